Source: an optimization exercise on an open RTL-to-GDS flow (aim: a short achievable clock period and few clock cycles). Production flows keep margins and buffers that such runs may drop. At most, simulation tests tie the RTL to the original design; equivalence was not proved. Runs are listed by start time; runs that overlapped did not see each other's results, and the first one shown may already differ from the original design. Some runs may be left out. An edit can pass the tests and still lose a function that they never use. The RTL of runs 1 to 3 was laid out without a check of its function.

## flow/run.sh

```bash
#!/bin/bash
# synth_recipe.tcl (not shown) runs the flow's synth.tcl, then flattens the netlist and writes it again
# the make line also repeats each setting of config.mk as NAME=value (left out here)
make -C /OpenROAD-flow-scripts/flow DESIGN_CONFIG=/design/flow/config.mk WORK_HOME=/design/flow/orfs CLKGATE_MAP_FILE= SYNTH_SCRIPT=/design/flow/synth_recipe.tcl finish
```

## flow/config.mk

```make
export PLATFORM = sky130hd
export DESIGN_NAME = cpu
export DESIGN_NICKNAME = cpu
export VERILOG_FILES = /design/flow/design.v
export SDC_FILE = /design/flow/constraint.sdc
export NUM_CORES = 4
export LEC_CHECK = 0
export CAP_MARGIN = 20
export CORE_MARGIN = 2
export CORE_UTILIZATION = 30
export SLEW_MARGIN = 20
```

## flow/constraint.sdc

```tcl
create_clock -name core_clock -period 10.0 [get_ports {clk}]
set_input_delay 2.0000 -clock core_clock [delete_from_list [all_inputs] [get_ports {clk}]]
set_output_delay 2.0000 -clock core_clock [all_outputs]
set_load 0.01 [all_outputs]
```

## flow/design.v

```verilog
module cpu (
	input clk,
	input reset,
	output [15:0] o_mem_addr,
	output o_mem_rd,
	output o_mem_wr,
	input  [15:0] i_mem_rddata,
	output [15:0] o_mem_wrdata
);
	logic [15:0] addr_q, wdata_q;
	logic        rd_q, wr_q;
	assign o_mem_addr   = addr_q;
	assign o_mem_rd     = rd_q;
	assign o_mem_wr     = wr_q;
	assign o_mem_wrdata = wdata_q;
	logic [15:0] lfa_q;      
	logic        fly_q;      
	logic        arv_q;      
	logic [15:0] arpc_q;     
	logic [1:0]  cnt_q;
	logic [15:0] qw_q [3];
	logic [15:0] qpc_q [3];
	logic       ldb_q, lda_q;
	logic [2:0] ldbd_q, ldad_q;
	logic [15:0] r_q [8];
	logic        n_q, z_q;
	logic [15:0] iw, ipc;
	assign iw  = qw_q[0];
	assign ipc = qpc_q[0];
	logic [3:0] op;
	logic       ii;
	logic [2:0] x, y;
	assign op = iw[3:0];
	assign ii = iw[4];
	assign x  = iw[7:5];
	assign y  = iw[10:8];
	logic [15:0] rx, ry, imm8, imm11, opb, sum, npc, target;
	assign rx = r_q[x];
	assign ry = r_q[y];
	assign imm8  = {{8{iw[15]}}, iw[15:8]};
	assign imm11 = {{5{iw[15]}}, iw[15:5]};
	assign opb = ii ? imm8 : ry;
	assign sum = (op[1]) ? rx - opb : rx + opb;
	assign npc = ipc + 16'd2;
	logic is_mv, is_alu, is_ld, is_st, is_hi, is_br, is_call;
	assign is_mv   = (op == 4'h0);
	assign is_alu  = (op == 4'h1) | (op == 4'h2) | (op == 4'h3);
	assign is_ld   = (op == 4'h4);
	assign is_st   = (op == 4'h5);
	assign is_hi   = (op == 4'h6);
	assign is_br   = (op == 4'h8) | (op == 4'h9) | (op == 4'hA) | (op == 4'hC);
	assign is_call = (op == 4'hC);
	logic use_x, use_y, hz;
	assign use_x = ~(op[3] & ii);
	assign use_y = ~ii & ~op[3] & ~op[2] | ~ii & (op == 4'h4 | op == 4'h5);
	logic hzb, hza;
	assign hzb = (use_x & (x == ldbd_q)) | (use_y & (y == ldbd_q)) | (is_call & (ldbd_q == 3'd7));
	assign hza = (use_x & (x == ldad_q)) | (use_y & (y == ldad_q)) | (is_call & (ldad_q == 3'd7));
	assign hz = (ldb_q & hzb) | (lda_q & hza);
	logic ex;    
	assign ex = (cnt_q != 2'd0) & ~hz;
	logic taken, redirect;
	assign taken = (op == 4'h8) | (op == 4'hC) | ((op == 4'h9) & z_q) | ((op == 4'hA) & n_q);
	assign target = ii ? npc + {imm11[14:0], 1'b0} : ((is_call & (x == 3'd7)) ? npc : rx);
	assign redirect = ex & is_br & taken & ~(ii & (iw[15:5] == 11'd0));
	logic        wex;
	logic [2:0]  wxi;
	logic [15:0] wxd;
	always_comb begin
		wex = ex & (is_mv | ((op == 4'h1) | (op == 4'h2)) | is_hi | is_call);
		wxi = is_call ? 3'd7 : x;
		if (is_mv)      wxd = ii ? imm8 : ry;
		else if (is_hi) wxd = {iw[15:8], rx[7:0]};
		else if (is_call) wxd = npc;
		else            wxd = sum;
	end
	logic [1:0] cnt_rm, cnt_n;
	logic       arv_n, memop, can_fetch;
	assign cnt_rm = cnt_q - {1'b0, ex};
	assign cnt_n  = redirect ? 2'd0 : cnt_rm + {1'b0, arv_q};
	assign arv_n  = fly_q & ~redirect;
	assign memop  = ex & (is_ld | is_st);
	assign can_fetch = ({1'b0, cnt_n} + {2'b0, arv_n}) <= 3'd2;
	always_ff @(posedge clk or posedge reset) begin
		if (reset) begin
			addr_q <= 16'd0;
			wdata_q <= 16'd0;
			rd_q <= 1'b1;
			wr_q <= 1'b0;
			lfa_q <= 16'd0;
			fly_q <= 1'b1;
			arv_q <= 1'b0;
			arpc_q <= 16'd0;
			cnt_q <= 2'd0;
			for (int i = 0; i < 3; i++) begin
				qw_q[i] <= 16'd0;
				qpc_q[i] <= 16'd0;
			end
			ldb_q <= 1'b0;
			lda_q <= 1'b0;
			ldbd_q <= 3'd0;
			ldad_q <= 3'd0;
			for (int i = 0; i < 8; i++) r_q[i] <= 16'd0;
			n_q <= 1'b0;
			z_q <= 1'b0;
		end else begin
			rd_q <= 1'b0;
			wr_q <= 1'b0;
			fly_q <= 1'b0;
			if (memop) begin
				addr_q <= ry;
				rd_q <= is_ld;
				wr_q <= is_st;
				wdata_q <= rx;
			end else if (redirect) begin
				addr_q <= target;
				lfa_q <= target;
				rd_q <= 1'b1;
				fly_q <= 1'b1;
			end else if (can_fetch) begin
				addr_q <= lfa_q + 16'd2;
				lfa_q <= lfa_q + 16'd2;
				rd_q <= 1'b1;
				fly_q <= 1'b1;
			end
			arv_q <= arv_n;
			arpc_q <= addr_q;
			cnt_q <= cnt_n;
			for (int i = 0; i < 3; i++) begin
				if (ex && i < 2) begin
					qw_q[i] <= qw_q[i+1];
					qpc_q[i] <= qpc_q[i+1];
				end
				if (arv_q && cnt_rm == i[1:0]) begin
					qw_q[i] <= i_mem_rddata;
					qpc_q[i] <= arpc_q;
				end
			end
			ldb_q <= ex & is_ld;
			ldbd_q <= x;
			lda_q <= ldb_q;
			ldad_q <= ldbd_q;
			for (int i = 0; i < 8; i++) begin
				if (lda_q && ldad_q == i[2:0]) r_q[i] <= i_mem_rddata;
				else if (wex && wxi == i[2:0]) r_q[i] <= wxd;
			end
			if (ex && is_alu) begin
				n_q <= sum[15];
				z_q <= (sum == 16'd0);
			end
		end
	end
endmodule
```

==> implementation parameters, run 1 <==
Parameter                              Value

Clock tree
  Longest Clk Path Bufs ... 3
  Number of buffers inserted for hold repair after clock tree synthesis ... 0
  Later-pin clock latency in the skew report ... 570 ps
  Clock tree root driver cell ... clkbuf_16
  Total number of clock tree sinks ... 304
  # Post-CTS Setup Buffers ... 0
  Clock tree from TritonCTS ... yes
  CTS Buf Count ... 35
  Clock transition time at the flip-flop clock pins of the worst setup and hold paths ... 60 ps
  Post_cts resized ... 0
  Number of H-tree levels ... 2

Setup path
  Reg-to-Reg Start ... qw_q[0][10]
  Capturing point of the worst reg2reg path ... r_q[7][15]
  Critical path depth ... 18
  Data required time at the worst endpoint ... 10,420 ps
  Worst Path Buf+Inv ... 2
  Register-to-register setup slack ... 2980 ps
  Endpoint type of the worst setup path ... register
  Delay of the slowest cell on the worst path ... 890 ps
  Chain of cells forming the critical path ... buf_4 > inv_1 > a32o_1 > o32ai_1 > o21ai_0 > nor4_2 > and2_1 > nor2_1 > xnor2_1 > ha_1 > o21a_1 > o211ai_1 > a21oi_1 > o41ai_1 > xnor2_1 > and2_1 > a211oi_2 > o31ai_1
  Cell family contributing the most delay on the critical path ... compound AO/OA/AOI/OAI gates
  Setup crit start kind ... register
  Critical path peak fanout ... 30
  Crit-path slowest cell ... dfrtp_2
  Signal arrival time at the worst endpoint ... 7430 ps
  Cell count of the worst reg-to-reg path ... 18
  Type of the setup path with the least slack ... reg2reg

Yosys
  Number of distinct standard cells referenced by the synthesized netlist ... 74
  Share of cell area taken by muxes after synthesis ... 10.8%
  Total of flip-flops plus latches after synthesis ... 304
  Count of yosys warnings during synthesis ... 4
  Adder-cell share of the synthesized area ... 2.84%
  Xor/xnor cell area share of the yosys netlist ... 3.69%
  Synthesized area ... 18,200 um^2
  Largest family of logic cells by synthesized area ... compound AO/OA/AOI/OAI gates
  Post-synth EDFFs ... 0
  Most instantiated flip-flop cell in the synthesis netlist ... dfrtp_1
  Synth Area in Compound Gates ... 22.4%
  Fraction of the yosys area taken by sequential cells ... 41.9%
  Share of synthesized registers carrying an async set or reset ... 100%
  Avg Cell Area, Syn ... 9.31 um^2
  Simple-gate share of the synthesized area ... 14.7%
  Synthesized netlist cell count ... 1,952

Floorplan
  Cell Rows ... 90
  Width of the die ... 250 um
  Placeable core region ... 60,100 um^2
  I/O pin count ... 52
  Chip Height ... 250 um
  Initial standard-cell utilization of the core ... 30.2%
  Floorplan die area ... 62,600 um^2

GRT
  Initial antenna violation count ... 3
  Sum of overflow across all layers after global routing ... 0
  Overall Global Routing Usage ... 22.6%
  Wire length of the first global-routing pass ... 107 mm
  Pin count of the biggest net entering global routing ... 170
  Number of global-route vias before repair ... 16,067

Detailed routing
  Vias per cell ... 6.01
  Count of vias placed by the detailed router ... 16,577
  Average routed wire per standard cell ... 26.0 um
  DRC violation count after routing ... 0
  Number of nets still failing antenna checks after routing ... 0
  Starting DRT DRC Count ... 2,003
  Drt pass-1 iters ... 8
  Detailed Route WL ... 71.7 mm

STA
  Min cycle time layout ... 7020 ps
  Number of failing setup endpoints in the final timing report ... 0
  Total Neg Setup Slack ... 0 ps
  Final Hold Violating Endpoints ... 0
  Fmax achieved ... 143 MHz
  Number of max-slew violations in the final report ... 0
  Slew headroom ... 13.9%
  Period Utilization, post-route ... 70.2%
  Transition time at the pin with the least slew margin ... 1290 ps
  RSZ-0062 raised after global routing ... false
  Final Skew ... 27.5 ps

Layout
  Total Nets Final ... 2,006
  Fill count ... 6,015
  Area growth, synth to finish ... 14.0%
  Share of post-route cells with drive strength above 1 ... 11.0%

Placed design
  DP Wirelength ... 50.3 mm
  # port buffers ... 51
  Placer congestion estimate ... 0.999

Hold path
  Hold path depth ... 0
  Worst hold start ... ldb_q
  Type of the tightest min-delay check ... reg2reg
  Min-Delay Endpoint ... lda_q

Flow run
  Reported max-cap violation count ... 0

Run status
  Outcome ... no timing/DRC/antenna violations
state kept, by name (all words and copies together), names as in the netlist, 2 cells and up:
register	count
r_q	128
qpc_q	48
qw_q	48
addr_q	16
arpc_q	16
lfa_q	16
wdata_q	16
ldad_q	3
ldbd_q	3
cnt_q	2
synth_stat cells, types with 11 or more instances:
| master | n | share of area (%) |
|---|---|---|
| mux4_2 | 18 | 2.2 |
| nand2b_1 | 20 | 0.69 |
| ha_1 | 38 | 2.6 |
| o31ai_1 | 19 | 0.78 |
| o21ai_0 | 119 | 3.3 |
| mux2i_1 | 110 | 6.1 |
| nor3_1 | 25 | 0.69 |
| o22ai_1 | 36 | 1.2 |
| xnor2_1 | 29 | 1.4 |
| a21o_1 | 18 | 0.74 |
| a31oi_1 | 17 | 0.59 |
| a22oi_1 | 70 | 2.9 |
| o221a_2 | 35 | 2.2 |
| buf_1 | 17 | 0.35 |
| mux2_2 | 41 | 2.5 |
| clkbuf_1 | 90 | 1.9 |
| dfrtp_1 | 302 | 42 |
| buf_2 | 15 | 0.41 |
| nor2_1 | 211 | 4.4 |
| o211ai_1 | 18 | 0.74 |
| or3_1 | 11 | 0.38 |
| inv_1 | 41 | 0.85 |
| a221oi_1 | 18 | 0.87 |
| a211oi_1 | 22 | 0.91 |
| and3_1 | 14 | 0.48 |
| nor2b_1 | 22 | 0.76 |
| a21oi_1 | 171 | 4.7 |
| nand2_1 | 165 | 3.4 |
| xor2_1 | 45 | 2.2 |
| nand3_1 | 38 | 1.0 |
stage by stage:
stage | utilization (%) | std cells | area (um^2) | hold WS, ps | setup WS (ps)
finish | 34.5 | 2757 | 20700 | 388 | 2980
global route | 34.5 | 2755 | 20700 | 413 | 2780
CTS | 34.4 | 2752 | 20700 | 391 | 3170
detailed placement | 32.4 | 2690 | 19500 | 378 | 3160
global placement | 32.4 | 2690 | 19500 | 374 | 3440
floorplan | - | 1952 | 18200 | 354 | 3960
cells in the final DEF, fill, tap and decap left out, types with 14 or more instances in the layout:
master / count
a21oi_1: 171
clkbuf_16: 36
a211oi_1: 22
nand2_1: 165
mux2i_1: 110
ha_1: 38
nand3_1: 36
a31oi_1: 17
nor2b_1: 22
buf_4: 29
clkdlybuf4s50_1: 51
mux2_2: 41
a21o_1: 18
a221oi_1: 18
a22oi_1: 70
o21ai_0: 117
nor3_1: 22
o31ai_1: 19
dfrtp_1: 297
mux4_2: 18
inv_1: 40
and3_1: 14
o22ai_1: 36
xor2_1: 45
nand2b_1: 20
nor2_1: 208
o211ai_1: 18
xnor2_1: 29
o221a_2: 35
how the worst max path moves through the flow:
stage | start | to | slack, ps
3_3_place_gp | qw_q[0][10] | r_q[5][15] | 3440
5_1_grt | qw_q[0][10] | r_q[7][15] | 2780
2_1_floorplan | reset | addr_q[0] | 3960
3_5_place_dp | qw_q[0][10] | r_q[6][15] | 3160
4_1_cts | qw_q[0][10] | r_q[6][15] | 3170
6_report | qw_q[0][10] | r_q[7][15] | 2980
cell type report:
cell class	count	area [um^2]	area share, %
antenna	2	5.00	0.0241
timing repair buffer	83	758	3.66
clock buffer	50	1020	4.94
sequential	304	7620	36.7
tap	782	978	4.72
inverter	45	173	0.833
clock inverter	12	205	0.990
multi-input combinational	1479	9970	48.1
worst register-to-register path, cell delays in order (launching register included):
cell,delay [ps]
dfrtp_2,890
buf_4,520
inv_1,310
a32o_1,320
o32ai_1,510
o21ai_0,350
nor4_2,660
and2_1,300
nor2_1,70
xnor2_1,140
ha_1,380
o21a_1,160
o211ai_1,290
a21oi_1,80
o41ai_1,620
xnor2_1,260
and2_1,220
a211oi_2,610
o31ai_1,180
logic make-up after synthesis:
family / after synthesis
AO/OA/AOI/OAI: 619
XOR/XNOR: 75
adder cells (fa/ha/maj): 40
buffers and inverters: 169
flip-flops: 304
multiplexers: 169
AND/OR/NAND/NOR: 576
layer usage:
metal / share of wire [%] / GRT usage (%) / up-vias
li1: - / - / 7197
met1: 41 / 30.2 / 8251
met2: 44 / 34.0 / 949
met3: 10 / 5.87 / 180
met4: 4.9 / 10.6 / 0
met5: 0 / 0 / -
Power of run 1 is not shown: default switching activity piles up to over one toggle a cycle in this logic, so the estimate is an artifact.
==> run 2, diff against run 1 <==
--- a/flow/config.mk
+++ b/flow/config.mk
@@ -10,2 +10,3 @@
 export CORE_UTILIZATION = 30
+export SETUP_SLACK_MARGIN = 5
 export SLEW_MARGIN = 20
==> run 2 against run 1 <==
Compared with the run above: still clean; global-route usage is 0.45 points higher; die area unchanged; utilization rose by 1.9 points; first-iteration DRC count grew 11%; largest cell class unchanged.
==> implementation parameters, run 2 <==
Parameter                              Value

Layout
  # diodes ... 0
  Registers with the most flip-flops ... r_q (128), qpc_q (48), qw_q (48)
  Area growth, synth to finish ... 20.4%
  Area occupied by multi-input gates ... 10,600 um^2
  Leading cell type in the layout, fill and taps excluded ... dfrtp_1
  Utilization after layout ... 36.4%
  Max FFs per register ... 128
  Most frequent cells in the layout ... dfrtp_1 (293), nor2_1 (199), nand2_1 (160)
  Largest register by flop count ... r_q
  Total Nets Final ... 2,052
  Fill count ... 5,934
  Share of post-route cells with drive strength above 1 ... 17.8%
  FF+latch area ... 7640 um^2
  Final Non-Filler Cells ... 2,801

Detailed routing
  Drt pass-1 iters ... 8
  Starting DRT DRC Count ... 2,229
  Average routed wire per standard cell ... 26.5 um
  Amount of wire on met3 after detailed routing ... 8.23 mm
  Number of nets still failing antenna checks after routing ... 0
  Highest metal layer used by the detailed router ... met5
  Met2 WL post-DR ... 32.3 mm
  DRC violation count after routing ... 0
  Detailed Route WL ... 74.2 mm
  Vias per cell ... 6.07
  Routed length on met1 ... 29.9 mm
  Count of vias placed by the detailed router ... 17,002

Yosys
  Leading cell type by number of instances after synthesis ... dfrtp_1
  Xor/xnor cell area share of the yosys netlist ... 3.69%
  Total of flip-flops plus latches after synthesis ... 304
  Number of distinct standard cells referenced by the synthesized netlist ... 74
  Share of synthesized registers carrying an async set or reset ... 100%
  Adder-cell share of the synthesized area ... 2.84%
  Synth Area in Compound Gates ... 22.4%
  Count of yosys warnings during synthesis ... 4
  Simple-gate share of the synthesized area ... 14.7%
  Largest family of logic cells by synthesized area ... compound AO/OA/AOI/OAI gates
  Synthesized netlist cell count ... 1,952
  Avg Cell Area, Syn ... 9.31 um^2
  Most instantiated flip-flop cell in the synthesis netlist ... dfrtp_1
  Area share of the largest cell type after synthesis ... 41.6%
  Largest cells by area after synthesis ... dfrtp_1 (42%), mux2i_1 (6.1%), a21oi_1 (4.7%), nor2_1 (4.4%), nand2_1 (3.4%)
  Fraction of the yosys area taken by sequential cells ... 41.9%
  Post-synth EDFFs ... 0
  Synthesized area ... 18,200 um^2
  Yosys top cell by area ... dfrtp_1
  Share of cell area taken by muxes after synthesis ... 10.8%
  Most numerous cell types in the synthesized netlist ... dfrtp_1 (302), nor2_1 (211), a21oi_1 (171), nand2_1 (165), o21ai_0 (119)

GRT
  Wire length of the first global-routing pass ... 108 mm
  Pin count of the biggest net entering global routing ... 170
  Initial antenna violation count ... 6
  Sum of overflow across all layers after global routing ... 0
  Overall Global Routing Usage ... 23.0%
  Number of global-route vias before repair ... 16,236

STA
  Slew headroom ... 15.8%
  Final Skew ... 27.1 ps
  Fmax achieved ... 203 MHz
  Min cycle time layout ... 4930 ps
  Number of failing setup endpoints in the final timing report ... 0
  Final Hold Violating Endpoints ... 0
  Period Utilization, post-route ... 49.3%
  RSZ-0062 raised after global routing ... true
  Transition time at the pin with the least slew margin ... 1260 ps
  Total Neg Setup Slack ... 0 ps
  Number of max-slew violations in the final report ... 0

Clock tree
  Clock tree root driver cell ... clkbuf_16
  Total number of clock tree sinks ... 304
  Number of H-tree levels ... 2
  Clock tree from TritonCTS ... yes
  Clock transition time at the flip-flop clock pins of the worst setup and hold paths ... 60 ps
  CTS Buf Count ... 35
  Later-pin clock latency in the skew report ... 560 ps
  Longest Clk Path Bufs ... 3
  Number of buffers inserted for hold repair after clock tree synthesis ... 0

Floorplan
  Placeable core region ... 60,100 um^2
  Cell Rows ... 90
  Width of the die ... 250 um
  I/O pin count ... 52
  Floorplan die area ... 62,600 um^2
  Chip Height ... 250 um
  Initial standard-cell utilization of the core ... 30.2%

Run status
  Outcome ... no timing/DRC/antenna violations

Hold path
  Type of the tightest min-delay check ... reg2reg

Placed design
  # port buffers ... 51
  DP Wirelength ... 50.3 mm
  Placer congestion estimate ... 0.999
  Cell count after placement ... 2,690

Setup path
  Critical path peak fanout ... 47
  Type of the setup path with the least slack ... reg2reg
  Endpoint type of the worst setup path ... register
  Signal arrival time at the worst endpoint ... 5400 ps
  Setup crit start kind ... register
  Data required time at the worst endpoint ... 10,460 ps

Flow run
  Reported max-cap violation count ... 0
[run 2: logic make-up after synthesis]
kind of cell | after synthesis
buffers and inverters | 169
adder cells (fa/ha/maj) | 40
AO/OA/AOI/OAI | 619
AND/OR/NAND/NOR | 576
XOR/XNOR | 75
flip-flops | 304
multiplexers | 169
[run 2: routing by layer]
metal,GRT usage (%),vias up
li1,-,7301
met3,6.48,210
met4,10.9,8
met1,30.5,8456
met5,0,-
met2,34.7,1027
[run 2: timing repair]
action,4_1_cts,5_1_grt
buffers inserted,20,27
endpoints found under the setup margin,143,92
pin swaps,14,23
cloned,0,2
gates resized for setup,68,94
[run 2: through the flow]
step	instance area (um^2)	setup slack [ps]	hold WS [ps]
2_1_floorplan	18200	3960	354
3_3_place_gp	19500	3440	374
3_5_place_dp	19500	3160	378
4_1_cts	21200	4980	391
5_1_grt	21900	4960	413
6_report	21900	5070	396
[run 2: worst max-delay path: stages, from the launching register on]
cell and delay, ps:
dfrtp_2 410, buf_12 200, nor2b_2 250, a221oi_1 560, o22ai_4 240, o21ai_1 470
nor2_1 120, a31oi_1 220, xor2_1 190, ha_1 300, and3_4 210, o211ai_1 130
a21oi_2 70, o41ai_4 420, xnor2_2 180, nor4b_4 340, a211oi_4 70, buf_6 170
o31ai_2 240
[run 2: worst paths after layout]
kind | startpoint | to | slack, ps | cells after the start
worst min register to register | ldb_q | lda_q | 400 | 0
worst max-delay path | qw_q[0][9] | r_q[6][15] | 5070 | 18
worst min-delay path | ldb_q | lda_q | 400 | 0
min in group asynchronous | reset | qpc_q[2][4] | 1870 | 2
max in group asynchronous | reset | wdata_q[11] | 6300 | 4
worst max register to register | qw_q[0][9] | r_q[6][15] | 5070 | 18
[run 2: final cells by class]
cell class | count | area share [%]
repair buffers | 128 | 5.79
well taps | 782 | 4.47
clock inverters | 12 | 0.938
inverters | 45 | 0.852
clock buffers | 50 | 4.68
flip-flops and latches | 304 | 34.9
multi-input cells | 1480 | 48.4
Power of run 2 is left out for the same reason.
==> run 3, diff against run 2 <==
==> flow/design.v (replaced) <==
module cpu (
	input clk,
	input reset,
	output [15:0] o_mem_addr,
	output o_mem_rd,
	output o_mem_wr,
	input  [15:0] i_mem_rddata,
	output [15:0] o_mem_wrdata
);
	logic [15:0] addr_q, wdata_q;
	logic        rd_q, wr_q;
	assign o_mem_addr   = addr_q;
	assign o_mem_rd     = rd_q;
	assign o_mem_wr     = wr_q;
	assign o_mem_wrdata = wdata_q;
	logic [15:0] nfa_q;      
	logic        pend_q;
	logic        fly_q;      
	logic        arv_q;      
	logic [15:0] arpc_q;     
	localparam int NC = 14;
	localparam int C_MV = 0, C_ADD = 1, C_SUB = 2, C_CMP = 3, C_LD = 4, C_ST = 5,
	               C_HI = 6, C_BR = 7, C_JZ = 8, C_JN = 9, C_CALL = 10, C_TIMM = 11,
	               C_NXT = 12, C_WR = 13;
	logic [2:0]         v_q;
	logic [2:0][15:0]   qw_q;
	logic [2:0][15:0]   qnpc_q;
	logic [2:0][15:0]   qtg_q;
	logic [2:0][7:0]    qxo_q;
	logic [2:0][7:0]    qyo_q;
	logic [2:0][7:0]    qtm_q;
	logic [2:0][NC-1:0] qc_q;
	logic [2:0][15:0]   qa_q;    
	logic [2:0][15:0]   qb_q;    
	logic               hz_q;    
	logic       ldb_q, lda_q;
	logic [7:0] ldbo_q, ldao_q;
	logic [7:0][15:0] r_q;
	logic             n_q, z_q;
	function automatic logic [15:0] rsel(input logic [7:0][15:0] r, input logic [7:0] o);
		rsel = '0;
		for (int i = 0; i < 8; i++) rsel = rsel | (r[i] & {16{o[i]}});
	endfunction
	logic [15:0]   iw;
	logic [NC-1:0] c;
	logic [7:0]    xo, yo;
	logic          ii;
	assign iw = qw_q[0];
	assign c  = qc_q[0];
	assign xo = qxo_q[0];
	assign yo = qyo_q[0];
	assign ii = iw[4];
	logic ex, setf;
	assign ex   = v_q[0] & ~hz_q;
	assign setf = ex & (c[C_ADD] | c[C_SUB]);
	logic [15:0] rx, ry, opb, sum, xtg;
	assign rx  = qa_q[0];
	assign opb = qb_q[0];
	assign ry  = qb_q[0];
	cpu_add #(.W(16)) u_alu (.a(rx), .b(opb ^ {16{c[C_SUB]}}), .ci(c[C_SUB]), .s(sum), .co());
	logic zf;
	assign zf = c[C_SUB] ? (rx == opb) : ((rx ^ opb) == {rx[14:0] | opb[14:0], 1'b0});
	logic taken, xred;
	assign taken = ~(c[C_JZ] | c[C_JN]) | (c[C_JZ] & z_q) | (c[C_JN] & n_q);
	assign xred  = ex & c[C_BR] & taken & ~c[C_NXT];
	assign xtg   = c[C_TIMM] ? qtg_q[0] : rx;
	logic        wex;
	logic [7:0]  wxo;
	logic [15:0] wxd, wxf;
	assign wex = ex & c[C_WR];
	assign wxo = c[C_CALL] ? 8'h80 : xo;
	assign wxf = c[C_MV] ? opb : (c[C_HI] ? {iw[15:8], rx[7:0]} : qnpc_q[0]);
	assign wxd = (c[C_ADD] | c[C_SUB]) ? sum : wxf;
	logic [15:0]   aw;
	logic [3:0]    aop;
	logic          aii;
	logic [NC-1:0] ac;
	logic [7:0]    axo, ayo, atm;
	logic [15:0]   aoff, anpc, atgi, arx, atg;
	assign aw  = i_mem_rddata;
	assign aop = aw[3:0];
	assign aii = aw[4];
	always_comb begin
		for (int i = 0; i < 8; i++) begin
			axo[i] = (aw[7:5] == i[2:0]);
			ayo[i] = (aw[10:8] == i[2:0]);
		end
	end
	logic [11:0] atlo;
	logic [3:0]  ahi, ahi_p, ahi_m;
	assign anpc  = arpc_q + 16'd2;
	assign ahi   = anpc[15:12];
	assign ahi_p = anpc[15:12] + 4'd1;
	assign ahi_m = anpc[15:12] - 4'd1;
	logic acy;
	cpu_add #(.W(11)) u_atg (.a(anpc[11:1]), .b(aw[15:5]), .ci(1'b0), .s(atlo[11:1]), .co(acy));
	assign atlo[0] = anpc[0];
	assign atgi = {(acy == aw[15]) ? ahi : (acy ? ahi_p : ahi_m), atlo};
	logic a_br, a_j, a_jz, a_jn, a_call, a_nxt, a_safe, a_res, a_tk, ared;
	logic fwd, fwd_slow, a_usex, a_usey;
	assign a_j    = (aop == 4'h8);
	assign a_jz   = (aop == 4'h9);
	assign a_jn   = (aop == 4'hA);
	assign a_call = (aop == 4'hC);
	assign a_br   = a_j | a_jz | a_jn | a_call;
	assign a_nxt  = (aii & (aw[15:5] == 11'd0)) | (~aii & a_call & (aw[7:5] == 3'd7));
	assign a_usex = ~(a_br & aii);
	assign a_usey = ~aii & ~aop[3] & ~(aop[2] & aop[1]);
	assign atm    = (axo & {8{a_usex}}) | (ayo & {8{a_usey}}) | {a_call, 7'd0};
	assign fwd  = wex & |(wxo & axo);
	assign fwd_slow = fwd & (c[C_ADD] | c[C_SUB]);
	logic [15:0] rfx, rfy, aqa, aqb;
	assign rfx  = rsel(r_q, axo);
	assign rfy  = rsel(r_q, ayo);
	assign arx  = fwd ? wxf : rfx;
	assign aqa  = fwd ? wxd : rfx;
	assign aqb  = aii ? {{8{aw[15]}}, aw[15:8]} : ((wex & |(wxo & ayo)) ? wxd : rfy);
	assign atg  = aii ? atgi : arx;
	assign a_safe = ((a_j | a_call) & aii) |
	                (~v_q[1] & (~v_q[0] | ex) &
	                 ~(~aii & ((ldb_q & |(ldbo_q & axo)) | (ex & c[C_LD] & |(xo & axo)) | fwd_slow)) &
	                 ~((a_jz | a_jn) & setf));
	assign a_res  = arv_q & ~xred & a_br & a_safe;
	assign a_tk   = a_j | a_call | (a_jz & z_q) | (a_jn & n_q);
	assign ared   = a_res & a_tk & ~a_nxt;
	always_comb begin
		ac = '0;
		ac[C_MV]  = (aop == 4'h0);
		ac[C_ADD] = (aop == 4'h1);
		ac[C_SUB] = (aop == 4'h2) | (aop == 4'h3);
		ac[C_CMP] = (aop == 4'h3);
		ac[C_LD]  = (aop == 4'h4);
		ac[C_ST]  = (aop == 4'h5);
		ac[C_HI]  = (aop == 4'h6);
		ac[C_BR]  = a_br & ~a_safe;    
		ac[C_JZ]  = a_jz;
		ac[C_JN]  = a_jn;
		ac[C_CALL] = a_call;
		ac[C_TIMM] = aii | (a_call & (aw[7:5] == 3'd7));
		ac[C_NXT]  = a_nxt;
		ac[C_WR]   = (aop == 4'h0) | (aop == 4'h1) | (aop == 4'h2) | (aop == 4'h6) | a_call;
	end
	logic       enq, memop, arv_n, can_fetch, issue, redir;
	logic [2:0] v_rm, v_n, wpos;
	logic [15:0] nxt;
	assign enq    = arv_q & ~xred & ~(a_res & ~a_call);
	assign v_rm   = ex ? {1'b0, v_q[2:1]} : v_q;
	assign wpos   = {v_rm[1] & ~v_rm[2], v_rm[0] & ~v_rm[1], ~v_rm[0]};
	assign v_n    = xred ? 3'd0 : (v_rm | (wpos & {3{enq}}));
	assign arv_n  = fly_q & ~xred & ~ared;
	assign memop  = ex & (c[C_LD] | c[C_ST]);
	assign can_fetch = ({2'b0, v_rm[0]} + {2'b0, v_rm[1]} + {2'b0, v_rm[2]} +
	                    {2'b0, arv_q} + {2'b0, fly_q & ~xred}) <= 3'd2;
	assign issue  = ~memop & (can_fetch | xred);
	assign redir  = xred | ared;
	assign nxt    = pend_q ? nfa_q : nfa_q + 16'd2;
	logic [7:0] ntm;
	logic       ldb_n, hz_n;
	assign ntm   = (ex | ~v_q[0]) ? (v_q[1] & ex ? qtm_q[1] : atm) : qtm_q[0];
	assign ldb_n = ex & c[C_LD];
	assign hz_n  = (ldb_n & |(ntm & xo)) | (ldb_q & |(ntm & ldbo_q));
	logic [2:0][15:0] sna, snb;
	for (genvar i = 0; i < 3; i++) begin : g_snoop
		localparam int J = (i < 2) ? i + 1 : i;
		logic [15:0] sa, sb;
		logic [7:0]  so, sy;
		logic        sbr;
		assign sa  = ex ? qa_q[J] : qa_q[i];
		assign sb  = ex ? qb_q[J] : qb_q[i];
		assign so  = ex ? qxo_q[J] : qxo_q[i];
		assign sy  = ex ? qyo_q[J] : qyo_q[i];
		assign sbr = ex ? ~qw_q[J][4] : ~qw_q[i][4];
		assign sna[i] = (wex & |(wxo & so)) ? wxd :
		                (lda_q & |(ldao_q & so)) ? i_mem_rddata : sa;
		assign snb[i] = (sbr & wex & |(wxo & sy)) ? wxd :
		                (sbr & lda_q & |(ldao_q & sy)) ? i_mem_rddata : sb;
	end
	always_ff @(posedge clk or posedge reset) begin
		if (reset) begin
			addr_q <= 16'd0;
			wdata_q <= 16'd0;
			rd_q <= 1'b1;
			wr_q <= 1'b0;
			nfa_q <= 16'd0;
			pend_q <= 1'b0;
			fly_q <= 1'b1;
			arv_q <= 1'b0;
			arpc_q <= 16'd0;
			v_q <= 3'd0;
			qw_q <= '0;
			qnpc_q <= '0;
			qtg_q <= '0;
			qxo_q <= '0;
			qyo_q <= '0;
			qtm_q <= '0;
			qc_q <= '0;
			qa_q <= '0;
			qb_q <= '0;
			hz_q <= 1'b0;
			ldb_q <= 1'b0;
			lda_q <= 1'b0;
			ldbo_q <= 8'd0;
			ldao_q <= 8'd0;
			r_q <= '0;
			n_q <= 1'b0;
			z_q <= 1'b0;
		end else begin
			rd_q <= 1'b0;
			wr_q <= 1'b0;
			fly_q <= 1'b0;
			if (memop) begin
				rd_q <= c[C_LD];
				wr_q <= c[C_ST];
				wdata_q <= rx;
			end else if (issue) begin
				rd_q <= 1'b1;
				fly_q <= 1'b1;
			end
			if (ared & issue) addr_q <= atg;
			else if (memop)   addr_q <= ry;
			else if (xred)    addr_q <= xtg;
			else              addr_q <= nxt;
			if (ared)         nfa_q <= atg;
			else if (xred)    nfa_q <= xtg;
			else if (issue)   nfa_q <= nxt;
			if (issue)        pend_q <= 1'b0;
			else if (redir)   pend_q <= 1'b1;
			arv_q <= arv_n;
			arpc_q <= addr_q;
			v_q <= v_n;
			hz_q <= hz_n;
			for (int i = 0; i < 3; i++) begin
				if (arv_q && wpos[i]) begin
					qa_q[i] <= aqa;
					qb_q[i] <= aqb;
				end else begin
					qa_q[i] <= sna[i];
					qb_q[i] <= snb[i];
				end
			end
			if (ex) begin
				for (int i = 0; i < 2; i++) begin
					qw_q[i] <= qw_q[i+1];
					qnpc_q[i] <= qnpc_q[i+1];
					qtg_q[i] <= qtg_q[i+1];
					qxo_q[i] <= qxo_q[i+1];
					qyo_q[i] <= qyo_q[i+1];
					qtm_q[i] <= qtm_q[i+1];
					qc_q[i] <= qc_q[i+1];
				end
			end
			for (int i = 0; i < 3; i++) begin
				if (arv_q && wpos[i]) begin
					qw_q[i] <= aw;
					qnpc_q[i] <= anpc;
					qtg_q[i] <= atgi;
					qxo_q[i] <= axo;
					qyo_q[i] <= ayo;
					qtm_q[i] <= atm;
					qc_q[i] <= ac;
				end
			end
			ldb_q <= ldb_n;
			ldbo_q <= xo;
			lda_q <= ldb_q;
			ldao_q <= ldbo_q;
			for (int i = 0; i < 8; i++) begin
				if (lda_q && ldao_q[i]) r_q[i] <= i_mem_rddata;
				else if (wex && wxo[i]) r_q[i] <= wxd;
			end
			if (setf) begin
				n_q <= sum[15];
				z_q <= zf;
			end
		end
	end
endmodule
module cpu_add #(parameter int W = 16) (
	input  [W-1:0] a,
	input  [W-1:0] b,
	input          ci,
	output [W-1:0] s,
	output         co
);
	logic [W-1:0] g0, p0;
	assign g0 = a & b;
	assign p0 = a ^ b;
	localparam int L = $clog2(W + 1);
	logic [L:0][W:0] g, p;
	assign g[0] = {g0, ci};
	assign p[0] = {p0, 1'b0};
	for (genvar l = 0; l < L; l++) begin : g_lvl
		for (genvar i = 0; i <= W; i++) begin : g_bit
			if (i >= (1 << l)) begin : g_m
				assign g[l+1][i] = g[l][i] | (p[l][i] & g[l][i - (1 << l)]);
				assign p[l+1][i] = p[l][i] & p[l][i - (1 << l)];
			end else begin : g_p
				assign g[l+1][i] = g[l][i];
				assign p[l+1][i] = p[l][i];
			end
		end
	end
	assign s  = p0 ^ g[L][W-1:0];
	assign co = g[L][W];
endmodule
==> flow/flow/run.sh (new file) <==
#!/bin/bash
set -euo pipefail
bash standard.sh SETUP_SLACK_MARGIN=7 finish > make_finish.log 2>&1
==> flow/standard.sh (new file) <==
#!/bin/bash
# synth_recipe.tcl (not shown) runs the flow's synth.tcl, then flattens the netlist and writes it again
# the make line also repeats each setting of config.mk as NAME=value (left out here)
make -C /OpenROAD-flow-scripts/flow DESIGN_CONFIG=/design/flow/config.mk WORK_HOME=/design/flow/orfs CLKGATE_MAP_FILE= SYNTH_SCRIPT=/design/flow/synth_recipe.tcl "${@:-finish}"
--- a/flow/config.mk
+++ b/flow/config.mk
@@ -10,3 +10,2 @@
 export CORE_UTILIZATION = 30
-export SETUP_SLACK_MARGIN = 5
 export SLEW_MARGIN = 20
removed: flow/run.sh
==> run 3 against run 2 <==
Compared with the run above: non-clock buffer count increased by 311; wire length increased by 98%; global-route usage increased by 1.3 points; via count increased by 96%; clock-buffer cell count increased by 51; flip-flop and latch count increased by 244; synthesized area increased by 84%; utilization increased by 3.0 points; first-iteration DRC count increased by 110%; die area increased by 82%.
==> implementation parameters, run 3 <==
Parameter                              Value

Layout
  Area occupied by multi-input gates ... 20,300 um^2
  Max FFs per register ... 128
  Share of post-route cells with drive strength above 1 ... 24.0%
  Total Nets Final ... 4,128
  Area growth, synth to finish ... 30.2%
  Most frequent cells in the layout ... nand2_1 (744), dfrtp_1 (539), nor2_1 (268)
  Leading cell type in the layout, fill and taps excluded ... nand2_1
  Fill count ... 10,695
  Largest register by flop count ... r_q
  FF+latch area ... 13,700 um^2

Clock tree
  Clock transition time at the flip-flop clock pins of the worst setup and hold paths ... 60 ps
  Longest Clk Path Bufs ... 3
  Later-pin clock latency in the skew report ... 640 ps
  CTS Buf Count ... 67
  Clock tree root driver cell ... clkbuf_16
  Clock tree from TritonCTS ... yes
  Number of H-tree levels ... 3
  Total number of clock tree sinks ... 548
  Number of buffers inserted for hold repair after clock tree synthesis ... 0

Setup path
  Type of the setup path with the least slack ... in2reg
  Setup crit start kind ... primary input
  Endpoint type of the worst setup path ... register
  Signal arrival time at the worst endpoint ... 5010 ps
  Crit-path slowest cell ... or4_1
  Cell family contributing the most delay on the critical path ... compound AO/OA/AOI/OAI gates
  Data required time at the worst endpoint ... 10,490 ps
  Chain of cells forming the critical path ... buf_12 > buf_12 > ha_4 > o211ai_1 > o211ai_1 > buf_4 > a2111oi_4 > nor2_2 > clkinv_2 > ha_4 > nand3b_1 > o311a_1 > or4_1 > o21ai_2 > xor2_2 > o21ai_1
  Delay of the slowest cell on the worst path ... 420 ps
  Critical path peak fanout ... 5
  Worst Path Buf+Inv ... 4

Placed design
  # port buffers ... 51
  Placer congestion estimate ... 0.935
  DP Wirelength ... 83.9 mm
  Worst Setup Slack post-DPL ... 3900 ps

Yosys
  Largest cells by area after synthesis ... dfrtp_1 (41%), nand2_1 (8.5%), mux2i_1 (6.7%), o21ai_0 (4.4%), a21oi_1 (3.7%)
  Most numerous cell types in the synthesized netlist ... nand2_1 (758), dfrtp_1 (546), o21ai_0 (294), nor2_1 (290), clkbuf_1 (259)
  Area share of the largest cell type after synthesis ... 40.9%
  Count of yosys warnings during synthesis ... 1
  Share of synthesized registers carrying an async set or reset ... 100%
  Avg Cell Area, Syn ... 8.59 um^2
  Synthesized netlist cell count ... 3,890
  Leading cell type by number of instances after synthesis ... nand2_1
  Total of flip-flops plus latches after synthesis ... 548
  Synthesized area ... 33,400 um^2
  Number of distinct standard cells referenced by the synthesized netlist ... 103
  Yosys top cell by area ... dfrtp_1
  Most instantiated flip-flop cell in the synthesis netlist ... dfrtp_1
  Fraction of the yosys area taken by sequential cells ... 41.0%
  Post-synth EDFFs ... 0

Floorplan
  Cell Rows ... 122
  Width of the die ... 338 um
  Initial standard-cell utilization of the core ... 30.2%
  Floorplan die area ... 114,000 um^2
  I/O pin count ... 52
  Chip Height ... 338 um
  Placeable core region ... 111,000 um^2

GRT
  Sum of overflow across all layers after global routing ... 0
  Wire length of the first global-routing pass ... 208 mm
  Pin count of the biggest net entering global routing ... 82
  Initial antenna violation count ... 4
  Overall Global Routing Usage ... 24.3%
  Number of global-route vias before repair ... 31,013

Detailed routing
  DRC violation count after routing ... 0
  Vias per cell ... 5.95
  Starting DRT DRC Count ... 4,583
  Drt pass-1 iters ... 8
  Detailed Route WL ... 147 mm
  Number of nets still failing antenna checks after routing ... 0
  Count of vias placed by the detailed router ... 33,310
  Average routed wire per standard cell ... 26.2 um

STA
  RSZ-0062 raised after global routing ... true
  Total Neg Setup Slack ... 0 ps
  Slew headroom ... 23.3%
  Final Skew ... 35.4 ps
  Min cycle time layout ... 4520 ps
  Fmax achieved ... 221 MHz
  Transition time at the pin with the least slew margin ... 1150 ps
  Final Hold Violating Endpoints ... 0
  Number of failing setup endpoints in the final timing report ... 0
  Number of max-slew violations in the final report ... 0
  Setup slack after layout ... 5480 ps
  Period Utilization, post-route ... 45.2%

Flow run
  Reported max-cap violation count ... 0

Run status
  Outcome ... no timing/DRC/antenna violations

Hold path
  Type of the tightest min-delay check ... reg2reg
==> run 3: changes by cell type in the layout (fill, tap and decap cells not counted), moves of 44 or more <==
cell and delta:
a21oi_1 +44, a31oi_1 +83, buf_12 +46, buf_4 +165
buf_6 +77, clkdlybuf4s50_1 -50, dfrtp_1 +246, mux2i_1 +108
nand2_1 +584, nor2_1 +69, o21ai_0 +90, o21ai_1 +76
==> run 3: final timing paths <==
check	startpoint	to	slack (ps)	cells after the start
max reg2reg	arpc_q[1]	qtg_q[47]	5580	16
max	i_mem_rddata[9]	qtg_q[47]	5480	16
min in group asynchronous	reset	wr_q	1710	2
min reg2reg	addr_q[4]	arpc_q[4]	390	0
min	addr_q[4]	arpc_q[4]	390	0
max in group asynchronous	reset	qa_q[19]	7120	4
==> run 3: logic make-up after synthesis <==
| kind of cell | after synthesis | share of synthesized area, % |
|---|---|---|
| multiplexers | 319 | 10.0 |
| AO/OA/AOI/OAI | 1118 | 21.8 |
| flip-flops | 548 | 41.0 |
| adder cells (fa/ha/maj) | 54 | 2.10 |
| XOR/XNOR | 77 | 2.10 |
| buffers and inverters | 417 | 5.19 |
| AND/OR/NAND/NOR | 1357 | 17.7 |
==> run 3: per-layer routing <==
layer / routed length, um / GRT usage [%] / part of all wire [%] / up-vias
met5: 13 / 0 / 0.0089 / -
met4: 10300 / 15.0 / 7.0 / 2
met3: 18100 / 6.33 / 12 / 613
met2: 62600 / 36.3 / 43 / 2301
met1: 55700 / 31.3 / 38 / 16134
li1: - / - / - / 14260
==> run 3: area by class of cell <==
| type | instances | share of cell area, % |
|---|---|---|
| clock buffers | 101 | 4.43 |
| inverters | 67 | 0.644 |
| multi-input cells | 2934 | 46.8 |
| repair buffers | 439 | 11.7 |
| clock inverters | 19 | 0.564 |
| well taps | 1488 | 4.28 |
| flip-flops and latches | 548 | 31.6 |
| diodes | 5 | 0.0288 |
==> run 3: metrics by stage <==
| step | instance area (um^2) | cells | hold WS (ps) | utilization [%] |
|---|---|---|---|---|
| floorplan | 34300 | 3890 | 352 | - |
| global placement | 35700 | 5172 | 394 | 32.3 |
| detailed placement | 35700 | 5172 | 390 | 32.3 |
| CTS | 41200 | 5466 | 402 | 37.3 |
| global route | 43500 | 5596 | 421 | 39.4 |
| finish | 43500 | 5601 | 393 | 39.4 |
==> run 3: timing repair <==
action                     in CTS  in global routing
gates resized for setup       507                292
pin swaps                      89                128
gates cloned                   29                  9
buffers inserted              145                121
setup endpoints to repair     801                303
Power of run 3 is not shown: the default activity estimate is doubtful for this run.
==> run 4, diff against run 3 <==
--- a/flow/design.v
+++ b/flow/design.v
@@ -32,4 +32,2 @@
 	logic [2:0][NC-1:0] qc_q;
-	logic [2:0][15:0]   qa_q;    
-	logic [2:0][15:0]   qb_q;    
 	logic               hz_q;    
@@ -55,7 +53,10 @@
 	assign setf = ex & (c[C_ADD] | c[C_SUB]);
-	logic [15:0] rx, ry, opb, sum, xtg;
-	assign rx  = qa_q[0];
-	assign opb = qb_q[0];
-	assign ry  = qb_q[0];
-	cpu_add #(.W(16)) u_alu (.a(rx), .b(opb ^ {16{c[C_SUB]}}), .ci(c[C_SUB]), .s(sum), .co());
+	logic [15:0] rx, ry, imm8, opb, sum, xtg;
+	assign rx = rsel(r_q, xo);
+	assign ry = rsel(r_q, yo);
+	assign imm8 = {{8{iw[15]}}, iw[15:8]};
+	assign opb  = ii ? imm8 : ry;
+	logic [16:0] sum_c;
+	assign sum_c = {rx, 1'b1} + {opb ^ {16{c[C_SUB]}}, c[C_SUB]};
+	assign sum = sum_c[16:1];
 	logic zf;
@@ -88,12 +89,5 @@
 	end
-	logic [11:0] atlo;
-	logic [3:0]  ahi, ahi_p, ahi_m;
-	assign anpc  = arpc_q + 16'd2;
-	assign ahi   = anpc[15:12];
-	assign ahi_p = anpc[15:12] + 4'd1;
-	assign ahi_m = anpc[15:12] - 4'd1;
-	logic acy;
-	cpu_add #(.W(11)) u_atg (.a(anpc[11:1]), .b(aw[15:5]), .ci(1'b0), .s(atlo[11:1]), .co(acy));
-	assign atlo[0] = anpc[0];
-	assign atgi = {(acy == aw[15]) ? ahi : (acy ? ahi_p : ahi_m), atlo};
+	assign aoff = aii ? {{4{aw[15]}}, aw[15:5], 1'b0} : 16'd0;
+	assign anpc = arpc_q + 16'd2;
+	assign atgi = anpc + aoff;
 	logic a_br, a_j, a_jz, a_jn, a_call, a_nxt, a_safe, a_res, a_tk, ared;
@@ -111,8 +105,3 @@
 	assign fwd_slow = fwd & (c[C_ADD] | c[C_SUB]);
-	logic [15:0] rfx, rfy, aqa, aqb;
-	assign rfx  = rsel(r_q, axo);
-	assign rfy  = rsel(r_q, ayo);
-	assign arx  = fwd ? wxf : rfx;
-	assign aqa  = fwd ? wxd : rfx;
-	assign aqb  = aii ? {{8{aw[15]}}, aw[15:8]} : ((wex & |(wxo & ayo)) ? wxd : rfy);
+	assign arx  = fwd ? wxf : rsel(r_q, axo);
 	assign atg  = aii ? atgi : arx;
@@ -161,18 +150,2 @@
 	assign hz_n  = (ldb_n & |(ntm & xo)) | (ldb_q & |(ntm & ldbo_q));
-	logic [2:0][15:0] sna, snb;
-	for (genvar i = 0; i < 3; i++) begin : g_snoop
-		localparam int J = (i < 2) ? i + 1 : i;
-		logic [15:0] sa, sb;
-		logic [7:0]  so, sy;
-		logic        sbr;
-		assign sa  = ex ? qa_q[J] : qa_q[i];
-		assign sb  = ex ? qb_q[J] : qb_q[i];
-		assign so  = ex ? qxo_q[J] : qxo_q[i];
-		assign sy  = ex ? qyo_q[J] : qyo_q[i];
-		assign sbr = ex ? ~qw_q[J][4] : ~qw_q[i][4];
-		assign sna[i] = (wex & |(wxo & so)) ? wxd :
-		                (lda_q & |(ldao_q & so)) ? i_mem_rddata : sa;
-		assign snb[i] = (sbr & wex & |(wxo & sy)) ? wxd :
-		                (sbr & lda_q & |(ldao_q & sy)) ? i_mem_rddata : sb;
-	end
 	always_ff @(posedge clk or posedge reset) begin
@@ -196,4 +169,2 @@
 			qc_q <= '0;
-			qa_q <= '0;
-			qb_q <= '0;
 			hz_q <= 1'b0;
@@ -231,11 +202,2 @@
 			hz_q <= hz_n;
-			for (int i = 0; i < 3; i++) begin
-				if (arv_q && wpos[i]) begin
-					qa_q[i] <= aqa;
-					qb_q[i] <= aqb;
-				end else begin
-					qa_q[i] <= sna[i];
-					qb_q[i] <= snb[i];
-				end
-			end
 			if (ex) begin
@@ -277,29 +239 @@
 endmodule
-module cpu_add #(parameter int W = 16) (
-	input  [W-1:0] a,
-	input  [W-1:0] b,
-	input          ci,
-	output [W-1:0] s,
-	output         co
-);
-	logic [W-1:0] g0, p0;
-	assign g0 = a & b;
-	assign p0 = a ^ b;
-	localparam int L = $clog2(W + 1);
-	logic [L:0][W:0] g, p;
-	assign g[0] = {g0, ci};
-	assign p[0] = {p0, 1'b0};
-	for (genvar l = 0; l < L; l++) begin : g_lvl
-		for (genvar i = 0; i <= W; i++) begin : g_bit
-			if (i >= (1 << l)) begin : g_m
-				assign g[l+1][i] = g[l][i] | (p[l][i] & g[l][i - (1 << l)]);
-				assign p[l+1][i] = p[l][i] & p[l][i - (1 << l)];
-			end else begin : g_p
-				assign g[l+1][i] = g[l][i];
-				assign p[l+1][i] = p[l][i];
-			end
-		end
-	end
-	assign s  = p0 ^ g[L][W-1:0];
-	assign co = g[L][W];
-endmodule
==> run 4 against run 3 <==
Compared with the run above: still clean; non-clock buffer count fell by 86; cell area fell by 20%; hold slack improved by 32 ps; synthesized cell count fell by 27%; global-route usage fell by 0.38 points; sequential share of layout area rose by 1.2 points; utilization rose by 1.2 points; critical endpoint is now r_q[63].
==> implementation parameters, run 4 <==
Parameter                              Value

Yosys
  Synthesized area ... 26,000 um^2
  Total of flip-flops plus latches after synthesis ... 452
  Yosys top cell by area ... dfrtp_1
  Most numerous cell types in the synthesized netlist ... dfrtp_1 (450), nand2_1 (371), o21ai_0 (357), mux2i_1 (199), a22oi_1 (187)
  Area share of the largest cell type after synthesis ... 43.4%
  Fraction of the yosys area taken by sequential cells ... 43.6%
  Share of synthesized registers carrying an async set or reset ... 100%
  Leading cell type by number of instances after synthesis ... dfrtp_1
  Largest cells by area after synthesis ... dfrtp_1 (43%), mux2i_1 (7.7%), o21ai_0 (6.9%), a22oi_1 (5.4%), nand2_1 (5.4%)
  Post-synth EDFFs ... 0
  Number of distinct standard cells referenced by the synthesized netlist ... 80
  Most instantiated flip-flop cell in the synthesis netlist ... dfrtp_1
  Synthesized netlist cell count ... 2,830
  Avg Cell Area, Syn ... 9.17 um^2
  Count of yosys warnings during synthesis ... 1

GRT
  Initial antenna violation count ... 3
  Pin count of the biggest net entering global routing ... 95
  Sum of overflow across all layers after global routing ... 0
  Number of global-route vias before repair ... 23,786
  Overall Global Routing Usage ... 23.9%
  Wire length of the first global-routing pass ... 161 mm

Clock tree
  Clock transition time at the flip-flop clock pins of the worst setup and hold paths ... 60 ps
  Number of H-tree levels ... 2
  Later-pin clock latency in the skew report ... 640 ps
  Clock tree root driver cell ... clkbuf_16
  Total number of clock tree sinks ... 452
  Longest Clk Path Bufs ... 3
  Clock tree from TritonCTS ... yes
  CTS Buf Count ... 52

Setup path
  Data required time at the worst endpoint ... 10,480 ps
  Critical path peak fanout ... 13
  Type of the setup path with the least slack ... reg2reg
  Launching instance or port of the critical path ... qw_q[4]
  Reg-to-Reg Start ... qw_q[4]
  Signal arrival time at the worst endpoint ... 4540 ps
  Setup crit start kind ... register
  Endpoint type of the worst setup path ... register

STA
  Fmax achieved ... 247 MHz
  Final Skew ... 40.5 ps
  Final Hold Violating Endpoints ... 0
  RSZ-0062 raised after global routing ... true
  Period Utilization, post-route ... 40.6%
  Transition time at the pin with the least slew margin ... 1260 ps
  Min cycle time layout ... 4060 ps
  Total Neg Setup Slack ... 0 ps
  Number of failing setup endpoints in the final timing report ... 0
  Slew headroom ... 15.8%
  Number of max-slew violations in the final report ... 0

Floorplan
  Width of the die ... 298 um
  Floorplan die area ... 88,900 um^2
  Cell Rows ... 107
  I/O pin count ... 52
  Placeable core region ... 85,400 um^2
  Initial standard-cell utilization of the core ... 30.4%
  Chip Height ... 298 um

Hold path
  Type of the tightest min-delay check ... reg2reg
  Worst hold start ... ldbo_q[0]

Layout
  Largest register by flop count ... r_q
  Area growth, synth to finish ... 33.4%
  Final Non-Filler Cells ... 4,205
  Registers with the most flip-flops ... r_q (128), qnpc_q (48), qtg_q (45)
  Total Nets Final ... 3,092
  Final Cell Area ... 34,600 um^2
  Most frequent cells in the layout ... dfrtp_1 (437), nand2_1 (334), o21ai_0 (207)
  Max FFs per register ... 128
  Fill count ... 8,219
  Share of post-route cells with drive strength above 1 ... 28.7%
  Leading cell type in the layout, fill and taps excluded ... dfrtp_1

Flow run
  Reported max-cap violation count ... 0

Detailed routing
  Number of nets still failing antenna checks after routing ... 0
  Detailed Route WL ... 111 mm
  Starting DRT DRC Count ... 3,586
  Average routed wire per standard cell ... 26.5 um
  Count of vias placed by the detailed router ... 24,987
  DRC violation count after routing ... 0
  Drt pass-1 iters ... 9
  Vias per cell ... 5.94

Placed design
  Cell count after placement ... 3,864
  Placer congestion estimate ... 0.967
  # port buffers ... 51
  DP Wirelength ... 65.1 mm
  Placed instance area ... 28,100 um^2

Run status
  Outcome ... no timing/DRC/antenna violations
run 4: changes by cell type in the layout (fill, tap and decap cells not counted), moves of 29 or more:
| cell | delta |
|---|---|
| a22oi_1 | +89 |
| a21oi_1 | -105 |
| mux2i_1 | -29 |
| a31oi_1 | -72 |
| nor3_1 | -29 |
| dfrtp_1 | -102 |
| o211ai_1 | -34 |
| nor2_1 | -146 |
| buf_4 | -38 |
| nand2_1 | -410 |
run 4: worst paths after layout:
check | cells after the start | slack (ps) | end
setup reg to reg | 13 | 5940 | r_q[63]
max in group asynchronous | 4 | 7210 | fly_q
setup / recovery | 13 | 5940 | r_q[63]
hold / removal | 0 | 420 | ldao_q[0]
hold reg to reg | 0 | 420 | ldao_q[0]
min in group asynchronous | 2 | 1960 | qtm_q[17]
run 4: cells by family after synthesis:
group                    Yosys count  synth area share (%)
AO/OA/AOI/OAI                    883                  21.1
AND/OR/NAND/NOR                  820                  14.9
flip-flops                       452                  43.6
multiplexers                     274                  11.0
buffers and inverters            266                  4.07
XOR/XNOR                          82                  2.77
adder cells (fa/ha/maj)           53                  2.63
run 4: worst max-delay path: stages, from the launching register on:
cell	delay, ps
dfrtp_2	720
nand2b_2	420
o21ai_1	200
buf_4	190
xnor2_1	160
ha_2	340
or2_2	340
a21oi_1	260
o31ai_4	110
or3_4	350
o22ai_4	250
mux2i_4	310
buf_12	160
a31oi_1	80
run 4: layout make-up:
type	instances	area, um^2	area share, %
repair inverters	2	12.5	0.0361
multi-input cells	2118	16100	46.5
inverters	43	180	0.520
diodes	1	2.50	0.00722
clock buffers	74	1480	4.28
repair buffers	353	3840	11.1
clock inverters	18	259	0.748
well taps	1144	1430	4.13
flip-flops and latches	452	11300	32.7
run 4: routing by layer:
layer	vias up	share of wire [%]	track usage (%)
met5	-	0.033	0
met4	4	7.0	13.9
met3	413	12	6.94
met2	1638	42	34.6
met1	12251	39	31.6
li1	10681	-	-
run 4: repair_timing:
action	4_1_cts	5_1_grt
endpoints found under the hold margin	0	0
hold buffers	0	0
buffers inserted	150	75
setup endpoints to repair	810	349
gates resized for setup	630	200
pin swaps	170	111
cloned	18	5
run 4: per-stage QoR:
step                hold slack, ps  worst slack [ps]  utilization, %
floorplan                      369              1890               -
global placement               397              4420            32.8
detailed placement             397              4400            32.8
CTS                            419              5960            38.7
global route                   445              5890            40.6
finish                         425              5940            40.6
Testbench counts for the RTL of run 4, summed over its fixed seeds: cycles 44,815.
Power of run 4 is not shown: the default activity estimate is doubtful for this run.
==> run 5, diff against run 4 <==
--- a/flow/design.v
+++ b/flow/design.v
@@ -32,2 +32,4 @@
 	logic [2:0][NC-1:0] qc_q;
+	logic [2:0][15:0]   qa_q;    
+	logic [2:0][15:0]   qb_q;    
 	logic               hz_q;    
@@ -53,10 +55,7 @@
 	assign setf = ex & (c[C_ADD] | c[C_SUB]);
-	logic [15:0] rx, ry, imm8, opb, sum, xtg;
-	assign rx = rsel(r_q, xo);
-	assign ry = rsel(r_q, yo);
-	assign imm8 = {{8{iw[15]}}, iw[15:8]};
-	assign opb  = ii ? imm8 : ry;
-	logic [16:0] sum_c;
-	assign sum_c = {rx, 1'b1} + {opb ^ {16{c[C_SUB]}}, c[C_SUB]};
-	assign sum = sum_c[16:1];
+	logic [15:0] rx, ry, opb, sum, xtg;
+	assign rx  = qa_q[0];
+	assign opb = qb_q[0];
+	assign ry  = qb_q[0];
+	cpu_add #(.W(16)) u_alu (.a(rx), .b(opb ^ {16{c[C_SUB]}}), .ci(c[C_SUB]), .s(sum), .co());
 	logic zf;
@@ -89,5 +88,7 @@
 	end
-	assign aoff = aii ? {{4{aw[15]}}, aw[15:5], 1'b0} : 16'd0;
-	assign anpc = arpc_q + 16'd2;
-	assign atgi = anpc + aoff;
+	logic [3:0]  ahi_p, ahi_m;
+	assign anpc  = arpc_q + 16'd2;
+	assign ahi_p = anpc[15:12] + 4'd1;
+	assign ahi_m = anpc[15:12] - 4'd1;
+	cpu_atg u_atg (.npc(anpc), .hi_p(ahi_p), .hi_m(ahi_m), .imm(aw[15:5]), .t(atgi));
 	logic a_br, a_j, a_jz, a_jn, a_call, a_nxt, a_safe, a_res, a_tk, ared;
@@ -105,3 +106,8 @@
 	assign fwd_slow = fwd & (c[C_ADD] | c[C_SUB]);
-	assign arx  = fwd ? wxf : rsel(r_q, axo);
+	logic [15:0] rfx, rfy, aqa, aqb;
+	assign rfx  = rsel(r_q, axo);
+	assign rfy  = rsel(r_q, ayo);
+	assign arx  = fwd ? wxf : rfx;
+	assign aqa  = fwd ? wxd : rfx;
+	assign aqb  = aii ? {{8{aw[15]}}, aw[15:8]} : ((wex & |(wxo & ayo)) ? wxd : rfy);
 	assign atg  = aii ? atgi : arx;
@@ -150,2 +156,18 @@
 	assign hz_n  = (ldb_n & |(ntm & xo)) | (ldb_q & |(ntm & ldbo_q));
+	logic [2:0][15:0] sna, snb;
+	for (genvar i = 0; i < 3; i++) begin : g_snoop
+		localparam int J = (i < 2) ? i + 1 : i;
+		logic [15:0] sa, sb;
+		logic [7:0]  so, sy;
+		logic        sbr;
+		assign sa  = ex ? qa_q[J] : qa_q[i];
+		assign sb  = ex ? qb_q[J] : qb_q[i];
+		assign so  = ex ? qxo_q[J] : qxo_q[i];
+		assign sy  = ex ? qyo_q[J] : qyo_q[i];
+		assign sbr = ex ? ~qw_q[J][4] : ~qw_q[i][4];
+		assign sna[i] = (wex & |(wxo & so)) ? wxd :
+		                (lda_q & |(ldao_q & so)) ? i_mem_rddata : sa;
+		assign snb[i] = (sbr & wex & |(wxo & sy)) ? wxd :
+		                (sbr & lda_q & |(ldao_q & sy)) ? i_mem_rddata : sb;
+	end
 	always_ff @(posedge clk or posedge reset) begin
@@ -169,2 +191,4 @@
 			qc_q <= '0;
+			qa_q <= '0;
+			qb_q <= '0;
 			hz_q <= 1'b0;
@@ -202,2 +226,11 @@
 			hz_q <= hz_n;
+			for (int i = 0; i < 3; i++) begin
+				if (arv_q && wpos[i]) begin
+					qa_q[i] <= aqa;
+					qb_q[i] <= aqb;
+				end else begin
+					qa_q[i] <= sna[i];
+					qb_q[i] <= snb[i];
+				end
+			end
 			if (ex) begin
@@ -239 +272,41 @@
 endmodule
+module cpu_add #(parameter int W = 16) (
+	input  [W-1:0] a,
+	input  [W-1:0] b,
+	input          ci,
+	output [W-1:0] s,
+	output         co
+);
+	logic [W-1:0] g0, p0;
+	assign g0 = a & b;
+	assign p0 = a ^ b;
+	localparam int L = $clog2(W + 1);
+	logic [L:0][W:0] g, p;
+	assign g[0] = {g0, ci};
+	assign p[0] = {p0, 1'b0};
+	for (genvar l = 0; l < L; l++) begin : g_lvl
+		for (genvar i = 0; i <= W; i++) begin : g_bit
+			if (i >= (1 << l)) begin : g_m
+				assign g[l+1][i] = g[l][i] | (p[l][i] & g[l][i - (1 << l)]);
+				assign p[l+1][i] = p[l][i] & p[l][i - (1 << l)];
+			end else begin : g_p
+				assign g[l+1][i] = g[l][i];
+				assign p[l+1][i] = p[l][i];
+			end
+		end
+	end
+	assign s  = p0 ^ g[L][W-1:0];
+	assign co = g[L][W];
+endmodule
+module cpu_atg (
+	input  [15:0] npc,
+	input  [3:0]  hi_p,
+	input  [3:0]  hi_m,
+	input  [10:0] imm,
+	output [15:0] t
+);
+	logic [10:0] lo;
+	logic        cy;
+	cpu_add #(.W(11)) u_add (.a(npc[11:1]), .b(imm), .ci(1'b0), .s(lo), .co(cy));
+	assign t = {(cy == imm[10]) ? npc[15:12] : (cy ? hi_p : hi_m), lo, npc[0]};
+endmodule
--- a/flow/config.mk
+++ b/flow/config.mk
@@ -11 +11,3 @@
 export SLEW_MARGIN = 20
+export SYNTH_HIERARCHICAL = 1
+export SYNTH_MINIMUM_KEEP_SIZE = 0
==> run 5 against run 4 <==
Compared with the run above: still clean; synthesized area up 29%; sequential share of layout area decreased by 1.9 points; register-to-register slack gained 520 ps; via count rose by 34%; flip-flop and latch count up 99; fmax rose by 2.5%; cell area grew 29%; synthesized cell count up 37%; clock-buffer cell count rose by 31; die area grew 28%; non-clock buffer count grew 91; hold slack worse by 2.2 ps; critical path type is now in2reg.
==> implementation parameters, run 5 <==
Parameter                              Value

Setup path
  Setup crit start kind ... primary input
  Type of the setup path with the least slack ... in2reg
  Critical path peak fanout ... 13
  Signal arrival time at the worst endpoint ... 4450 ps
  Endpoint type of the worst setup path ... register
  Data required time at the worst endpoint ... 10,490 ps
  Register-to-register setup slack ... 6460 ps

Placed design
  DP Wirelength ... 82.8 mm
  # port buffers ... 51
  Placer congestion estimate ... 0.931

Hold path
  Type of the tightest min-delay check ... reg2reg

STA
  Number of failing setup endpoints in the final timing report ... 0
  Number of max-slew violations in the final report ... 0
  RSZ-0062 raised after global routing ... true
  Final Skew ... 23.0 ps
  Min cycle time layout ... 3960 ps
  Final Hold Violating Endpoints ... 0
  Slew headroom ... 19.7%
  Fmax achieved ... 253 MHz
  Period Utilization, post-route ... 39.6%
  Transition time at the pin with the least slew margin ... 1200 ps
  Total Neg Setup Slack ... 0 ps

Layout
  FF+latch area ... 13,800 um^2
  Share of post-route cells with drive strength above 1 ... 30.1%
  Area growth, synth to finish ... 34.2%
  Max FFs per register ... 128
  Total Nets Final ... 4,128
  Fill count ... 10,618
  Leading cell type in the layout, fill and taps excluded ... nand2_1
  Most frequent cells in the layout ... nand2_1 (666), dfrtp_1 (540), o21ai_0 (249)
  Area occupied by multi-input gates ... 21,200 um^2
  Largest register by flop count ... r_q

Floorplan
  I/O pin count ... 52
  Chip Height ... 338 um
  Width of the die ... 338 um
  Cell Rows ... 122
  Placeable core region ... 111,000 um^2
  Floorplan die area ... 114,000 um^2
  Initial standard-cell utilization of the core ... 30.2%

Clock tree
  Longest Clk Path Bufs ... 3
  Total number of clock tree sinks ... 551
  Clock tree root driver cell ... clkbuf_16
  CTS Buf Count ... 68
  Clock transition time at the flip-flop clock pins of the worst setup and hold paths ... 60 ps
  Number of H-tree levels ... 3
  Later-pin clock latency in the skew report ... 620 ps
  Clock tree from TritonCTS ... yes

GRT
  Initial antenna violation count ... 7
  Wire length of the first global-routing pass ... 209 mm
  Overall Global Routing Usage ... 24.3%
  Number of global-route vias before repair ... 30,982
  Sum of overflow across all layers after global routing ... 0
  Pin count of the biggest net entering global routing ... 157

Detailed routing
  Vias per cell ... 5.96
  Starting DRT DRC Count ... 4,474
  Drt pass-1 iters ... 7
  DRC violation count after routing ... 0
  Count of vias placed by the detailed router ... 33,395
  Detailed Route WL ... 144 mm
  Number of nets still failing antenna checks after routing ... 0
  Average routed wire per standard cell ... 25.8 um

Yosys
  Avg Cell Area, Syn ... 8.62 um^2
  Synthesized netlist cell count ... 3,877
  Count of yosys warnings during synthesis ... 7
  Synthesized area ... 33,400 um^2

Run status
  Outcome ... no timing/DRC/antenna violations

Flow run
  Reported max-cap violation count ... 0
==> run 5: changes by cell type in the layout (fill, tap and decap cells not counted), moves of 35 or more <==
cell      change
a211oi_1     +36
a22oi_1     -120
nand2_1     +332
buf_4        +35
a31oi_1      +62
dfrtp_1     +103
o21ai_0      +42
mux2_2       +58
nor2_1      +118
a221o_1      +37
==> run 5: through the flow <==
step	cell area (um^2)	instances	hold slack [ps]	setup WS (ps)	utilization, %
final	44800	5600	423	6040	40.6
after global routing	44800	5597	431	6050	40.6
after CTS	42100	5490	410	6210	38.1
after detailed placement	35800	5176	402	3980	32.4
after global placement	35800	5176	401	4000	32.4
after floorplan	34100	3878	352	504	-
==> run 5: path summary, 6_finish.rpt <==
check                      depth (start not counted)       startpoint        end
max in group asynchronous                          4            reset    r_q[10]
min                                                0        addr_q[6]  arpc_q[6]
max                                               10  i_mem_rddata[5]   qa_q[39]
max reg2reg                                       13        arpc_q[1]  nfa_q[12]
min reg2reg                                        0        addr_q[6]  arpc_q[6]
min in group asynchronous                          3            reset     v_q[0]
==> run 5: routing by layer <==
metal | GRT usage [%] | wire length (um) | vias to the layer above
li1 | - | - | 14286
met2 | 36.6 | 62500 | 2172
met3 | 7.32 | 17800 | 519
met4 | 12.2 | 8340 | 8
met5 | 0 | 49 | -
met1 | 31.5 | 55600 | 16410
==> run 5: critical path, stage by stage <==
cell       delay [ps]
buf_16            120
buf_4             120
buf_12            130
buf_16            170
o2bb2ai_1          90
a222oi_1          870
o211ai_1          360
o21ai_2           190
o21ai_1            90
mux2_4            300
==> run 5: final cells by class <==
| type | count | share of cell area (%) |
|---|---|---|
| diodes | 3 | 0.0167 |
| flip-flops and latches | 551 | 30.8 |
| inverters | 84 | 0.806 |
| well taps | 1488 | 4.15 |
| clock inverters | 17 | 0.329 |
| clock buffers | 105 | 4.65 |
| multi-input cells | 2908 | 47.3 |
| repair buffers | 444 | 11.9 |
==> run 5: what timing repair did <==
action,in CTS,in global routing
gates resized for setup,676,494
endpoints found under the setup margin,841,561
hold endpoints to repair,0,0
pin swaps,120,140
gates cloned,34,5
hold buffers,0,0
buffers inserted,158,102
Testbench counts for the RTL of run 5, summed over its fixed seeds: cycles 44,815.
Power of run 5 is not shown: the default activity estimate is doubtful for this run.
==> run 6, diff against run 5 <==
--- a/flow/design.v
+++ b/flow/design.v
@@ -27,3 +27,2 @@
 	logic [2:0][15:0]   qnpc_q;
-	logic [2:0][15:0]   qtg_q;
 	logic [2:0][7:0]    qxo_q;
@@ -34,2 +33,5 @@
 	logic [2:0][15:0]   qb_q;    
+	logic [2:0]         qfa_q;   
+	logic [2:0]         qfb_q;   
+	logic [15:0]        wres_q;  
 	logic               hz_q;    
@@ -56,5 +58,5 @@
 	logic [15:0] rx, ry, opb, sum, xtg;
-	assign rx  = qa_q[0];
-	assign opb = qb_q[0];
-	assign ry  = qb_q[0];
+	assign rx  = qfa_q[0] ? wres_q : qa_q[0];
+	assign opb = qfb_q[0] ? wres_q : qb_q[0];
+	assign ry  = opb;
 	cpu_add #(.W(16)) u_alu (.a(rx), .b(opb ^ {16{c[C_SUB]}}), .ci(c[C_SUB]), .s(sum), .co());
@@ -65,3 +67,6 @@
 	assign xred  = ex & c[C_BR] & taken & ~c[C_NXT];
-	assign xtg   = c[C_TIMM] ? qtg_q[0] : rx;
+	logic [15:0] xoff, xtgi;
+	assign xoff  = ii ? {{4{iw[15]}}, iw[15:5], 1'b0} : 16'd0;
+	cpu_add #(.W(16)) u_xtg (.a(qnpc_q[0]), .b(xoff), .ci(1'b0), .s(xtgi), .co());
+	assign xtg   = c[C_TIMM] ? xtgi : rx;
 	logic        wex;
@@ -78,3 +83,3 @@
 	logic [7:0]    axo, ayo, atm;
-	logic [15:0]   aoff, anpc, atgi, arx, atg;
+	logic [15:0]   anpc, atgi, arx, atg;
 	assign aw  = i_mem_rddata;
@@ -88,7 +93,9 @@
 	end
-	logic [3:0]  ahi_p, ahi_m;
+	logic [6:0]  ahi_p, ahi_m;
+	logic        afit;
 	assign anpc  = arpc_q + 16'd2;
-	assign ahi_p = anpc[15:12] + 4'd1;
-	assign ahi_m = anpc[15:12] - 4'd1;
-	cpu_atg u_atg (.npc(anpc), .hi_p(ahi_p), .hi_m(ahi_m), .imm(aw[15:5]), .t(atgi));
+	assign ahi_p = anpc[15:9] + 7'd1;
+	assign ahi_m = anpc[15:9] - 7'd1;
+	assign afit  = (aw[15:12] == 4'h0) | (aw[15:12] == 4'hF);
+	cpu_atg u_atg (.npc(anpc), .hi_p(ahi_p), .hi_m(ahi_m), .imm(aw[12:5]), .t(atgi));
 	logic a_br, a_j, a_jz, a_jn, a_call, a_nxt, a_safe, a_res, a_tk, ared;
@@ -107,14 +114,18 @@
 	logic [15:0] rfx, rfy, aqa, aqb;
-	assign rfx  = rsel(r_q, axo);
-	assign rfy  = rsel(r_q, ayo);
+	logic        afa, afb;
+	cpu_rmux u_rfx (.r(r_q), .i(aw[7:5]), .o(rfx));
+	cpu_rmux u_rfy (.r(r_q), .i(aw[10:8]), .o(rfy));
 	assign arx  = fwd ? wxf : rfx;
-	assign aqa  = fwd ? wxd : rfx;
-	assign aqb  = aii ? {{8{aw[15]}}, aw[15:8]} : ((wex & |(wxo & ayo)) ? wxd : rfy);
+	assign aqa  = rfx;
+	assign aqb  = aii ? {{8{aw[15]}}, aw[15:8]} : rfy;
+	assign afa  = fwd;
+	assign afb  = ~aii & wex & |(wxo & ayo);
 	assign atg  = aii ? atgi : arx;
-	assign a_safe = ((a_j | a_call) & aii) |
+	assign a_safe = ((a_j | a_call) & aii & afit) |
 	                (~v_q[1] & (~v_q[0] | ex) &
+	                 ~(aii & ~afit) &
 	                 ~(~aii & ((ldb_q & |(ldbo_q & axo)) | (ex & c[C_LD] & |(xo & axo)) | fwd_slow)) &
-	                 ~((a_jz | a_jn) & setf));
+	                 ~(a_jn & setf));
 	assign a_res  = arv_q & ~xred & a_br & a_safe;
-	assign a_tk   = a_j | a_call | (a_jz & z_q) | (a_jn & n_q);
+	assign a_tk   = a_j | a_call | (a_jz & (setf ? zf : z_q)) | (a_jn & n_q);
 	assign ared   = a_res & a_tk & ~a_nxt;
@@ -157,2 +168,3 @@
 	logic [2:0][15:0] sna, snb;
+	logic [2:0]       snfa, snfb;
 	for (genvar i = 0; i < 3; i++) begin : g_snoop
@@ -161,3 +173,5 @@
 		logic [7:0]  so, sy;
-		logic        sbr;
+		logic        sbr, sfa, sfb;
+		assign sfa = ex ? qfa_q[J] : qfa_q[i];
+		assign sfb = ex ? qfb_q[J] : qfb_q[i];
 		assign sa  = ex ? qa_q[J] : qa_q[i];
@@ -167,6 +181,6 @@
 		assign sbr = ex ? ~qw_q[J][4] : ~qw_q[i][4];
-		assign sna[i] = (wex & |(wxo & so)) ? wxd :
-		                (lda_q & |(ldao_q & so)) ? i_mem_rddata : sa;
-		assign snb[i] = (sbr & wex & |(wxo & sy)) ? wxd :
-		                (sbr & lda_q & |(ldao_q & sy)) ? i_mem_rddata : sb;
+		assign snfa[i] = wex & |(wxo & so);
+		assign snfb[i] = sbr & wex & |(wxo & sy);
+		assign sna[i]  = (lda_q & |(ldao_q & so)) ? i_mem_rddata : (sfa ? wres_q : sa);
+		assign snb[i]  = (sbr & lda_q & |(ldao_q & sy)) ? i_mem_rddata : (sfb ? wres_q : sb);
 	end
@@ -186,3 +200,2 @@
 			qnpc_q <= '0;
-			qtg_q <= '0;
 			qxo_q <= '0;
@@ -193,2 +206,5 @@
 			qb_q <= '0;
+			qfa_q <= '0;
+			qfb_q <= '0;
+			wres_q <= '0;
 			hz_q <= 1'b0;
@@ -230,2 +246,4 @@
 					qb_q[i] <= aqb;
+					qfa_q[i] <= afa;
+					qfb_q[i] <= afb;
 				end else begin
@@ -233,4 +251,7 @@
 					qb_q[i] <= snb[i];
+					qfa_q[i] <= snfa[i];
+					qfb_q[i] <= snfb[i];
 				end
 			end
+			wres_q <= wxd;
 			if (ex) begin
@@ -239,3 +260,2 @@
 					qnpc_q[i] <= qnpc_q[i+1];
-					qtg_q[i] <= qtg_q[i+1];
 					qxo_q[i] <= qxo_q[i+1];
@@ -250,3 +270,2 @@
 					qnpc_q[i] <= anpc;
-					qtg_q[i] <= atgi;
 					qxo_q[i] <= axo;
@@ -302,11 +321,18 @@
 	input  [15:0] npc,
-	input  [3:0]  hi_p,
-	input  [3:0]  hi_m,
-	input  [10:0] imm,
+	input  [6:0]  hi_p,
+	input  [6:0]  hi_m,
+	input  [7:0]  imm,
 	output [15:0] t
 );
-	logic [10:0] lo;
-	logic        cy;
-	cpu_add #(.W(11)) u_add (.a(npc[11:1]), .b(imm), .ci(1'b0), .s(lo), .co(cy));
-	assign t = {(cy == imm[10]) ? npc[15:12] : (cy ? hi_p : hi_m), lo, npc[0]};
+	logic [7:0] lo;
+	logic       cy;
+	cpu_add #(.W(8)) u_add (.a(npc[8:1]), .b(imm), .ci(1'b0), .s(lo), .co(cy));
+	assign t = {(cy == imm[7]) ? npc[15:9] : (cy ? hi_p : hi_m), lo, npc[0]};
+endmodule
+module cpu_rmux (
+	input  [7:0][15:0] r,
+	input  [2:0]       i,
+	output [15:0]      o
+);
+	assign o = r[i];
 endmodule
--- a/flow/config.mk
+++ b/flow/config.mk
@@ -7,2 +7,3 @@
 export LEC_CHECK = 0
+export ABC_AREA = 1
 export CAP_MARGIN = 20
==> run 6 against run 5 <==
Compared with the run above: utilization fell by 1.9 points; non-clock buffer count fell by 86; flip-flop and latch count fell by 17; final cell count rose by 22%; via count rose by 12%; synthesized cell count rose by 32%; still clean; hold slack got worse by 4.1 ps; critical path depth rose by 11; fmax rose by 9.9%; clock-buffer cell count fell by 24.
==> implementation parameters, run 6 <==
Parameter                              Value

STA
  Transition time at the pin with the least slew margin ... 1370 ps
  Final Hold Violating Endpoints ... 0
  RSZ-0062 raised after global routing ... true
  Total Neg Setup Slack ... 0 ps
  Final Skew ... 39.6 ps
  Slew headroom ... 8.64%
  Fmax achieved ... 278 MHz
  Number of max-slew violations in the final report ... 0
  Min cycle time layout ... 3600 ps
  Number of failing setup endpoints in the final timing report ... 0
  Period Utilization, post-route ... 36.0%

Layout
  Area growth, synth to finish ... 27.4%
  Leading cell type in the layout, fill and taps excluded ... nand2_1
  Utilization after layout ... 38.6%
  Most frequent cells in the layout ... nand2_1 (1,758), inv_1 (600), dfrtp_1 (523)
  Largest register by flop count ... r_q
  Max FFs per register ... 128
  Total Nets Final ... 5,340
  Share of post-route cells with drive strength above 1 ... 17.5%

Floorplan
  Cell Rows ... 124
  Placeable core region ... 115,000 um^2
  I/O pin count ... 52
  Width of the die ... 344 um
  Initial standard-cell utilization of the core ... 30.3%
  Floorplan die area ... 119,000 um^2
  Chip Height ... 344 um

Setup path
  Signal arrival time at the worst endpoint ... 4180 ps
  Register-to-register setup slack ... 6510 ps
  Data required time at the worst endpoint ... 10,580 ps
  Critical path peak fanout ... 7
  Cell count of the worst reg-to-reg path ... 22
  Capturing point of the worst reg2reg path ... addr_q[10]
  Endpoint type of the worst setup path ... register
  Delay of the slowest cell on the worst path ... 240 ps
  Launching instance or port of the critical path ... i_mem_rddata[7]
  Setup crit start kind ... primary input
  End point of the critical path ... addr_q[10]
  Crit-path slowest cell ... nor2_8
  Reg-to-Reg Start ... qfb_q[0]
  Most used cell along the critical path ... nand2_1
  Chain of cells forming the critical path ... buf_12 > buf_16 > buf_12 > buf_8 > nand2_4 > inv_4 > nand2_2 > nand2_1 > nor2_1 > nand2_1 > nand2_1 > nand3_2 > nand2_2 > nand2_4 > nor2_8 > nand2_8 > buf_6 > nor2_4 > buf_6 > nand2_2 > nand2_1
  Type of the setup path with the least slack ... in2reg

Detailed routing
  Number of nets still failing antenna checks after routing ... 0
  Detailed Route WL ... 161 mm
  Average routed wire per standard cell ... 23.7 um
  Met2 WL post-DR ... 66.8 mm
  Drt pass-1 iters ... 7
  Vias per cell ... 5.50
  Starting DRT DRC Count ... 4,912
  Highest metal layer used by the detailed router ... met5
  DRC violation count after routing ... 0
  Count of vias placed by the detailed router ... 37,507
  Amount of wire on met3 after detailed routing ... 22.7 mm
  Routed length on met1 ... 64.3 mm

GRT
  Wire length of the first global-routing pass ... 228 mm
  Number of global-route vias before repair ... 34,212
  Overall Global Routing Usage ... 25.6%
  Sum of overflow across all layers after global routing ... 0
  Pin count of the biggest net entering global routing ... 90
  Initial antenna violation count ... 8

Flow run
  Reported max-cap violation count ... 0

Clock tree
  Clock tree from TritonCTS ... yes
  CTS Buf Count ... 59
  Total number of clock tree sinks ... 534
  Later-pin clock latency in the skew report ... 680 ps
  Number of H-tree levels ... 2
  Clock tree root driver cell ... clkbuf_16
  Clock transition time at the flip-flop clock pins of the worst setup and hold paths ... 60 ps
  Longest Clk Path Bufs ... 3

Run status
  Outcome ... no timing/DRC/antenna violations

Yosys
  Synthesized netlist cell count ... 5,104
  Avg Cell Area, Syn ... 6.81 um^2
  Synthesized area ... 34,800 um^2
  Count of yosys warnings during synthesis ... 7

Hold path
  Hold path depth ... 0
  Type of the tightest min-delay check ... reg2reg

Placed design
  # port buffers ... 51
  DP Wirelength ... 96.0 mm
  Placer congestion estimate ... 0.979
## run 6: worst min path at each step
stage / startpoint / to / slack, ps
after floorplan: qxo_q[2] / ldbo_q[2] / 370
after global placement: qxo_q[2] / ldbo_q[2] / 400
after detailed placement: addr_q[5] / arpc_q[5] / 390
after CTS: ldbo_q[7] / ldao_q[7] / 410
after global routing: ldbo_q[7] / ldao_q[7] / 420
final: qxo_q[2] / ldbo_q[2] / 420
## run 6: through the flow
stage               instances  cell area (um^2)  hold slack [ps]  setup WS [ps]
global route             6816             44300              425           6300
detailed placement       6466             36900              394           4340
floorplan                5108             35300              374            742
global placement         6466             36800              403           4350
CTS                      6712             41600              409           6530
finish                   6817             44300              419           6400
## run 6: repair_timing
action                                  4_1_cts  5_1_grt
cloned                                       25       24
hold buffers                                  0        0
setup buffers                               111       80
endpoints found under the setup margin      932      512
gates resized for setup                     498      395
pin swaps                                    61       72
## run 6: area by class of cell
cell class | count | area (um^2)
multi-input combinational | 3621 | 19600
fill | 11857 | 70300
timing repair buffer | 358 | 4360
clock inverter | 29 | 369
clock buffer | 81 | 1690
antenna | 1 | 2.50
tap | 1512 | 1890
inverter | 675 | 2910
sequential | 534 | 13400
timing repair inverter | 6 | 95.1
## run 6: metal layers
layer,track usage [%],up-vias
met2,37.8,2269
met4,10.9,14
met1,34.5,17932
li1,-,16841
met5,0,-
met3,7.74,451
## run 6: worst max-delay path, delay by kind of cell
| family | cells | cell delay (ps) |
|---|---|---|
| buffers and inverters | 7 | 860 |
| and+or+nand+nor | 14 | 1320 |
Testbench counts for the RTL of run 6, summed over its fixed seeds: cycles 44,460.
Power of run 6 is not shown: the default activity estimate is doubtful for this run.
==> run 7, diff against run 6 <==
--- a/flow/design.v
+++ b/flow/design.v
@@ -20,2 +20,4 @@
 	logic [15:0] arpc_q;     
+	logic [15:0] arnpc_q;    
+	logic [6:0]  arhp_q, arhm_q;   
 	localparam int NC = 14;
@@ -95,5 +97,5 @@
 	logic        afit;
-	assign anpc  = arpc_q + 16'd2;
-	assign ahi_p = anpc[15:9] + 7'd1;
-	assign ahi_m = anpc[15:9] - 7'd1;
+	assign anpc  = arnpc_q;
+	assign ahi_p = arhp_q;
+	assign ahi_m = arhm_q;
 	assign afit  = (aw[15:12] == 4'h0) | (aw[15:12] == 4'hF);
@@ -111,4 +113,8 @@
 	assign atm    = (axo & {8{a_usex}}) | (ayo & {8{a_usey}}) | {a_call, 7'd0};
-	assign fwd  = wex & |(wxo & axo);
-	assign fwd_slow = fwd & (c[C_ADD] | c[C_SUB]);
+	logic [7:0] wmask, umask;
+	assign wmask = wxo & {8{wex}};
+	assign umask = (ldbo_q & {8{ldb_q}}) | (xo & {8{ex & c[C_LD]}}) |
+	               (wxo & {8{wex & (c[C_ADD] | c[C_SUB])}});
+	assign fwd  = wmask[aw[7:5]];
+	assign fwd_slow = umask[aw[7:5]];
 	logic [15:0] rfx, rfy, aqa, aqb;
@@ -126,3 +132,3 @@
 	                 ~(aii & ~afit) &
-	                 ~(~aii & ((ldb_q & |(ldbo_q & axo)) | (ex & c[C_LD] & |(xo & axo)) | fwd_slow)) &
+	                 ~(~aii & fwd_slow) &
 	                 ~(a_jn & setf));
@@ -156,2 +162,4 @@
 	assign arv_n  = fly_q & ~xred & ~ared;
+	logic [15:0] bus_npc;
+	assign bus_npc = addr_q + 16'd2;
 	assign memop  = ex & (c[C_LD] | c[C_ST]);
@@ -197,2 +205,5 @@
 			arpc_q <= 16'd0;
+			arnpc_q <= 16'd0;
+			arhp_q <= 7'd0;
+			arhm_q <= 7'd0;
 			v_q <= 3'd0;
@@ -240,2 +251,5 @@
 			arpc_q <= addr_q;
+			arnpc_q <= bus_npc;
+			arhp_q <= bus_npc[15:9] + 7'd1;
+			arhm_q <= bus_npc[15:9] - 7'd1;
 			v_q <= v_n;
==> run 7 against run 6 <==
Compared with the run above: still clean on timing, DRC and antenna; non-clock buffer count rose by 36; global-route usage decreased by 0.35 points; synthesized cell count grew 0.84%; die area grew 2.0%; setup slack gained 220 ps; critical path type unchanged; critical endpoint is now nfa_q[13].
==> implementation parameters, run 7 <==
Parameter                              Value

STA
  Final Hold Violating Endpoints ... 0
  Period Utilization, post-route ... 33.8%
  Transition time at the pin with the least slew margin ... 1280 ps
  Min cycle time layout ... 3380 ps
  Final Skew ... 39.1 ps
  RSZ-0062 raised after global routing ... true
  Fmax achieved ... 296 MHz
  Slew headroom ... 13.7%
  Total Neg Setup Slack ... 0 ps
  Setup slack after layout ... 6620 ps
  Number of max-slew violations in the final report ... 0
  Number of failing setup endpoints in the final timing report ... 0

Floorplan
  Cell Rows ... 126
  Floorplan die area ... 121,000 um^2
  Initial standard-cell utilization of the core ... 30.2%
  Width of the die ... 348 um
  I/O pin count ... 52
  Placeable core region ... 118,000 um^2
  Chip Height ... 348 um

GRT
  Sum of overflow across all layers after global routing ... 0
  Pin count of the biggest net entering global routing ... 85
  Initial antenna violation count ... 3
  Wire length of the first global-routing pass ... 231 mm
  Overall Global Routing Usage ... 25.3%
  Number of global-route vias before repair ... 35,017

Flow run
  Reported max-cap violation count ... 0

Clock tree
  Longest Clk Path Bufs ... 3
  Clock tree root driver cell ... clkbuf_16
  CTS Buf Count ... 67
  Clock tree from TritonCTS ... yes
  Clock transition time at the flip-flop clock pins of the worst setup and hold paths ... 60 ps
  Total number of clock tree sinks ... 547
  Later-pin clock latency in the skew report ... 660 ps
  Number of H-tree levels ... 3

Layout
  Share of post-route cells with drive strength above 1 ... 22.3%
  Area growth, synth to finish ... 31.3%
  Utilization after layout ... 39.6%
  Final Non-Filler Cells ... 6,929
  Total Nets Final ... 5,431
  FF+latch area ... 13,700 um^2
  Most frequent cells in the layout ... nand2_1 (1,660), inv_1 (628), dfrtp_1 (523)
  Fill count ... 11,904
  Leading cell type in the layout, fill and taps excluded ... nand2_1
  Area occupied by multi-input gates ... 20,600 um^2
  Max FFs per register ... 128
  Largest register by flop count ... r_q

Detailed routing
  Count of vias placed by the detailed router ... 38,828
  DRC violation count after routing ... 0
  Vias per cell ... 5.60
  Drt pass-1 iters ... 8
  Starting DRT DRC Count ... 5,513
  Number of nets still failing antenna checks after routing ... 0
  Average routed wire per standard cell ... 24.0 um
  Detailed Route WL ... 166 mm

Placed design
  Cell count after placement ... 6,525
  Worst Setup Slack post-DPL ... 4570 ps
  Placer congestion estimate ... 0.954
  # port buffers ... 51
  DP Wirelength ... 96.7 mm

Yosys
  Synthesized area ... 35,500 um^2
  Avg Cell Area, Syn ... 6.89 um^2
  Synthesized netlist cell count ... 5,147
  Count of yosys warnings during synthesis ... 7

Setup path
  Data required time at the worst endpoint ... 10,510 ps
  Type of the setup path with the least slack ... in2reg
  Cell count of the worst reg-to-reg path ... 22
  Signal arrival time at the worst endpoint ... 3890 ps
  Critical path peak fanout ... 8
  Endpoint type of the worst setup path ... register
  Setup crit start kind ... primary input

Hold path
  Type of the tightest min-delay check ... reg2reg
  Hold path depth ... 0

Run status
  Outcome ... no timing/DRC/antenna violations
[run 7: layer usage]
metal	track usage (%)	routed length [um]	up-vias	share of wire, %
li1	-	-	17048	-
met1	34.1	64500	18662	39
met2	37.6	70100	2551	42
met3	5.92	21300	561	13
met4	12.8	10100	6	6.1
met5	0	41	-	0.025
[run 7: worst paths after layout]
kind                                  from    endpoint  slack [ps]
setup / recovery           i_mem_rddata[7]   nfa_q[13]        6620
hold / removal                   ldbo_q[4]   ldao_q[4]         440
setup reg to reg                  qfb_q[0]  addr_q[14]        6680
hold reg to reg                  ldbo_q[4]   ldao_q[4]         440
max in group asynchronous            reset  qnpc_q[29]        7180
min in group asynchronous            reset   qyo_q[16]        1960
[run 7: layout make-up]
cell class	instances	area share, %
multi-input combinational	3600	44.2
sequential	547	29.5
timing repair buffer	394	10.3
inverter	723	6.51
clock buffer	94	4.23
tap	1536	4.13
clock inverter	22	0.690
timing repair inverter	12	0.508
antenna	1	0.00537
[run 7: timing repair]
action,in CTS,in global routing
setup endpoints to repair,1024,623
hold buffers,0,0
gates cloned,28,32
resized for setup,594,594
pin swaps,110,230
setup buffers,141,85
[run 7: per-stage QoR]
stage          instance area, um^2  hold WS (ps)
2_1_floorplan                36000           352
3_3_place_gp                 37500           414
3_5_place_dp                 37500           405
4_1_cts                      42900           431
5_1_grt                      46600           459
6_report                     46600           444
[run 7: worst max-delay path, cell delays in order]
cell,delay [ps]
buf_12,100
buf_12,130
ha_4,260
nand2_2,40
nand3b_1,180
nand2_1,120
nand2_1,80
nand2_2,120
clkinv_4,120
nand2_8,120
nand2_8,70
nand2_1,60
nand2_1,60
nand2_2,100
nand2_2,70
nand3_2,60
nand2_1,60
nand2_1,70
nand2_1,50
Testbench counts for the RTL of run 7, summed over its fixed seeds: cycles 44,460.
Power of run 7 is not shown: the default activity estimate is doubtful for this run.

==> afterwards: timing with drivers on the ports <==
In the flow no input, the clock included, has a driving cell. The finished layouts below were timed again as built, in two steps. Step 1 (the two cells are an assumption about what drives the block):
set clk [get_ports {clk}]
set_driving_cell -lib_cell sky130_fd_sc_hd__clkbuf_16 $clk
set_driving_cell -lib_cell sky130_fd_sc_hd__buf_2 [delete_from_list [all_inputs] $clk]
Step 2 moves the port delays by t, midway between the first and last clock arrival at a register: inputs arrive t later, outputs are due t later. That takes back most of the time a late clock gives input paths. Three values: ideal, step 1, step 2; two values: the first two.
| run | t (ns) | setup WS [ns] | worst slew at a driven data input, ns |
|---|---|---|---|
| run 1 | 0.611 | 2.984 / 2.984 / 2.984 | 0.04 |
| run 2 | 0.609 | 5.065 / 5.065 / 5.065 | 0.04 |
| run 3 | 0.695 | 5.483 / 5.506 / 4.811 | 0.10 |
| run 4 | 0.679 | 5.944 / 5.944 / 5.268 | 0.11 |
| run 5 | 0.675 | 6.041 / 6.015 / 5.340 | 0.10 |
| run 6 | 0.732 | 6.398 / 6.190 / 5.458 | 0.35 |
| run 7 | 0.718 | 6.621 / 6.502 / 5.785 | 0.38 |
After both steps every run listed still meets setup and hold. For run 6, which loses most, drivers alone change the setup slack by -0.208 ns; drivers and shift together by -0.940 ns.
